Context: an optimization exercise on an open-source flow, tuned for small area and a short achievable clock period. The choices shown serve that exercise and are no tape-out recipe. Function was checked by simulation only, so behaviour that the tests miss may differ from the original. The runs stand in the order in which they began. Some may have run side by side, so a run need not build on the results above it, and the first need not be the original design. The series may have gaps, and a smaller design here may also do less where the tests do not look.

==> design/flow/design.v <==
module BoothSeq(
    A,
    B,
    clk,
    reset,
    result
);
input clk, reset;
input [31:0] A, B;
output reg [63:0] result;
reg signed [31:0] AReg, BReg;
reg               resetReg;
wire signed [63:0] product = AReg * BReg;
always @(posedge clk) begin
    AReg <= A;
    BReg <= B;
    resetReg <= reset;
    if (reset | resetReg) result <= 64'd0;
    else result <= product;
end
endmodule
==> design/flow/run.sh <==
#!/bin/bash
# synth_recipe.tcl (not shown) runs the flow's synth.tcl, then flattens the netlist and writes it again
# the make line also repeats each setting of config.mk as NAME=value (left out here)
make -C /OpenROAD-flow-scripts/flow DESIGN_CONFIG=/design/flow/config.mk WORK_HOME=/design/flow/orfs CLKGATE_MAP_FILE= SYNTH_SCRIPT=/design/flow/synth_recipe.tcl finish
==> design/flow/config.mk <==
export PLATFORM = sky130hd
export DESIGN_NAME = BoothSeq
export DESIGN_NICKNAME = BoothSeq
export VERILOG_FILES = /design/flow/design.v
export SDC_FILE = /design/flow/constraint.sdc
export NUM_CORES = 4
export LEC_CHECK = 0
export CAP_MARGIN = 20
export CORE_MARGIN = 2
export CORE_UTILIZATION = 40
export SLEW_MARGIN = 20
==> design/flow/constraint.sdc <==
create_clock -name core_clock -period 70.0 [get_ports {clk}]
set_input_delay 14.0000 -clock core_clock [delete_from_list [all_inputs] [get_ports {clk}]]
set_output_delay 14.0000 -clock core_clock [all_outputs]
set_load 0.01 [all_outputs]
==> run summary, run 1 <==
run status complete, no violations; average size of a mapped cell 9.629 um2; Async SR Flop Fraction 0%; Max Fclk 64.98 MHz; CTS Hold Buffers Added 0; largest fanout on the critical path 1; slack of the worst reg-to-reg path 61230 ps; share of the synthesized netlist area taken by xor and xnor gates 1.416%; clock latency at the later pin of the worst-skew pair 530 ps; overall die height 316.2 um; Post-Synth Adder-Cell Area 61.48%; total DRC errors in the routed layout 0; synth unique cells 62; Net count, final 5358; cell count after synthesis 4048; Period minus WS final 15390 ps; violation count after the first detailed-route iteration 1144; number of cells on the critical path 1; critical-path cell with the highest stage delay sky130_fd_sc_hd__clkdlybuf4s50_1; clock slew seen by the registers of the worst setup and hold paths 70 ps; Max H-tree Level 4; type of the setup path with the least slack flip-flop to output port; Synth Area in Compound Gates 3.602%; num rows 114; relative slew slack 28.46%; Clk Tree Root Cell sky130_fd_sc_hd__clkbuf_16; Die Footprint 99960 um2; post-synthesis sequential element count 129; CP Cell Sequence clkdlybuf4s50_1; arrival time at the worst endpoint 1390 ps; initial antenna violation count 0; placed instance area 41410 um2; Worst path top cell family by delay buffers and inverters; placeable core region 96570 um2; Post-Synthesis Cell Area 38980 um2; required time of the critical path 56000 ps; transition time at the pin with the least slew margin 1073 ps; portion of the clock cycle consumed by the worst path in the final layout 21.99%; buffer depth of the longest clock path 2; R2R cell count 25; horizontal die dimension 316.2 um; ports placed on the boundary 130; buffers inserted by post-CTS timing repair 0; number of clock buffers inserted by TritonCTS 17; Worst Setup Start Kind flip-flop; vias after detailed routing 26520; Final Routed Wirelength 103900 um; DP HPWL 81880 um; number of global-route vias before repair 29600; Port-buffer cells 129; unrepaired setup endpoints after global routing false; number of warnings issued by yosys 1; proportion of synthesized chip area in sequential cells 6.626%; start of the worst register-to-register path BReg[5]; total iterations of the first detailed-routing run 5; Fin. Hold Viols 0; Final Slew Violations 0; area fraction in and, or, nand and nor cells after synthesis 15.57%; sum of buffers and inverters on the critical path 1; ratio of routed vias to standard cells 4.983; endpoint type of the worst setup path output port; total congestion overflow 0; aggregate negative setup slack 0 ps; detail-routed net length per standard cell 19.52 um; class of the most critical hold timing path flip-flop to flip-flop; maximum single-stage delay on the critical path 550 ps; routability-driven placement congestion ratio 0.8402; first-pass GRT wire length 166200 um; maximum number of pins on one net before global-route repair 57; ANT nets after route 0; layout overhead on the synthesized area 7.913%; share of cells above drive strength 1 2.996%; combined flip-flop and latch cell area 2619 um2; EDFF count, synth 0; Initial Utilization 40.36%; clock tree from TritonCTS built; area of all placed cells without fillers 42060 um2; post-cts resize count 0; Clock Sink Count 129; post-layout utilization of the core 43.56%; final setup vio count 0; top flip-flop cell by instance count after synthesis sky130_fd_sc_hd__dfxtp_1; Filler Cell Count 9354; all-layer global routing usage 22.06%; combinational family with the most area after synthesis adder cells; Worst Setup SP result[57]; area occupied by multi-input gates 32020 um2; mux share of post-synthesis cell area 0.07704%; capture point of the worst path result[57]; max-capacitance violation count 0; Final Skew 19.57 ps; Reg2Reg Capture Point result[62]
-- synthesized netlist by cell type (all sizes together), types with 9 or more instances --
master	n	area (um2)
xor2	23	201.4
nand2	516	1937
a21o	40	302.8
ha	184	2302
and2	521	3259
nand3	27	135.1
o21bai	9	67.56
a21oi	59	306.5
clkbuf	207	777.0
o21ai	32	167.7
nor2	95	359.1
inv	956	3588
and3	10	62.56
dfxtp	129	2582
fa	1082	21660
xnor2	40	350.3
nor3	16	85.08
-- cells by family (layout without fill, tap and decap cells) --
family                   count (synthesis)  after routing
AO/OA/AOI/OAI                          201            201
XOR/XNOR                                63             63
adder cells (fa/ha/maj)               1266           1266
buffers and inverters                 1166           1157
flip-flops                             129            129
multiplexers                             3              3
other                                    0              6
AND/OR/NAND/NOR                       1220           1220
-- worst min-delay path by stage --
stage,startpoint,to,slack [ps],depth (start not counted)
after CTS,resetReg,result[62],580,2
after floorplan,AReg[0],result[0],490,1
after global routing,resetReg,result[62],640,2
final,resetReg,result[62],590,2
after detailed placement,resetReg,result[62],560,2
after global placement,resetReg,result[62],560,2
-- layout by cell type (no fill, tap or decap), drive strengths merged, types with 59 or more instances in the layout --
master and instances:
a21oi 59, and2 521, clkdlybuf4s50 129, dfxtp 129, fa 1082, ha 184, inv 961, nand2 516
nor2 95
-- layer usage --
metal	track usage, %	routed length, um	vias up
met3	2.139	3044	176
met2	41.27	57280	581
met5	0	0	-
li1	-	-	11530
met4	9.629	4527	0
met1	25.54	39000	14230
-- worst reg2reg max path: cells and delay by family, from the launching register on --
family | cells | cell delay [ps]
and+or+nand+nor | 3 | 510
buffers and inverters | 6 | 1490
muxes | 1 | 120
adders and majority gates | 9 | 4770
DFF | 1 | 320
AOI/OAI and AO/OA | 6 | 1460
-- metrics by stage --
| stage | instances | setup slack [ps] | hold WS (ps) |
|---|---|---|---|
| 2_1_floorplan | 4048 | 55060 | 491.5 |
| 3_3_place_gp | 5283 | 53810 | 563.3 |
| 3_5_place_dp | 5283 | 53800 | 562.5 |
| 4_1_cts | 5315 | 54370 | 577.0 |
| 5_1_grt | 5315 | 54560 | 637.2 |
| 6_report | 5321 | 54610 | 585.3 |
-- sequential cells by signal, summed over array words and instances (netlist names) --
signal and cells:
result 64, BReg 32, resetReg 1, AReg 32
-- layout make-up --
| cell class | instances | area share, % |
|---|---|---|
| multi-input combinational | 2753 | 76.13 |
| inverter | 956 | 8.531 |
| timing repair buffer | 169 | 3.784 |
| tap | 1276 | 3.796 |
| clock inverter | 13 | 0.4730 |
| clock buffer | 19 | 1.029 |
| antenna | 6 | 0.03570 |
| sequential | 129 | 6.226 |
Power of run 1 is left out: the tool's default activity adds up to more than one toggle a clock period on the data nets, which glitch-free logic cannot reach.
--- run 2: outline of the changes from run 1 ---
design/flow/design.v: 21 -> 3563 lines; modules unchanged: 0
  FullAdder: new, 10 lines
  HalfAdder: new, 9 lines
  BoothEnc: new, 12 lines
  BoothEnc0: new, 7 lines
  XorCell: new, 7 lines
  BoothSel: new, 9 lines
  BoothSignN: new, 8 lines
  Booth: new, 3479 lines, shown in part
  BoothSeq: edited, 21 -> 22 lines
==> module FullAdder as of run 2 <==
module FullAdder (
    input a,
    input b,
    input cin,
    output sum,
    output cout
);
    assign sum = a ^ b ^ cin;
    assign cout = (a & b) | (cin & ( a ^ b ));
endmodule
==> module HalfAdder as of run 2 <==
module HalfAdder (
    input a,
    input b,
    output sum,
    output cout
);
    assign sum = a ^ b;
    assign cout = a & b;
endmodule
==> module BoothEnc as of run 2 <==
module BoothEnc (
    input b2,
    input b1,
    input b0,
    output one,
    output two,
    output neg
);
    assign one = b1 ^ b0;
    assign two = (b2 & ~b1 & ~b0) | (~b2 & b1 & b0);
    assign neg = b2 & ~(b1 & b0);
endmodule
==> module BoothEnc0 as of run 2 <==
module BoothEnc0 (
    input b2,
    input b1,
    output two
);
    assign two = b2 & ~b1;
endmodule
==> module XorCell as of run 2 <==
module XorCell (
    input a,
    input b,
    output y
);
    assign y = a ^ b;
endmodule
==> module BoothSel as of run 2 <==
module BoothSel (
    input one,
    input two,
    input x,
    input y,
    output pp
);
    assign pp = (one & x) | (two & y);
endmodule
==> module BoothSignN as of run 2 <==
module BoothSignN (
    input one,
    input two,
    input x,
    output ppn
);
    assign ppn = ~((one | two) & x);
endmodule
==> module Booth as of run 2, first 59 of 3479 lines <==
module Booth(
    input [31:0] AReg, BReg,
    output [63:0] result
);
    wire one0, two0, neg0;
    assign one0 = BReg[0];
    assign neg0 = BReg[1];
    BoothEnc0 u_enc0 (BReg[1], BReg[0], two0);
    wire xa0_0;
    XorCell u_xa0_0 (AReg[0], neg0, xa0_0);
    wire xa0_1;
    XorCell u_xa0_1 (AReg[1], neg0, xa0_1);
    wire xa0_2;
    XorCell u_xa0_2 (AReg[2], neg0, xa0_2);
    wire xa0_3;
    XorCell u_xa0_3 (AReg[3], neg0, xa0_3);
    wire xa0_4;
    XorCell u_xa0_4 (AReg[4], neg0, xa0_4);
    wire xa0_5;
    XorCell u_xa0_5 (AReg[5], neg0, xa0_5);
    wire xa0_6;
    XorCell u_xa0_6 (AReg[6], neg0, xa0_6);
    wire xa0_7;
    XorCell u_xa0_7 (AReg[7], neg0, xa0_7);
    wire xa0_8;
    XorCell u_xa0_8 (AReg[8], neg0, xa0_8);
    wire xa0_9;
    XorCell u_xa0_9 (AReg[9], neg0, xa0_9);
    wire xa0_10;
    XorCell u_xa0_10 (AReg[10], neg0, xa0_10);
    wire xa0_11;
    XorCell u_xa0_11 (AReg[11], neg0, xa0_11);
    wire xa0_12;
    XorCell u_xa0_12 (AReg[12], neg0, xa0_12);
    wire xa0_13;
    XorCell u_xa0_13 (AReg[13], neg0, xa0_13);
    wire xa0_14;
    XorCell u_xa0_14 (AReg[14], neg0, xa0_14);
    wire xa0_15;
    XorCell u_xa0_15 (AReg[15], neg0, xa0_15);
    wire xa0_16;
    XorCell u_xa0_16 (AReg[16], neg0, xa0_16);
    wire xa0_17;
    XorCell u_xa0_17 (AReg[17], neg0, xa0_17);
    wire xa0_18;
    XorCell u_xa0_18 (AReg[18], neg0, xa0_18);
    wire xa0_19;
    XorCell u_xa0_19 (AReg[19], neg0, xa0_19);
    wire xa0_20;
    XorCell u_xa0_20 (AReg[20], neg0, xa0_20);
    wire xa0_21;
    XorCell u_xa0_21 (AReg[21], neg0, xa0_21);
    wire xa0_22;
    XorCell u_xa0_22 (AReg[22], neg0, xa0_22);
    wire xa0_23;
    XorCell u_xa0_23 (AReg[23], neg0, xa0_23);
    wire xa0_24;
    XorCell u_xa0_24 (AReg[24], neg0, xa0_24);
    wire xa0_25;
==> module BoothSeq as of run 2 <==
module BoothSeq(
    A,
    B,
    clk,
    reset,
    result
);
input clk, reset;
input [31:0] A, B;
output reg [63:0] result;
reg [31:0] AReg, BReg;
reg        resetReg;
wire [63:0] product;
Booth multiplier(AReg, BReg, product);
always @(posedge clk) begin
    AReg <= A;
    BReg <= B;
    resetReg <= reset;
    if (reset | resetReg) result <= 64'd0;
    else result <= product;
end
endmodule
--- a/design/flow/config.mk
+++ b/design/flow/config.mk
@@ -11 +11,2 @@
 export SLEW_MARGIN = 20
+export SYNTH_HIERARCHICAL = 1
==> run summary, run 2 <==
critical-path cell with the highest stage delay sky130_fd_sc_hd__clkdlybuf4s50_1; detail-routed net length per standard cell 26.28 um (+35%); total iterations of the first detailed-routing run 5 (unchanged); all-layer global routing usage 25.32% (+3.3 points); Final Skew 10.63 ps (-8.939 ps); total DRC errors in the routed layout 0 (unchanged); CTS Hold Buffers Added 0 (unchanged); violation count after the first detailed-route iteration 1714 (+50%); most area-consuming cells after synthesis sky130_fd_sc_hd__fa_1 39%, sky130_fd_sc_hd__xor2_1 18%, sky130_fd_sc_hd__a22o_1 18%, sky130_fd_sc_hd__dfxtp_1 10%, sky130_fd_sc_hd__ha_1 3.9%; flip-flop count of the largest register, all copies and words added 64 (unchanged); maximum single-stage delay on the critical path 550 ps (about the same); Clk Tree Root Cell sky130_fd_sc_hd__clkbuf_16; clock latency at the later pin of the worst-skew pair 480 ps (-50 ps); worst setup slack after layout 54660 ps (+48.00 ps); relative slew slack 36.88% (+8.4 points); Post-Synthesis Cell Area 25400 um2 (-35%); clock slew seen by the registers of the worst setup and hold paths 60 ps (about the same); pre-CTS WS 54730 ps (+928.9 ps); highest-count cells in the layout ignoring fill and taps 530 x sky130_fd_sc_hd__xor2_1, 512 x sky130_fd_sc_hd__a22o_1, 495 x sky130_fd_sc_hd__fa_1; ports placed on the boundary 130 (unchanged); clock tree from TritonCTS built; proportion of synthesized chip area in sequential cells 10.17% (+3.5 points); arrival time at the worst endpoint 1340 ps (-50 ps); synth unique cells 49 (-21%); ANT nets after route 0 (unchanged); aggregate negative setup slack 0 ps (unchanged); average size of a mapped cell 12.08 um2 (+25%); layout overhead on the synthesized area 11.99%; top flip-flop cell by instance count after synthesis sky130_fd_sc_hd__dfxtp_1; ratio of routed vias to standard cells 6.088 (+22%); type of the setup path with the least slack flip-flop to output port; buffers inserted by post-CTS timing repair 0 (unchanged); slack of the worst reg-to-reg path 58960 ps (-2270 ps); number of warnings issued by yosys 7 (+6); vias after detailed routing 18970 (-28%); combined flip-flop and latch cell area 2594 um2 (-0.96%); portion of synthesized cell area occupied by the leading cell type 39.02% (-17 points); post-synthesis sequential element count 129 (unchanged); antenna cell count 0 (-6); initial antenna violation count 1 (+1); overall die height 256.0 um (-19%); class of the most critical hold timing path flip-flop to flip-flop; Filler Cell Count 5784 (-38%); Worst path top cell family by delay buffers and inverters; Final Routed Wirelength 81860 um (-21%); Clock Sink Count 129 (unchanged); horizontal die dimension 256.0 um (-19%); EDFF count, synth 0 (unchanged); number of clock buffers inserted by TritonCTS 17 (unchanged); Worst Setup Start Kind flip-flop; required time of the critical path 56000 ps (about the same); most common library cells after synthesis 530 x sky130_fd_sc_hd__xor2_1, 512 x sky130_fd_sc_hd__a22o_1, 495 x sky130_fd_sc_hd__fa_1; cell with the most instances after synthesis sky130_fd_sc_hd__xor2_1; number of global-route vias before repair 20630 (-30%); Final Slew Violations 0 (unchanged); post-cts resize count 0 (unchanged); area occupied by multi-input gates 22200 um2 (-31%); CP Cell Sequence clkdlybuf4s50_1; placeable core region 62970 um2 (-35%); maximum number of pins on one net before global-route repair 65 (+14%); share of cells above drive strength 1 9.652% (+6.7 points); num rows 92 (-19%); Port-buffer cells 129 (unchanged); cell count after synthesis 2102 (-48%); endpoint type of the worst setup path output port; unrepaired setup endpoints after global routing false; buffer depth of the longest clock path 2 (unchanged); Async SR Flop Fraction 0% (unchanged); portion of the clock cycle consumed by the worst path in the final layout 21.92% (-0.069 points); Max H-tree Level 4 (unchanged); Initial Utilization 40.33% (about the same); largest fanout on the critical path 1 (unchanged); register name with the most flops result; final setup vio count 0 (unchanged); first-pass GRT wire length 125700 um (-24%); Net count, final 2897 (-46%); Regs by FF count result: 64 flops, AReg: 32 flops, BReg: 32 flops; Fin. Hold Viols 0 (unchanged); sum of buffers and inverters on the critical path 1 (unchanged); routability-driven placement congestion ratio 0.9572 (+14%); Period minus WS final 15340 ps (-48.00 ps); Max Fclk 65.18 MHz (+0.31%); DP HPWL 58840 um (-28%); run status complete, no violations; total congestion overflow 0 (unchanged); cell accounting for the most synthesized area sky130_fd_sc_hd__fa_1; transition time at the pin with the least slew margin 945.0 ps (-128.1 ps); most common library cell in the layout ignoring fill and taps sky130_fd_sc_hd__xor2_1; max-capacitance violation count 0 (unchanged); Die Footprint 65520 um2 (-34%)
==> run 2: cell count changes in the layout (fill, tap and decap cells not counted), sizes merged, moves of 492 or more <==
| cell | before | now |
|---|---|---|
| inv | 961 | 44 |
| fa | 1082 | 495 |
| and2 | 521 | 0 |
| a22o | 0 | 512 |
| xor2 | 23 | 530 |
| nand2 | 516 | 24 |
==> run 2: worst register-to-register path, delay by kind of cell, from the launching register on <==
kind	cells	cell delay, ps
flops	1	310
buf+inv	2	800
xor+xnor	2	450
simple gates	3	350
compound gates	7	1880
fa+ha+maj	18	7110
==> run 2: cell families after synthesis <==
| kind of cell | share of synthesized area [%] |
|---|---|
| AO/OA/AOI/OAI | 20.07 |
| XOR/XNOR | 18.45 |
| adder cells (fa/ha/maj) | 42.96 |
| buffers and inverters | 3.074 |
| flip-flops | 10.17 |
| multiplexers | 0.03942 |
| other | 0.01477 |
| AND/OR/NAND/NOR | 5.218 |
==> run 2: path summary, 6_finish.rpt <==
kind	startpoint	to	depth (start not counted)
min reg2reg	resetReg	result[34]	1
max	result[56]	result[56]	1
min	resetReg	result[34]	1
max reg2reg	BReg[1]	result[54]	32
==> run 2: final cells by class <==
cell class / instances / area share, %
Clock inverter: 12 / 0.4355
Inverter: 38 / 0.5015
Timing Repair Buffer: 205 / 6.595
Tap cell: 846 / 3.722
Multi-Input combinational cell: 1865 / 78.06
Sequential cell: 129 / 9.120
Clock buffer: 20 / 1.571
==> run 2: layer usage <==
layer  GRT usage (%)  wire length, um  part of all wire, %  vias up
li1                -                -                    -     7870
met2           41.71            38870                   47     1087
met5          0.6579               56                0.068        -
met3           5.892             7389                  9.0      236
met1           31.09            31400                   38     9770
met4           12.65             4147                  5.1        2
==> run 2: metrics by stage <==
stage | util (%) | cell area, um2 | instances | hold slack, ps
after floorplan | - | 25430 | 2110 | 544.2
after global placement | 44.23 | 27850 | 3082 | 967.1
after detailed placement | 44.23 | 27850 | 3082 | 998.6
after CTS | 45.13 | 28420 | 3114 | 1023
after global routing | 45.17 | 28440 | 3115 | 831.1
final | 45.17 | 28440 | 3115 | 793.0
==> run 2: modules after synthesis (local to each module, per instance) <==
module	flops+latches	area [um2]	copies in the design	cells inside
Booth	0	2211	1	268
BoothEnc	0	41.29	15	5
BoothEnc0	0	13.76	1	1
BoothSel	0	8.758	512	1
BoothSeq	129	3521	1	207
BoothSignN	0	5.005	16	1
FullAdder	0	20.02	478	1
HalfAdder	0	12.51	33	1
XorCell	0	8.758	512	1
Power of run 2 is left out for the same reason.
==> run 3: too many edits to list; what changed since run 2 <==
design/flow/design.v: 3563 -> 3787 lines; modules unchanged: 3
  XnorCell: new, 7 lines
  OrCell: new, 7 lines
  BlackN: new, 11 lines
  BlackP: new, 11 lines
  GrayN: new, 8 lines
  GrayP: new, 8 lines
  Inv: new, 6 lines
  SumGate: new, 8 lines
  SumGateN: new, 8 lines
  AndGate: new, 7 lines
  BoothEnc: edited, 12 -> 12 lines
  BoothEnc0: edited, 7 -> 11 lines
  BoothXnor: new, 7 lines
  BoothSel: edited, 9 -> 9 lines
  BoothSignN: edited, 8 -> 8 lines
  Booth: edited, 3479 -> 3611 lines, shown in part
  BoothSeq: edited, 22 -> 22 lines
==> module XnorCell as of run 3 <==
module XnorCell (
    input a,
    input b,
    output y
);
    assign y = ~(a ^ b);
endmodule
==> module OrCell as of run 3 <==
module OrCell (
    input a,
    input b,
    output y
);
    assign y = a | b;
endmodule
==> module BlackN as of run 3 <==
module BlackN (
    input gh,
    input ph,
    input gl,
    input pl,
    output gn,
    output pn
);
    assign gn = ~(gh | (ph & gl));
    assign pn = ~(ph & pl);
endmodule
==> module BlackP as of run 3 <==
module BlackP (
    input ghn,
    input phn,
    input gln,
    input pln,
    output g,
    output p
);
    assign g = ~(ghn & (phn | gln));
    assign p = ~(phn | pln);
endmodule
==> module GrayN as of run 3 <==
module GrayN (
    input gh,
    input ph,
    input gl,
    output gn
);
    assign gn = ~(gh | (ph & gl));
endmodule
==> module GrayP as of run 3 <==
module GrayP (
    input ghn,
    input phn,
    input gln,
    output g
);
    assign g = ~(ghn & (phn | gln));
endmodule
==> module Inv as of run 3 <==
module Inv (
    input a,
    output y
);
    assign y = ~a;
endmodule
==> module SumGate as of run 3 <==
module SumGate (
    input p,
    input c,
    input rr,
    output q
);
    assign q = ~rr & (p ^ c);
endmodule
==> module SumGateN as of run 3 <==
module SumGateN (
    input p,
    input cn,
    input rr,
    output q
);
    assign q = ~rr & ~(p ^ cn);
endmodule
==> module AndGate as of run 3 <==
module AndGate (
    input p,
    input rrn,
    output q
);
    assign q = p & rrn;
endmodule
==> module BoothEnc as of run 3 <==
module BoothEnc (
    input b2,
    input b1,
    input b0,
    output onen,
    output twon,
    output neg
);
    assign onen = ~(b1 ^ b0);
    assign twon = ~((b2 & ~b1 & ~b0) | (~b2 & b1 & b0));
    assign neg = b2 & ~(b1 & b0);
endmodule
==> module BoothEnc0 as of run 3 <==
module BoothEnc0 (
    input b2,
    input b1,
    output onen,
    output twon,
    output neg
);
    assign onen = ~b1;
    assign twon = ~(b2 & ~b1);
    assign neg = b2;
endmodule
==> module BoothXnor as of run 3 <==
module BoothXnor (
    input a,
    input neg,
    output xn
);
    assign xn = ~(a ^ neg);
endmodule
==> module BoothSel as of run 3 <==
module BoothSel (
    input onen,
    input xn,
    input twon,
    input yn,
    output pp
);
    assign pp = ~((onen | xn) & (twon | yn));
endmodule
==> module BoothSignN as of run 3 <==
module BoothSignN (
    input onen,
    input twon,
    input xn,
    output ppn
);
    assign ppn = (onen & twon) | xn;
endmodule
==> module Booth as of run 3, first 57 of 3611 lines <==
module Booth(
    input [31:0] AReg, BReg,
    input rr,
    input rrn,
    output [63:0] result
);
    wire onen0, twon0, neg0;
    BoothEnc0 u_enc0 (BReg[1], BReg[0], onen0, twon0, neg0);
    wire xn0_0;
    BoothXnor u_xn0_0 (AReg[0], neg0, xn0_0);
    wire xn0_1;
    BoothXnor u_xn0_1 (AReg[1], neg0, xn0_1);
    wire xn0_2;
    BoothXnor u_xn0_2 (AReg[2], neg0, xn0_2);
    wire xn0_3;
    BoothXnor u_xn0_3 (AReg[3], neg0, xn0_3);
    wire xn0_4;
    BoothXnor u_xn0_4 (AReg[4], neg0, xn0_4);
    wire xn0_5;
    BoothXnor u_xn0_5 (AReg[5], neg0, xn0_5);
    wire xn0_6;
    BoothXnor u_xn0_6 (AReg[6], neg0, xn0_6);
    wire xn0_7;
    BoothXnor u_xn0_7 (AReg[7], neg0, xn0_7);
    wire xn0_8;
    BoothXnor u_xn0_8 (AReg[8], neg0, xn0_8);
    wire xn0_9;
    BoothXnor u_xn0_9 (AReg[9], neg0, xn0_9);
    wire xn0_10;
    BoothXnor u_xn0_10 (AReg[10], neg0, xn0_10);
    wire xn0_11;
    BoothXnor u_xn0_11 (AReg[11], neg0, xn0_11);
    wire xn0_12;
    BoothXnor u_xn0_12 (AReg[12], neg0, xn0_12);
    wire xn0_13;
    BoothXnor u_xn0_13 (AReg[13], neg0, xn0_13);
    wire xn0_14;
    BoothXnor u_xn0_14 (AReg[14], neg0, xn0_14);
    wire xn0_15;
    BoothXnor u_xn0_15 (AReg[15], neg0, xn0_15);
    wire xn0_16;
    BoothXnor u_xn0_16 (AReg[16], neg0, xn0_16);
    wire xn0_17;
    BoothXnor u_xn0_17 (AReg[17], neg0, xn0_17);
    wire xn0_18;
    BoothXnor u_xn0_18 (AReg[18], neg0, xn0_18);
    wire xn0_19;
    BoothXnor u_xn0_19 (AReg[19], neg0, xn0_19);
    wire xn0_20;
    BoothXnor u_xn0_20 (AReg[20], neg0, xn0_20);
    wire xn0_21;
    BoothXnor u_xn0_21 (AReg[21], neg0, xn0_21);
    wire xn0_22;
    BoothXnor u_xn0_22 (AReg[22], neg0, xn0_22);
    wire xn0_23;
    BoothXnor u_xn0_23 (AReg[23], neg0, xn0_23);
    wire xn0_24;
==> module BoothSeq as of run 3 <==
module BoothSeq(
    A,
    B,
    clk,
    reset,
    result
);
input clk, reset;
input [31:0] A, B;
output reg [63:0] result;
reg [31:0] AReg, BReg;
reg        resetReg;
wire [63:0] product;
wire rr = reset | resetReg;
Booth multiplier(AReg, BReg, rr, ~rr, product);
always @(posedge clk) begin
    AReg <= A;
    BReg <= B;
    resetReg <= reset;
    result <= product;
end
endmodule
==> run summary, run 3 <==
Period minus WS final 15380 ps (+40.00 ps); Worst path top cell family by delay buffers and inverters; horizontal die dimension 246.5 um (-3.7%); count of cells along the worst hold path 2 (+1); worst hold slack 773.0 ps (-19.97 ps); Port-buffer cells 129 (unchanged); relative slew slack 28.00% (-8.9 points); Worst Setup Start Kind flip-flop; max-capacitance violation count 0 (unchanged); Reg2Reg Capture Point result[62]; num rows 88 (-4.3%); cell accounting for the most synthesized area sky130_fd_sc_hd__fa_1; DP HPWL 55430 um (-5.8%); ratio of routed vias to standard cells 6.123 (+0.56%); critical-path cell with the highest stage delay sky130_fd_sc_hd__clkdlybuf4s50_1; ANT nets after route 0 (unchanged); clock latency at the later pin of the worst-skew pair 490 ps (about the same); Regs by FF count result: 64 flops, AReg: 32 flops, BReg: 32 flops; flip-flop count of the largest register, all copies and words added 64 (unchanged); Async SR Flop Fraction 0% (unchanged); synth unique cells 20 (-59%); overall die height 246.5 um (-3.7%); highest-count cells in the layout ignoring fill and taps 541 x sky130_fd_sc_hd__xnor2_1, 513 x sky130_fd_sc_hd__o22ai_1, 459 x sky130_fd_sc_hd__fa_1; Max Fclk 65.01 MHz (-0.26%); maximum single-stage delay on the critical path 560 ps (about the same); start point of the worst min-delay path resetReg; number of clock buffers inserted by TritonCTS 17 (unchanged); clock slew seen by the registers of the worst setup and hold paths 80 ps (+20 ps); combinational family with the most area after synthesis adder cells; Max H-tree Level 4 (unchanged); most common library cell in the layout ignoring fill and taps sky130_fd_sc_hd__xnor2_1; final setup vio count 0 (unchanged); combined flip-flop and latch cell area 2589 um2 (-0.19%); vias after detailed routing 18990 (+0.14%); share of cells above drive strength 1 9.628% (-0.024 points); post-cts resize count 0 (unchanged); Worst Hold End result[1]; arrival time at the worst endpoint 1380 ps (+40 ps); register name with the most flops result; maximum number of pins on one net before global-route repair 45 (-31%); largest fanout on the critical path 1 (unchanged); start of the worst register-to-register path BReg[1]; layout overhead on the synthesized area 13.52%; transition time at the pin with the least slew margin 1078 ps (+132.6 ps); Clock Sink Count 129 (unchanged); EDFF count, synth 0 (unchanged); violation count after the first detailed-route iteration 1746 (+1.9%); mux share of post-synthesis cell area 0% (-0.039 points); top flip-flop cell by instance count after synthesis sky130_fd_sc_hd__dfxtp_1; sum of buffers and inverters on the critical path 1 (unchanged); Initial Utilization 40.62% (+0.29 points); Die Footprint 60770 um2 (-7.3%); number of global-route vias before repair 20260 (-1.8%); type of the setup path with the least slack flip-flop to output port; average size of a mapped cell 10.98 um2 (-9.1%); detail-routed net length per standard cell 24.67 um (-6.1%); cell with the most instances after synthesis sky130_fd_sc_hd__xnor2_1; CP Cell Sequence clkdlybuf4s50_1; buffers inserted by post-CTS timing repair 0 (unchanged); required time of the critical path 56000 ps (about the same); CTS Hold Buffers Added 0 (unchanged); endpoint type of the worst setup path output port; area occupied by multi-input gates 20510 um2 (-7.6%); ports placed on the boundary 130 (unchanged); portion of synthesized cell area occupied by the leading cell type 39.06% (+0.039 points); class of the most critical hold timing path flip-flop to flip-flop; post-synthesis sequential element count 129 (unchanged); cell count after synthesis 2143 (+2.0%); aggregate negative setup slack 0 ps (unchanged); share of the synthesized netlist area taken by xor and xnor gates 21.22% (+2.8 points); routability-driven placement congestion ratio 0.9257 (-3.3%); Synth Area in Compound Gates 17.43% (-2.6 points); Post-Synth Adder-Cell Area 43.69% (+0.72 points); placeable core region 57920 um2 (-8.0%); slack of the worst reg-to-reg path 57410 ps (-1550 ps); clock tree from TritonCTS built; total iterations of the first detailed-routing run 5 (unchanged); buffer depth of the longest clock path 2 (unchanged); total DRC errors in the routed layout 0 (unchanged); Post-Synthesis Cell Area 23530 um2 (-7.4%); total congestion overflow 0 (unchanged); Clk Tree Root Cell sky130_fd_sc_hd__clkbuf_16; Net count, final 2936 (+1.3%); Final Slew Violations 0 (unchanged); Final Routed Wirelength 76510 um (-6.5%); Final Skew 24.96 ps (+14.33 ps); first-pass GRT wire length 117800 um (-6.3%); most area-consuming cells after synthesis sky130_fd_sc_hd__fa_1 39%, sky130_fd_sc_hd__xnor2_1 20%, sky130_fd_sc_hd__o22ai_1 14%, sky130_fd_sc_hd__dfxtp_1 11%, sky130_fd_sc_hd__ha_1 4.6%; antenna cell count 0 (unchanged); number of warnings issued by yosys 7 (unchanged); initial antenna violation count 0 (-1); R2R cell count 37 (+16%); unrepaired setup endpoints after global routing false; most common library cells after synthesis 541 x sky130_fd_sc_hd__xnor2_1, 513 x sky130_fd_sc_hd__o22ai_1, 459 x sky130_fd_sc_hd__fa_1; Fin. Hold Viols 0 (unchanged); all-layer global routing usage 25.63% (+0.32 points); area fraction in and, or, nand and nor cells after synthesis 3.845% (-1.4 points); portion of the clock cycle consumed by the worst path in the final layout 21.97% (+0.057 points); Filler Cell Count 5471 (-5.4%); run status complete, no violations; proportion of synthesized chip area in sequential cells 10.98% (+0.81 points)
run 3: worst max-delay path by stage:
| stage | start | end | slack [ps] | depth (start not counted) |
|---|---|---|---|---|
| 3_5_place_dp | reset | result[17] | 54510 | 3 |
| 3_3_place_gp | reset | result[44] | 54570 | 4 |
| 2_1_floorplan | reset | result[20] | 54880 | 3 |
| 5_1_grt | result[13] | result[13] | 54590 | 1 |
| 4_1_cts | result[13] | result[13] | 54570 | 1 |
| 6_report | result[13] | result[13] | 54620 | 1 |
run 3: per-layer routing:
| layer | up-vias | share of wire [%] | wire length (um) | track usage, % |
|---|---|---|---|---|
| met5 | - | 0 | 0 | 0 |
| met4 | 0 | 4.1 | 3151 | 10.77 |
| met3 | 225 | 10 | 7642 | 6.776 |
| met2 | 1179 | 48 | 36810 | 42.49 |
| met1 | 9577 | 38 | 28910 | 31.52 |
| li1 | 8011 | - | - | - |
run 3: logic make-up after synthesis:
family	after synthesis
compound gates	623
xor+xnor	570
fa+ha+maj	546
simple gates	162
flops	129
buf+inv	111
other cells	2
run 3: layout make-up:
type | count | share of cell area, %
Tap cell | 765 | 3.584
Clock buffer | 19 | 1.659
Timing Repair Buffer | 207 | 7.028
Sequential cell | 129 | 9.694
Clock inverter | 13 | 0.5716
Inverter | 46 | 0.6466
Multi-Input combinational cell | 1923 | 76.82
run 3: modules after synthesis, one instance, submodules excluded, excerpt:
module	copies in the design	cells	flip-flops and latches
BoothSeq	1	131	129
Booth	1	82	0
BoothEnc	15	6	0
FullAdder	459	1	0
BoothEnc0	1	3	0
BlackP	11	2	0
BoothXnor	512	1	0
GrayN	29	1	0
BoothSignN	16	1	0
AndGate	20	1	0
OrCell	14	1	0
BoothSel	513	1	0
GrayP	14	1	0
Inv	14	1	0
run 3: through the flow:
stage,utilization (%),worst slack [ps],instances,area (um2)
finish,46.11,54620,3102,26710
global route,46.11,54590,3102,26710
CTS,46.11,54570,3102,26710
detailed placement,45.08,54510,3070,26110
global placement,45.08,54570,3070,26110
floorplan,-,54880,2163,23600
Power of run 3 is left out for the same reason.
==> run 4, diff against run 3 <==
--- a/design/flow/design.v
+++ b/design/flow/design.v
@@ -107,2 +107,9 @@
 endmodule
+module NorCell (
+    input a,
+    input b,
+    output y
+);
+    assign y = ~(a | b);
+endmodule
 module BoothEnc (
@@ -115,4 +122,21 @@
 );
-    assign onen = ~(b1 ^ b0);
-    assign twon = ~((b2 & ~b1 & ~b0) | (~b2 & b1 & b0));
+    wire t;
+    XnorCell u_one (b1, b0, onen);
+    XorCell u_t (b2, b1, t);
+    NandCell u_two (onen, t, twon);
+    NegCell u_neg (b2, b1, b0, neg);
+endmodule
+module NandCell (
+    input a,
+    input b,
+    output y
+);
+    assign y = ~(a & b);
+endmodule
+module NegCell (
+    input b2,
+    input b1,
+    input b0,
+    output neg
+);
     assign neg = b2 & ~(b1 & b0);
@@ -3286,3 +3310,3 @@
     wire fs965, fc966;
-    FullAdder u_fs965 (pp0_1, 1'b0, fc964, fs965, fc966);
+    HalfAdder u_fs965 (pp0_1, fc964, fs965, fc966);
     wire q1;
@@ -3290,3 +3314,3 @@
     wire fs967, fc968;
-    FullAdder u_fs967 (s1, 1'b0, fc966, fs967, fc968);
+    HalfAdder u_fs967 (s1, fc966, fs967, fc968);
     wire q2;
@@ -3298,3 +3322,3 @@
     wire fs971, fc972;
-    FullAdder u_fs971 (s7, 1'b0, fc970, fs971, fc972);
+    HalfAdder u_fs971 (s7, fc970, fs971, fc972);
     wire q4;
@@ -3306,3 +3330,3 @@
     wire fs975, fc976;
-    FullAdder u_fs975 (s17, 1'b0, fc974, fs975, fc976);
+    HalfAdder u_fs975 (s17, fc974, fs975, fc976);
     wire q6;
@@ -3314,3 +3338,3 @@
     wire fs979, fc980;
-    FullAdder u_fs979 (s31, 1'b0, fc978, fs979, fc980);
+    HalfAdder u_fs979 (s31, fc978, fs979, fc980);
     wire q8;
@@ -3318,3 +3342,3 @@
     wire fs981, fc982;
-    FullAdder u_fs981 (s39, 1'b0, fc980, fs981, fc982);
+    HalfAdder u_fs981 (s39, fc980, fs981, fc982);
     wire q9;
@@ -3326,3 +3350,3 @@
     wire fs985, fc986;
-    FullAdder u_fs985 (s59, 1'b0, fc984, fs985, fc986);
+    HalfAdder u_fs985 (s59, fc984, fs985, fc986);
     wire q11;
@@ -3334,3 +3358,3 @@
     wire fs989, fc990;
-    FullAdder u_fs989 (s83, 1'b0, fc988, fs989, fc990);
+    HalfAdder u_fs989 (s83, fc988, fs989, fc990);
     wire q13;
@@ -3342,3 +3366,3 @@
     wire fs993, fc994;
-    FullAdder u_fs993 (s111, 1'b0, fc992, fs993, fc994);
+    HalfAdder u_fs993 (s111, fc992, fs993, fc994);
     wire q15;
@@ -3350,3 +3374,3 @@
     wire fs997, fc998;
-    FullAdder u_fs997 (s143, 1'b0, fc996, fs997, fc998);
+    HalfAdder u_fs997 (s143, fc996, fs997, fc998);
     wire q17;
@@ -3358,3 +3382,3 @@
     wire fs1001, fc1002;
-    FullAdder u_fs1001 (s179, 1'b0, fc1000, fs1001, fc1002);
+    HalfAdder u_fs1001 (s179, fc1000, fs1001, fc1002);
     wire q19;
@@ -3364,402 +3388,393 @@
     wire g1005, p1006;
-    HalfAdder u_g1005 (s219, 1'b0, p1006, g1005);
+    HalfAdder u_g1005 (s241, c220, p1006, g1005);
     wire g1007, p1008;
-    HalfAdder u_g1007 (s241, c220, p1008, g1007);
+    HalfAdder u_g1007 (s287, c264, p1008, g1007);
     wire g1009, p1010;
-    HalfAdder u_g1009 (s263, 1'b0, p1010, g1009);
+    HalfAdder u_g1009 (s337, c312, p1010, g1009);
     wire g1011, p1012;
-    HalfAdder u_g1011 (s287, c264, p1012, g1011);
+    HalfAdder u_g1011 (s419, c392, p1012, g1011);
     wire g1013, p1014;
-    HalfAdder u_g1013 (s311, 1'b0, p1014, g1013);
+    HalfAdder u_g1013 (s479, c450, p1014, g1013);
     wire g1015, p1016;
-    HalfAdder u_g1015 (s337, c312, p1016, g1015);
+    HalfAdder u_g1015 (s539, c510, p1016, g1015);
     wire g1017, p1018;
-    HalfAdder u_g1017 (s363, 1'b0, p1018, g1017);
+    HalfAdder u_g1017 (s597, c570, p1018, g1017);
     wire g1019, p1020;
-    HalfAdder u_g1019 (s391, 1'b0, p1020, g1019);
+    HalfAdder u_g1019 (s623, c598, p1020, g1019);
     wire g1021, p1022;
-    HalfAdder u_g1021 (s419, c392, p1022, g1021);
+    HalfAdder u_g1021 (s649, c624, p1022, g1021);
     wire g1023, p1024;
-    HalfAdder u_g1023 (s449, 1'b0, p1024, g1023);
+    HalfAdder u_g1023 (c650, s673, p1024, g1023);
     wire g1025, p1026;
-    HalfAdder u_g1025 (s479, c450, p1026, g1025);
+    HalfAdder u_g1025 (s697, c674, p1026, g1025);
     wire g1027, p1028;
-    HalfAdder u_g1027 (s509, 1'b0, p1028, g1027);
+    HalfAdder u_g1027 (c698, s719, p1028, g1027);
     wire g1029, p1030;
-    HalfAdder u_g1029 (s539, c510, p1030, g1029);
+    HalfAdder u_g1029 (s741, c720, p1030, g1029);
     wire g1031, p1032;
-    HalfAdder u_g1031 (s569, 1'b0, p1032, g1031);
+    HalfAdder u_g1031 (c742, s761, p1032, g1031);
     wire g1033, p1034;
-    HalfAdder u_g1033 (s597, c570, p1034, g1033);
+    HalfAdder u_g1033 (s781, c762, p1034, g1033);
     wire g1035, p1036;
-    HalfAdder u_g1035 (s623, c598, p1036, g1035);
+    HalfAdder u_g1035 (c782, s799, p1036, g1035);
     wire g1037, p1038;
-    HalfAdder u_g1037 (s649, c624, p1038, g1037);
+    HalfAdder u_g1037 (s817, c800, p1038, g1037);
     wire g1039, p1040;
-    HalfAdder u_g1039 (c650, s673, p1040, g1039);
+    HalfAdder u_g1039 (c818, s833, p1040, g1039);
     wire g1041, p1042;
-    HalfAdder u_g1041 (s697, c674, p1042, g1041);
+    HalfAdder u_g1041 (s849, c834, p1042, g1041);
     wire g1043, p1044;
-    HalfAdder u_g1043 (c698, s719, p1044, g1043);
+    HalfAdder u_g1043 (c850, s863, p1044, g1043);
     wire g1045, p1046;
-    HalfAdder u_g1045 (s741, c720, p1046, g1045);
+    HalfAdder u_g1045 (s877, c864, p1046, g1045);
     wire g1047, p1048;
-    HalfAdder u_g1047 (c742, s761, p1048, g1047);
+    HalfAdder u_g1047 (c878, s889, p1048, g1047);
     wire g1049, p1050;
-    HalfAdder u_g1049 (s781, c762, p1050, g1049);
+    HalfAdder u_g1049 (s901, c890, p1050, g1049);
     wire g1051, p1052;
-    HalfAdder u_g1051 (c782, s799, p1052, g1051);
+    HalfAdder u_g1051 (c902, s911, p1052, g1051);
     wire g1053, p1054;
-    HalfAdder u_g1053 (s817, c800, p1054, g1053);
+    HalfAdder u_g1053 (s921, c912, p1054, g1053);
     wire g1055, p1056;
-    HalfAdder u_g1055 (c818, s833, p1056, g1055);
+    HalfAdder u_g1055 (c922, s929, p1056, g1055);
     wire g1057, p1058;
-    HalfAdder u_g1057 (s849, c834, p1058, g1057);
+    HalfAdder u_g1057 (s937, c930, p1058, g1057);
     wire g1059, p1060;
-    HalfAdder u_g1059 (c850, s863, p1060, g1059);
+    HalfAdder u_g1059 (c938, s943, p1060, g1059);
     wire g1061, p1062;
-    HalfAdder u_g1061 (s877, c864, p1062, g1061);
+    HalfAdder u_g1061 (s949, c944, p1062, g1061);
     wire g1063, p1064;
-    HalfAdder u_g1063 (c878, s889, p1064, g1063);
+    HalfAdder u_g1063 (c950, s953, p1064, g1063);
     wire g1065, p1066;
-    HalfAdder u_g1065 (s901, c890, p1066, g1065);
+    HalfAdder u_g1065 (s957, c954, p1066, g1065);
     wire g1067, p1068;
-    HalfAdder u_g1067 (c902, s911, p1068, g1067);
+    HalfAdder u_g1067 (c958, s959, p1068, g1067);
     wire g1069, p1070;
-    HalfAdder u_g1069 (s921, c912, p1070, g1069);
-    wire g1071, p1072;
-    HalfAdder u_g1071 (c922, s929, p1072, g1071);
-    wire g1073, p1074;
-    HalfAdder u_g1073 (s937, c930, p1074, g1073);
-    wire g1075, p1076;
-    HalfAdder u_g1075 (c938, s943, p1076, g1075);
-    wire g1077, p1078;
-    HalfAdder u_g1077 (s949, c944, p1078, g1077);
-    wire g1079, p1080;
-    HalfAdder u_g1079 (c950, s953, p1080, g1079);
-    wire g1081, p1082;
-    HalfAdder u_g1081 (s957, c954, p1082, g1081);
-    wire g1083, p1084;
-    HalfAdder u_g1083 (c958, s959, p1084, g1083);
-    wire g1085, p1086;
-    HalfAdder u_g1085 (s961, 1'b0, p1086, g1085);
-    wire g1087, p1088;
-    HalfAdder u_g1087 (pp15_ns, c962, p1088, g1087);
-    wire g1089, p1090;
-    HalfAdder u_g1089 (1'b1, 1'b0, p1090, g1089);
-    wire G1091;
-    GrayN u_G1091 (g1003, p1004, fc1002, G1091);
+    HalfAdder u_g1069 (pp15_ns, c962, p1070, g1069);
+    wire G1071;
+    GrayN u_G1071 (g1003, p1004, fc1002, G1071);
+    wire P1072;
+    NandCell u_P1072 (p1006, s219, P1072);
+    wire P1073;
+    NandCell u_P1073 (p1008, s263, P1073);
+    wire P1074;
+    NandCell u_P1074 (p1010, s311, P1074);
+    wire P1075;
+    NandCell u_P1075 (s391, s363, P1075);
+    wire G1076;
+    NandCell u_G1076 (s449, g1011, G1076);
+    wire P1077;
+    NandCell u_P1077 (s449, p1012, P1077);
+    wire G1078;
+    NandCell u_G1078 (s509, g1013, G1078);
+    wire P1079;
+    NandCell u_P1079 (s509, p1014, P1079);
+    wire G1080;
+    NandCell u_G1080 (s569, g1015, G1080);
+    wire P1081;
+    NandCell u_P1081 (s569, p1016, P1081);
+    wire G1082;
+    wire P1083;
+    BlackN u_G1082 (g1019, p1020, g1017, p1018, G1082, P1083);
+    wire G1084;
+    wire P1085;
+    BlackN u_G1084 (g1023, p1024, g1021, p1022, G1084, P1085);
+    wire G1086;
+    wire P1087;
+    BlackN u_G1086 (g1027, p1028, g1025, p1026, G1086, P1087);
+    wire G1088;
+    wire P1089;
+    BlackN u_G1088 (g1031, p1032, g1029, p1030, G1088, P1089);
+    wire G1090;
+    wire P1091;
+    BlackN u_G1090 (g1035, p1036, g1033, p1034, G1090, P1091);
     wire G1092;
     wire P1093;
-    BlackN u_G1092 (g1007, p1008, g1005, p1006, G1092, P1093);
+    BlackN u_G1092 (g1039, p1040, g1037, p1038, G1092, P1093);
     wire G1094;
     wire P1095;
-    BlackN u_G1094 (g1011, p1012, g1009, p1010, G1094, P1095);
+    BlackN u_G1094 (g1043, p1044, g1041, p1042, G1094, P1095);
     wire G1096;
     wire P1097;
-    BlackN u_G1096 (g1015, p1016, g1013, p1014, G1096, P1097);
+    BlackN u_G1096 (g1047, p1048, g1045, p1046, G1096, P1097);
     wire G1098;
     wire P1099;
-    BlackN u_G1098 (g1019, p1020, g1017, p1018, G1098, P1099);
+    BlackN u_G1098 (g1051, p1052, g1049, p1050, G1098, P1099);
     wire G1100;
     wire P1101;
-    BlackN u_G1100 (g1023, p1024, g1021, p1022, G1100, P1101);
+    BlackN u_G1100 (g1055, p1056, g1053, p1054, G1100, P1101);
     wire G1102;
     wire P1103;
-    BlackN u_G1102 (g1027, p1028, g1025, p1026, G1102, P1103);
+    BlackN u_G1102 (g1059, p1060, g1057, p1058, G1102, P1103);
     wire G1104;
     wire P1105;
-    BlackN u_G1104 (g1031, p1032, g1029, p1030, G1104, P1105);
+    BlackN u_G1104 (g1063, p1064, g1061, p1062, G1104, P1105);
     wire G1106;
     wire P1107;
-    BlackN u_G1106 (g1035, p1036, g1033, p1034, G1106, P1107);
-    wire G1108;
-    wire P1109;
-    BlackN u_G1108 (g1039, p1040, g1037, p1038, G1108, P1109);
+    BlackN u_G1106 (g1067, p1068, g1065, p1066, G1106, P1107);
+    wire P1108;
+    NandCell u_P1108 (p1070, s961, P1108);
+    wire inv1109;
+    Inv u_inv1109 (g1005, inv1109);
     wire G1110;
-    wire P1111;
-    BlackN u_G1110 (g1043, p1044, g1041, p1042, G1110, P1111);
+    GrayP u_G1110 (inv1109, P1072, G1071, G1110);
+    wire inv1111;
+    Inv u_inv1111 (P1074, inv1111);
     wire G1112;
-    wire P1113;
-    BlackN u_G1112 (g1047, p1048, g1045, p1046, G1112, P1113);
-    wire G1114;
+    wire inv1113;
+    Inv u_inv1113 (P1073, inv1113);
+    wire P1114;
+    BlackN u_G1112 (g1009, inv1111, g1007, inv1113, G1112, P1114);
     wire P1115;
-    BlackN u_G1114 (g1051, p1052, g1049, p1050, G1114, P1115);
+    NorCell u_P1115 (P1077, P1075, P1115);
     wire G1116;
     wire P1117;
-    BlackN u_G1116 (g1055, p1056, g1053, p1054, G1116, P1117);
+    BlackP u_G1116 (G1080, P1081, G1078, P1079, G1116, P1117);
     wire G1118;
     wire P1119;
-    BlackN u_G1118 (g1059, p1060, g1057, p1058, G1118, P1119);
+    BlackP u_G1118 (G1084, P1085, G1082, P1083, G1118, P1119);
     wire G1120;
     wire P1121;
-    BlackN u_G1120 (g1063, p1064, g1061, p1062, G1120, P1121);
+    BlackP u_G1120 (G1088, P1089, G1086, P1087, G1120, P1121);
     wire G1122;
     wire P1123;
-    BlackN u_G1122 (g1067, p1068, g1065, p1066, G1122, P1123);
+    BlackP u_G1122 (G1092, P1093, G1090, P1091, G1122, P1123);
     wire G1124;
     wire P1125;
-    BlackN u_G1124 (g1071, p1072, g1069, p1070, G1124, P1125);
+    BlackP u_G1124 (G1096, P1097, G1094, P1095, G1124, P1125);
     wire G1126;
     wire P1127;
-    BlackN u_G1126 (g1075, p1076, g1073, p1074, G1126, P1127);
+    BlackP u_G1126 (G1100, P1101, G1098, P1099, G1126, P1127);
     wire G1128;
     wire P1129;
-    BlackN u_G1128 (g1079, p1080, g1077, p1078, G1128, P1129);
-    wire G1130;
-    wire P1131;
-    BlackN u_G1130 (g1083, p1084, g1081, p1082, G1130, P1131);
-    wire G1132;
-    wire P1133;
-    BlackN u_G1132 (g1087, p1088, g1085, p1086, G1132, P1133);
+    BlackP u_G1128 (G1104, P1105, G1102, P1103, G1128, P1129);
+    wire inv1130;
+    Inv u_inv1130 (g1069, inv1130);
+    wire G1131;
+    wire P1132;
+    BlackP u_G1131 (inv1130, P1108, G1106, P1107, G1131, P1132);
+    wire inv1133;
+    Inv u_inv1133 (G1110, inv1133);
     wire G1134;
-    GrayP u_G1134 (G1092, P1093, G1091, G1134);
-    wire G1135;
-    wire P1136;
-    BlackP u_G1135 (G1096, P1097, G1094, P1095, G1135, P1136);
-    wire G1137;
-    wire P1138;
-    BlackP u_G1137 (G1100, P1101, G1098, P1099, G1137, P1138);
-    wire G1139;
-    wire P1140;
-    BlackP u_G1139 (G1104, P1105, G1102, P1103, G1139, P1140);
-    wire G1141;
-    wire P1142;
-    BlackP u_G1141 (G1108, P1109, G1106, P1107, G1141, P1142);
-    wire G1143;
-    wire P1144;
-    BlackP u_G1143 (G1112, P1113, G1110, P1111, G1143, P1144);
+    GrayP u_G1134 (G1112, P1114, inv1133, G1134);
+    wire inv1135;
+    Inv u_inv1135 (G1076, inv1135);
+    wire G1136;
+    wire P1137;
+    BlackN u_G1136 (G1116, P1117, inv1135, P1115, G1136, P1137);
+    wire G1138;
+    wire P1139;
+    BlackN u_G1138 (G1120, P1121, G1118, P1119, G1138, P1139);
+    wire G1140;
+    wire P1141;
+    BlackN u_G1140 (G1124, P1125, G1122, P1123, G1140, P1141);
+    wire G1142;
+    wire P1143;
+    BlackN u_G1142 (G1128, P1129, G1126, P1127, G1142, P1143);
+    wire inv1144;
+    Inv u_inv1144 (G1134, inv1144);
     wire G1145;
-    wire P1146;
-    BlackP u_G1145 (G1116, P1117, G1114, P1115, G1145, P1146);
-    wire G1147;
-    wire P1148;
-    BlackP u_G1147 (G1120, P1121, G1118, P1119, G1147, P1148);
-    wire G1149;
-    wire P1150;
-    BlackP u_G1149 (G1124, P1125, G1122, P1123, G1149, P1150);
+    GrayP u_G1145 (G1136, P1137, inv1144, G1145);
+    wire G1146;
+    wire P1147;
+    BlackP u_G1146 (G1140, P1141, G1138, P1139, G1146, P1147);
+    wire G1148;
+    GrayN u_G1148 (G1146, P1147, G1145, G1148);
+    wire inv1149;
+    Inv u_inv1149 (G1145, inv1149);
+    wire G1150;
+    GrayP u_G1150 (G1138, P1139, inv1149, G1150);
     wire G1151;
-    wire P1152;
-    BlackP u_G1151 (G1128, P1129, G1126, P1127, G1151, P1152);
+    GrayP u_G1151 (G1142, P1143, G1148, G1151);
+    wire inv1152;
+    Inv u_inv1152 (G1076, inv1152);
     wire G1153;
-    wire P1154;
-    BlackP u_G1153 (G1132, P1133, G1130, P1131, G1153, P1154);
+    GrayN u_G1153 (inv1152, P1115, G1134, G1153);
+    wire G1154;
+    GrayN u_G1154 (G1118, P1119, G1145, G1154);
     wire G1155;
-    GrayN u_G1155 (G1135, P1136, G1134, G1155);
-    wire G1156;
-    wire P1157;
-    BlackN u_G1156 (G1139, P1140, G1137, P1138, G1156, P1157);
+    GrayN u_G1155 (G1122, P1123, G1150, G1155);
+    wire inv1156;
+    Inv u_inv1156 (G1148, inv1156);
+    wire G1157;
+    GrayN u_G1157 (G1126, P1127, inv1156, G1157);
     wire G1158;
-    wire P1159;
-    BlackN u_G1158 (G1143, P1144, G1141, P1142, G1158, P1159);
+    GrayN u_G1158 (G1131, P1132, G1151, G1158);
+    wire inv1159;
+    Inv u_inv1159 (P1073, inv1159);
     wire G1160;
-    wire P1161;
-    BlackN u_G1160 (G1147, P1148, G1145, P1146, G1160, P1161);
+    GrayN u_G1160 (g1007, inv1159, G1110, G1160);
+    wire inv1161;
+    Inv u_inv1161 (P1075, inv1161);
     wire G1162;
-    wire P1163;
-    BlackN u_G1162 (G1151, P1152, G1149, P1150, G1162, P1163);
-    wire G1164;
-    GrayP u_G1164 (G1156, P1157, G1155, G1164);
+    NandCell u_G1162 (inv1161, G1134, G1162);
+    wire G1163;
+    GrayP u_G1163 (G1078, P1079, G1153, G1163);
+    wire inv1164;
+    Inv u_inv1164 (G1145, inv1164);
     wire G1165;
-    wire P1166;
-    BlackP u_G1165 (G1160, P1161, G1158, P1159, G1165, P1166);
-    wire G1167;
-    GrayN u_G1167 (G1165, P1166, G1164, G1167);
-    wire inv1168;
-    Inv u_inv1168 (G1164, inv1168);
+    GrayP u_G1165 (G1082, P1083, inv1164, G1165);
+    wire G1166;
+    GrayP u_G1166 (G1086, P1087, G1154, G1166);
+    wire inv1167;
+    Inv u_inv1167 (G1150, inv1167);
+    wire G1168;
+    GrayP u_G1168 (G1090, P1091, inv1167, G1168);
     wire G1169;
-    GrayP u_G1169 (G1158, P1159, inv1168, G1169);
+    GrayP u_G1169 (G1094, P1095, G1155, G1169);
     wire G1170;
-    GrayP u_G1170 (G1162, P1163, G1167, G1170);
-    wire inv1171;
-    Inv u_inv1171 (G1155, inv1171);
-    wire G1172;
-    GrayN u_G1172 (G1137, P1138, inv1171, G1172);
+    GrayP u_G1170 (G1098, P1099, G1148, G1170);
+    wire G1171;
+    GrayP u_G1171 (G1102, P1103, G1157, G1171);
+    wire inv1172;
+    Inv u_inv1172 (G1151, inv1172);
     wire G1173;
-    GrayN u_G1173 (G1141, P1142, G1164, G1173);
-    wire G1174;
-    GrayN u_G1174 (G1145, P1146, G1169, G1174);
-    wire inv1175;
-    Inv u_inv1175 (G1167, inv1175);
+    GrayP u_G1173 (G1106, P1107, inv1172, G1173);
+    wire inv1174;
+    Inv u_inv1174 (G1071, inv1174);
+    wire G1175;
+    NandCell u_G1175 (s219, inv1174, G1175);
     wire G1176;
-    GrayN u_G1176 (G1149, P1150, inv1175, G1176);
-    wire G1177;
-    GrayN u_G1177 (G1153, P1154, G1170, G1177);
-    wire inv1178;
-    Inv u_inv1178 (G1134, inv1178);
+    NandCell u_G1176 (s263, G1110, G1176);
+    wire inv1177;
+    Inv u_inv1177 (G1160, inv1177);
+    wire G1178;
+    NandCell u_G1178 (s311, inv1177, G1178);
     wire G1179;
-    GrayP u_G1179 (G1094, P1095, inv1178, G1179);
-    wire G1180;
-    GrayP u_G1180 (G1098, P1099, G1155, G1180);
+    NandCell u_G1179 (s363, G1134, G1179);
+    wire inv1180;
+    Inv u_inv1180 (G1162, inv1180);
     wire G1181;
-    GrayP u_G1181 (G1102, P1103, G1172, G1181);
+    GrayN u_G1181 (g1011, p1012, inv1180, G1181);
     wire inv1182;
-    Inv u_inv1182 (G1164, inv1182);
+    Inv u_inv1182 (G1153, inv1182);
     wire G1183;
-    GrayP u_G1183 (G1106, P1107, inv1182, G1183);
+    GrayN u_G1183 (g1013, p1014, inv1182, G1183);
     wire G1184;
-    GrayP u_G1184 (G1110, P1111, G1173, G1184);
-    wire inv1185;
-    Inv u_inv1185 (G1169, inv1185);
+    GrayN u_G1184 (g1015, p1016, G1163, G1184);
+    wire G1185;
+    GrayN u_G1185 (g1017, p1018, G1145, G1185);
     wire G1186;
-    GrayP u_G1186 (G1114, P1115, inv1185, G1186);
-    wire G1187;
-    GrayP u_G1187 (G1118, P1119, G1174, G1187);
+    GrayN u_G1186 (g1021, p1022, G1165, G1186);
+    wire inv1187;
+    Inv u_inv1187 (G1154, inv1187);
     wire G1188;
-    GrayP u_G1188 (G1122, P1123, G1167, G1188);
+    GrayN u_G1188 (g1025, p1026, inv1187, G1188);
     wire G1189;
-    GrayP u_G1189 (G1126, P1127, G1176, G1189);
-    wire inv1190;
-    Inv u_inv1190 (G1170, inv1190);
+    GrayN u_G1189 (g1029, p1030, G1166, G1189);
+    wire G1190;
+    GrayN u_G1190 (g1033, p1034, G1150, G1190);
     wire G1191;
-    GrayP u_G1191 (G1130, P1131, inv1190, G1191);
+    GrayN u_G1191 (g1037, p1038, G1168, G1191);
     wire inv1192;
-    Inv u_inv1192 (G1091, inv1192);
+    Inv u_inv1192 (G1155, inv1192);
     wire G1193;
-    GrayN u_G1193 (g1005, p1006, inv1192, G1193);
+    GrayN u_G1193 (g1041, p1042, inv1192, G1193);
     wire G1194;
-    GrayN u_G1194 (g1009, p1010, G1134, G1194);
-    wire G1195;
-    GrayN u_G1195 (g1013, p1014, G1179, G1195);
-    wire inv1196;
-    Inv u_inv1196 (G1155, inv1196);
+    GrayN u_G1194 (g1045, p1046, G1169, G1194);
+    wire inv1195;
+    Inv u_inv1195 (G1148, inv1195);
+    wire G1196;
+    GrayN u_G1196 (g1049, p1050, inv1195, G1196);
     wire G1197;
-    GrayN u_G1197 (g1017, p1018, inv1196, G1197);
-    wire G1198;
-    GrayN u_G1198 (g1021, p1022, G1180, G1198);
-    wire inv1199;
-    Inv u_inv1199 (G1172, inv1199);
+    GrayN u_G1197 (g1053, p1054, G1170, G1197);
+    wire inv1198;
+    Inv u_inv1198 (G1157, inv1198);
+    wire G1199;
+    GrayN u_G1199 (g1057, p1058, inv1198, G1199);
     wire G1200;
-    GrayN u_G1200 (g1025, p1026, inv1199, G1200);
+    GrayN u_G1200 (g1061, p1062, G1171, G1200);
     wire G1201;
-    GrayN u_G1201 (g1029, p1030, G1181, G1201);
+    GrayN u_G1201 (g1065, p1066, G1151, G1201);
     wire G1202;
-    GrayN u_G1202 (g1033, p1034, G1164, G1202);
-    wire G1203;
-    GrayN u_G1203 (g1037, p1038, G1183, G1203);
-    wire inv1204;
-    Inv u_inv1204 (G1173, inv1204);
-    wire G1205;
-    GrayN u_G1205 (g1041, p1042, inv1204, G1205);
-    wire G1206;
-    GrayN u_G1206 (g1045, p1046, G1184, G1206);
-    wire G1207;
-    GrayN u_G1207 (g1049, p1050, G1169, G1207);
-    wire G1208;
-    GrayN u_G1208 (g1053, p1054, G1186, G1208);
-    wire inv1209;
-    Inv u_inv1209 (G1174, inv1209);
-    wire G1210;
-    GrayN u_G1210 (g1057, p1058, inv1209, G1210);
-    wire G1211;
-    GrayN u_G1211 (g1061, p1062, G1187, G1211);
-    wire inv1212;
-    Inv u_inv1212 (G1167, inv1212);
-    wire G1213;
-    GrayN u_G1213 (g1065, p1066, inv1212, G1213);
-    wire G1214;
-    GrayN u_G1214 (g1069, p1070, G1188, G1214);
-    wire inv1215;
-    Inv u_inv1215 (G1176, inv1215);
-    wire G1216;
-    GrayN u_G1216 (g1073, p1074, inv1215, G1216);
-    wire G1217;
-    GrayN u_G1217 (g1077, p1078, G1189, G1217);
-    wire G1218;
-    GrayN u_G1218 (g1081, p1082, G1170, G1218);
-    wire G1219;
-    GrayN u_G1219 (g1085, p1086, G1191, G1219);
-    wire inv1220;
-    Inv u_inv1220 (G1177, inv1220);
-    wire G1221;
-    GrayN u_G1221 (g1089, p1090, inv1220, G1221);
+    NandCell u_G1202 (s961, G1173, G1202);
+    wire q1203;
+    SumGate u_q1203 (p1004, fc1002, rr, q1203);
+    wire q1204;
+    SumGateN u_q1204 (s219, G1071, rr, q1204);
+    wire q1205;
+    SumGateN u_q1205 (p1006, G1175, rr, q1205);
+    wire q1206;
+    SumGate u_q1206 (s263, G1110, rr, q1206);
+    wire q1207;
+    SumGateN u_q1207 (p1008, G1176, rr, q1207);
+    wire q1208;
+    SumGateN u_q1208 (s311, G1160, rr, q1208);
+    wire q1209;
+    SumGateN u_q1209 (p1010, G1178, rr, q1209);
+    wire q1210;
+    SumGate u_q1210 (s363, G1134, rr, q1210);
+    wire q1211;
+    SumGateN u_q1211 (s391, G1179, rr, q1211);
+    wire q1212;
+    SumGateN u_q1212 (p1012, G1162, rr, q1212);
+    wire q1213;
+    SumGateN u_q1213 (s449, G1181, rr, q1213);
+    wire q1214;
+    SumGateN u_q1214 (p1014, G1153, rr, q1214);
+    wire q1215;
+    SumGateN u_q1215 (s509, G1183, rr, q1215);
+    wire q1216;
+    SumGate u_q1216 (p1016, G1163, rr, q1216);
+    wire q1217;
+    SumGateN u_q1217 (s569, G1184, rr, q1217);
+    wire q1218;
+    SumGate u_q1218 (p1018, G1145, rr, q1218);
+    wire q1219;
+    SumGateN u_q1219 (p1020, G1185, rr, q1219);
+    wire q1220;
+    SumGate u_q1220 (p1022, G1165, rr, q1220);
+    wire q1221;
+    SumGateN u_q1221 (p1024, G1186, rr, q1221);
     wire q1222;
-    SumGate u_q1222 (p1004, fc1002, rr, q1222);
+    SumGateN u_q1222 (p1026, G1154, rr, q1222);
     wire q1223;
-    SumGateN u_q1223 (p1006, G1091, rr, q1223);
+    SumGateN u_q1223 (p1028, G1188, rr, q1223);
     wire q1224;
-    SumGateN u_q1224 (p1008, G1193, rr, q1224);
+    SumGate u_q1224 (p1030, G1166, rr, q1224);
     wire q1225;
-    SumGate u_q1225 (p1010, G1134, rr, q1225);
+    SumGateN u_q1225 (p1032, G1189, rr, q1225);
     wire q1226;
-    SumGateN u_q1226 (p1012, G1194, rr, q1226);
+    SumGate u_q1226 (p1034, G1150, rr, q1226);
     wire q1227;
-    SumGate u_q1227 (p1014, G1179, rr, q1227);
+    SumGateN u_q1227 (p1036, G1190, rr, q1227);
     wire q1228;
-    SumGateN u_q1228 (p1016, G1195, rr, q1228);
+    SumGate u_q1228 (p1038, G1168, rr, q1228);
     wire q1229;
-    SumGateN u_q1229 (p1018, G1155, rr, q1229);
+    SumGateN u_q1229 (p1040, G1191, rr, q1229);
     wire q1230;
-    SumGateN u_q1230 (p1020, G1197, rr, q1230);
+    SumGateN u_q1230 (p1042, G1155, rr, q1230);
     wire q1231;
-    SumGate u_q1231 (p1022, G1180, rr, q1231);
+    SumGateN u_q1231 (p1044, G1193, rr, q1231);
     wire q1232;
-    SumGateN u_q1232 (p1024, G1198, rr, q1232);
+    SumGate u_q1232 (p1046, G1169, rr, q1232);
     wire q1233;
-    SumGateN u_q1233 (p1026, G1172, rr, q1233);
+    SumGateN u_q1233 (p1048, G1194, rr, q1233);
     wire q1234;
-    SumGateN u_q1234 (p1028, G1200, rr, q1234);
+    SumGateN u_q1234 (p1050, G1148, rr, q1234);
     wire q1235;
-    SumGate u_q1235 (p1030, G1181, rr, q1235);
+    SumGateN u_q1235 (p1052, G1196, rr, q1235);
     wire q1236;
-    SumGateN u_q1236 (p1032, G1201, rr, q1236);
+    SumGate u_q1236 (p1054, G1170, rr, q1236);
     wire q1237;
-    SumGate u_q1237 (p1034, G1164, rr, q1237);
+    SumGateN u_q1237 (p1056, G1197, rr, q1237);
     wire q1238;
-    SumGateN u_q1238 (p1036, G1202, rr, q1238);
+    SumGateN u_q1238 (p1058, G1157, rr, q1238);
     wire q1239;
-    SumGate u_q1239 (p1038, G1183, rr, q1239);
+    SumGateN u_q1239 (p1060, G1199, rr, q1239);
     wire q1240;
-    SumGateN u_q1240 (p1040, G1203, rr, q1240);
+    SumGate u_q1240 (p1062, G1171, rr, q1240);
     wire q1241;
-    SumGateN u_q1241 (p1042, G1173, rr, q1241);
+    SumGateN u_q1241 (p1064, G1200, rr, q1241);
     wire q1242;
-    SumGateN u_q1242 (p1044, G1205, rr, q1242);
+    SumGate u_q1242 (p1066, G1151, rr, q1242);
     wire q1243;
-    SumGate u_q1243 (p1046, G1184, rr, q1243);
+    SumGateN u_q1243 (p1068, G1201, rr, q1243);
     wire q1244;
-    SumGateN u_q1244 (p1048, G1206, rr, q1244);
+    SumGate u_q1244 (s961, G1173, rr, q1244);
     wire q1245;
-    SumGate u_q1245 (p1050, G1169, rr, q1245);
+    SumGateN u_q1245 (p1070, G1202, rr, q1245);
     wire q1246;
-    SumGateN u_q1246 (p1052, G1207, rr, q1246);
-    wire q1247;
-    SumGate u_q1247 (p1054, G1186, rr, q1247);
-    wire q1248;
-    SumGateN u_q1248 (p1056, G1208, rr, q1248);
-    wire q1249;
-    SumGateN u_q1249 (p1058, G1174, rr, q1249);
-    wire q1250;
-    SumGateN u_q1250 (p1060, G1210, rr, q1250);
-    wire q1251;
-    SumGate u_q1251 (p1062, G1187, rr, q1251);
-    wire q1252;
-    SumGateN u_q1252 (p1064, G1211, rr, q1252);
-    wire q1253;
-    SumGateN u_q1253 (p1066, G1167, rr, q1253);
-    wire q1254;
-    SumGateN u_q1254 (p1068, G1213, rr, q1254);
-    wire q1255;
-    SumGate u_q1255 (p1070, G1188, rr, q1255);
-    wire q1256;
-    SumGateN u_q1256 (p1072, G1214, rr, q1256);
-    wire q1257;
-    SumGateN u_q1257 (p1074, G1176, rr, q1257);
-    wire q1258;
-    SumGateN u_q1258 (p1076, G1216, rr, q1258);
-    wire q1259;
-    SumGate u_q1259 (p1078, G1189, rr, q1259);
-    wire q1260;
-    SumGateN u_q1260 (p1080, G1217, rr, q1260);
-    wire q1261;
-    SumGate u_q1261 (p1082, G1170, rr, q1261);
-    wire q1262;
-    SumGateN u_q1262 (p1084, G1218, rr, q1262);
-    wire q1263;
-    SumGate u_q1263 (p1086, G1191, rr, q1263);
-    wire q1264;
-    SumGateN u_q1264 (p1088, G1219, rr, q1264);
-    wire q1265;
-    SumGateN u_q1265 (p1090, G1177, rr, q1265);
-    assign result = {q1265, q1264, q1263, q1262, q1261, q1260, q1259, q1258, q1257, q1256, q1255, q1254, q1253, q1252, q1251, q1250, q1249, q1248, q1247, q1246, q1245, q1244, q1243, q1242, q1241, q1240, q1239, q1238, q1237, q1236, q1235, q1234, q1233, q1232, q1231, q1230, q1229, q1228, q1227, q1226, q1225, q1224, q1223, q1222, q19, q18, q17, q16, q15, q14, q13, q12, q11, q10, q9, q8, q7, q6, q5, q4, q3, q2, q1, q0};
+    AndGate u_q1246 (G1158, rrn, q1246);
+    assign result = {q1246, q1245, q1244, q1243, q1242, q1241, q1240, q1239, q1238, q1237, q1236, q1235, q1234, q1233, q1232, q1231, q1230, q1229, q1228, q1227, q1226, q1225, q1224, q1223, q1222, q1221, q1220, q1219, q1218, q1217, q1216, q1215, q1214, q1213, q1212, q1211, q1210, q1209, q1208, q1207, q1206, q1205, q1204, q1203, q19, q18, q17, q16, q15, q14, q13, q12, q11, q10, q9, q8, q7, q6, q5, q4, q3, q2, q1, q0};
 endmodule
==> run summary, run 4 <==
Die Footprint 59380 um2 (-2.3%); clock tree from TritonCTS built; num rows 87 (-1.1%); Regs by FF count result: 64 flops, AReg: 32 flops, BReg: 32 flops; share of cells above drive strength 1 8.732% (-0.90 points); Port-buffer cells 129 (unchanged); horizontal die dimension 243.7 um (-1.1%); DP HPWL 53470 um (-3.5%); number of cells on the critical path 1 (unchanged); Async SR Flop Fraction 0% (unchanged); combined flip-flop and latch cell area 2585 um2 (-0.14%); start of the worst register-to-register path BReg[1]; total congestion overflow 0 (unchanged); detail-routed net length per standard cell 24.08 um (-2.4%); Worst path top cell family by delay buffers and inverters; clock latency at the later pin of the worst-skew pair 490 ps (about the same); most area-consuming cells after synthesis sky130_fd_sc_hd__fa_1 39%, sky130_fd_sc_hd__xnor2_1 21%, sky130_fd_sc_hd__o22ai_1 14%, sky130_fd_sc_hd__dfxtp_1 11%, sky130_fd_sc_hd__ha_1 4.0%; aggregate negative setup slack 0 ps (unchanged); overall die height 243.7 um (-1.1%); most common library cell in the layout ignoring fill and taps sky130_fd_sc_hd__xnor2_1; largest fanout on the critical path 1 (unchanged); clock slew seen by the registers of the worst setup and hold paths 70 ps (about the same); routability-driven placement congestion ratio 0.9060 (-2.1%); max-capacitance violation count 0 (unchanged); CP Cell Sequence clkdlybuf4s50_1; sum of buffers and inverters on the critical path 1 (unchanged); area occupied by multi-input gates 19990 um2 (-2.5%); global-route met1 utilization 30.93% (-0.59 points); transition time at the pin with the least slew margin 1154 ps (+76.01 ps); final setup vio count 0 (unchanged); number of global-route vias before repair 20030 (-1.1%); violation count after the first detailed-route iteration 1771 (+1.4%); met3 Resource Use GR 6.731% (-0.045 points); average size of a mapped cell 10.93 um2 (-0.46%); Post-Synthesis Cell Area 22980 um2 (-2.3%); capture point of the worst path result[54]; ports placed on the boundary 130 (unchanged); unrepaired setup endpoints after global routing false; ratio of routed vias to standard cells 6.109 (-0.22%); most congested layer reported by global routing met2; ANT nets after route 0 (unchanged); buffer depth of the longest clock path 2 (unchanged); class of the most critical hold timing path flip-flop to flip-flop; Clock Sink Count 129 (unchanged); Max Fclk 65.17 MHz (+0.24%); post-cts resize count 0 (unchanged); post-synthesis sequential element count 129 (unchanged); cell with the most instances after synthesis sky130_fd_sc_hd__xnor2_1; Net count, final 2853 (-2.8%); layout overhead on the synthesized area 14.03%; total iterations of the first detailed-routing run 6 (+1); cell count after synthesis 2103 (-1.9%); CTS Hold Buffers Added 0 (unchanged); type of the setup path with the least slack flip-flop to output port; met2 usage in global routing 41.03% (-1.5 points); maximum single-stage delay on the critical path 540 ps (-20 ps); EDFF count, synth 0 (unchanged); arrival time at the worst endpoint 1340 ps (-40 ps); Final Skew 18.50 ps (-6.462 ps); total DRC errors in the routed layout 0 (unchanged); relative slew slack 22.98% (-5.0 points); Final Routed Wirelength 73090 um (-4.5%); number of warnings issued by yosys 7 (unchanged); proportion of synthesized chip area in sequential cells 11.24% (+0.26 points); endpoint type of the worst setup path output port; cell accounting for the most synthesized area sky130_fd_sc_hd__fa_1; placeable core region 56600 um2 (-2.3%); flip-flop count of the largest register, all copies and words added 64 (unchanged); most common library cells after synthesis 555 x sky130_fd_sc_hd__xnor2_1, 513 x sky130_fd_sc_hd__o22ai_1, 448 x sky130_fd_sc_hd__fa_1; register name with the most flops result; R2R cell count 38 (+2.7%); Filler Cell Count 5374 (-1.8%); synth unique cells 18 (-10%); buffers inserted by post-CTS timing repair 0 (unchanged); initial antenna violation count 1 (+1); highest-count cells in the layout ignoring fill and taps 540 x sky130_fd_sc_hd__xnor2_1, 513 x sky130_fd_sc_hd__o22ai_1, 448 x sky130_fd_sc_hd__fa_1; Worst Setup SP result[54]; Reg2Reg Capture Point result[62]; Period minus WS final 15340 ps (-37.40 ps); slack of the worst reg-to-reg path 60100 ps (+2690 ps); Max H-tree Level 4 (unchanged); Final Slew Violations 0 (unchanged); vias after detailed routing 18540 (-2.4%); Worst Setup Start Kind flip-flop; Clk Tree Root Cell sky130_fd_sc_hd__clkbuf_16; portion of the clock cycle consumed by the worst path in the final layout 21.92% (-0.053 points); first-pass GRT wire length 114700 um (-2.6%); top flip-flop cell by instance count after synthesis sky130_fd_sc_hd__dfxtp_1; portion of synthesized cell area occupied by the leading cell type 39.03% (about the same); Initial Utilization 40.60% (about the same); maximum number of pins on one net before global-route repair 44 (-2.2%); all-layer global routing usage 25.17% (-0.47 points); Fin. Hold Viols 0 (unchanged); run status complete, no violations; critical-path cell with the highest stage delay sky130_fd_sc_hd__clkdlybuf4s50_1; required time of the critical path 56000 ps (about the same); antenna cell count 0 (unchanged); number of clock buffers inserted by TritonCTS 17 (unchanged)
-- run 4: cell types whose count changed in the layout (fill, tap and decap cells not counted), sizes merged, moves of 14 or more --
cell / before / now
nor2b: 30 / 0
a21oi: 69 / 42
nand2: 25 / 50
conb: 22 / 0
a21boi: 0 / 15
nor3b: 15 / 0
xor2: 29 / 44
ha: 87 / 73
xnor2: 541 / 555
-- run 4: through the flow --
stage / hold slack [ps] / util, % / setup WS, ps / instance area, um2 / instances
after floorplan: 761.2 / - / 54900 / 22980 / 2103
after global placement: 760.7 / 45.16 / 54580 / 25560 / 3003
after detailed placement: 790.1 / 45.16 / 54500 / 25560 / 3003
after CTS: 803.7 / 46.29 / 54610 / 26200 / 3035
after global routing: 756.1 / 46.30 / 54600 / 26210 / 3035
final: 685.5 / 46.30 / 54660 / 26210 / 3035
-- run 4: Yosys stat by module, one instance, submodules excluded, a selection --
| module | flops+latches | copies in the design |
|---|---|---|
| OrCell | 0 | 14 |
| GrayP | 0 | 13 |
| BoothSignN | 0 | 16 |
| BoothXnor | 0 | 512 |
| GrayN | 0 | 24 |
| FullAdder | 0 | 448 |
| XnorCell | 0 | 29 |
| NorCell | 0 | 1 |
| AndGate | 0 | 21 |
| XorCell | 0 | 15 |
| BoothSeq | 129 | 1 |
| BoothEnc0 | 0 | 1 |
| BlackP | 0 | 9 |
| Booth | 0 | 1 |
-- run 4: layer usage --
layer | share of wire (%) | vias to the layer above | wire (um)
met5 | 0 | - | 0
met4 | 4.9 | 0 | 3575
met3 | 10 | 261 | 7428
met2 | 47 | 1157 | 34580
met1 | 38 | 9275 | 27500
li1 | - | 7847 | -
-- run 4: kinds of logic after synthesis --
group / share of synthesized area [%]
buffers and inverters: 2.777
and+or+nand+nor: 2.706
AOI/OAI and AO/OA: 17.45
DFF: 11.24
xor gates and xnor gates: 22.83
adders and majority gates: 43.00
-- run 4: how the worst min path moves through the flow --
stage | from | endpoint | slack [ps] | cells after the start
finish | resetReg | result[6] | 690 | 2
global route | resetReg | result[6] | 760 | 2
CTS | resetReg | result[6] | 800 | 2
detailed placement | resetReg | result[6] | 790 | 2
global placement | resetReg | result[7] | 760 | 2
floorplan | resetReg | result[0] | 760 | 3
-- run 4: final cells by class --
cell class	instances	share of cell area (%)
Multi-Input combinational cell	1869	76.29
Sequential cell	129	9.864
Timing Repair Buffer	209	7.219
Tap cell	756	3.610
Clock buffer	17	1.623
Clock inverter	15	0.8165
Inverter	40	0.5730
Power of run 4 is left out for the same reason.
==> run 5, diff against run 4 <==
==> design/flow/flow/run.sh (new file) <==
#!/bin/bash
# The standard layout (standard.sh: standard synthesis, then ORFS to
# finish), except that the port buffers are the smallest plain buffer
# instead of the delay cell buffer_ports picks by default.
set -euo pipefail
export BUFFER_PORTS_ARGS="-buffer_cell sky130_fd_sc_hd__buf_1"
bash standard.sh > standard.log 2>&1
==> design/flow/standard.sh (new file) <==
#!/bin/bash
# synth_recipe.tcl (not shown) runs the flow's synth.tcl, then flattens the netlist and writes it again
# the make line also repeats each setting of config.mk as NAME=value (left out here)
make -C /OpenROAD-flow-scripts/flow DESIGN_CONFIG=/design/flow/config.mk WORK_HOME=/design/flow/orfs CLKGATE_MAP_FILE= SYNTH_SCRIPT=/design/flow/synth_recipe.tcl "${@:-finish}"
removed: design/flow/run.sh
==> run summary, run 5 <==
DP HPWL 53260 um (-0.39%); number of global-route vias before repair 20230 (+0.98%); proportion of synthesized chip area in sequential cells 11.24% (unchanged); clock slew seen by the registers of the worst setup and hold paths 70 ps (about the same); maximum single-stage delay on the critical path 330 ps (-210 ps); aggregate negative setup slack 0 ps (unchanged); cell count after synthesis 2103 (unchanged); start of the worst register-to-register path BReg[1]; maximum number of pins on one net before global-route repair 44 (unchanged); share of cells above drive strength 1 8.644% (-0.088 points); DRT met1 WL 27930 um (+1.5%); R2R cell count 38 (unchanged); final setup vio count 0 (unchanged); flip-flop count of the largest register, all copies and words added 64 (unchanged); buffers inserted by post-CTS timing repair 0 (unchanged); Worst path top cell family by delay flip-flops; Period minus WS final 14960 ps (-384.9 ps); num rows 87 (unchanged); Post-Synthesis Cell Area 22980 um2 (unchanged); CP Cell Sequence buf_1; Max Fclk 66.85 MHz (+2.6%); total congestion overflow 0 (unchanged); portion of synthesized cell area occupied by the leading cell type 39.03% (unchanged); synth unique cells 18 (unchanged); arrival time at the worst endpoint 960 ps (-380 ps); Max H-tree Level 4 (unchanged); layout overhead on the synthesized area 10.49%; detail-routed net length per standard cell 24.04 um (-0.19%); critical-path cell with the highest stage delay sky130_fd_sc_hd__dfxtp_1; EDFF count, synth 0 (unchanged); Clk Tree Root Cell sky130_fd_sc_hd__clkbuf_16; vias after detailed routing 18480 (-0.32%); post-synthesis sequential element count 129 (unchanged); Reg2Reg Capture Point result[62]; Die Footprint 59380 um2 (unchanged); required time of the critical path 56000 ps (about the same); register name with the most flops result; top flip-flop cell by instance count after synthesis sky130_fd_sc_hd__dfxtp_1; slack of the worst reg-to-reg path 60050 ps (-50 ps); post-cts resize count 0 (unchanged); buffer depth of the longest clock path 2 (unchanged); largest fanout on the critical path 1 (unchanged); CTS Hold Buffers Added 0 (unchanged); most area-consuming cells after synthesis sky130_fd_sc_hd__fa_1 39%, sky130_fd_sc_hd__xnor2_1 21%, sky130_fd_sc_hd__o22ai_1 14%, sky130_fd_sc_hd__dfxtp_1 11%, sky130_fd_sc_hd__ha_1 4.0%; all-layer global routing usage 25.12% (-0.048 points); unrepaired setup endpoints after global routing false; run status complete, no violations; total DRC errors in the routed layout 0 (unchanged); count of cells along the worst hold path 2 (unchanged); total iterations of the first detailed-routing run 6 (unchanged); Worst Setup Start Kind flip-flop; violation count after the first detailed-route iteration 1980 (+12%); Final Slew Violations 0 (unchanged); overall die height 243.7 um (unchanged); most common library cells after synthesis 555 x sky130_fd_sc_hd__xnor2_1, 513 x sky130_fd_sc_hd__o22ai_1, 448 x sky130_fd_sc_hd__fa_1; number of clock buffers inserted by TritonCTS 17 (unchanged); number of warnings issued by yosys 7 (unchanged); ratio of routed vias to standard cells 6.089 (-0.32%); worst setup slack after layout 55040 ps (+384.9 ps); initial antenna violation count 0 (-1); portion of the clock cycle consumed by the worst path in the final layout 21.37% (-0.55 points); routed length on met3 7593 um (+2.2%); max-capacitance violation count 0 (unchanged); highest-count cells in the layout ignoring fill and taps 540 x sky130_fd_sc_hd__xnor2_1, 513 x sky130_fd_sc_hd__o22ai_1, 448 x sky130_fd_sc_hd__fa_1; transition time at the pin with the least slew margin 1077 ps (-77.02 ps); routability-driven placement congestion ratio 0.8795 (-2.9%); Clock Sink Count 129 (unchanged); placeable core region 56600 um2 (unchanged); class of the most critical hold timing path flip-flop to flip-flop; Port-buffer cells 129 (unchanged); Net count, final 2853 (unchanged); antenna cell count 0 (unchanged); most common library cell in the layout ignoring fill and taps sky130_fd_sc_hd__xnor2_1; Fin. Hold Viols 0 (unchanged); Final Routed Wirelength 72950 um (-0.19%); ANT nets after route 0 (unchanged); relative slew slack 28.13% (+5.1 points); cell with the most instances after synthesis sky130_fd_sc_hd__xnor2_1; ports placed on the boundary 130 (unchanged); Regs by FF count result: 64 flops, AReg: 32 flops, BReg: 32 flops; start point of the worst min-delay path resetReg; first-pass GRT wire length 114800 um (about the same); average size of a mapped cell 10.93 um2 (unchanged); endpoint type of the worst setup path output port; clock tree from TritonCTS built; Final Skew 14.94 ps (-3.561 ps); Initial Utilization 40.60% (unchanged); cell accounting for the most synthesized area sky130_fd_sc_hd__fa_1; clock latency at the later pin of the worst-skew pair 490 ps (about the same); pre-CTS WS 54850 ps (+354.3 ps); Detail Route met2 WL 34090 um (-1.4%); Worst Hold End result[8]; Async SR Flop Fraction 0% (unchanged); horizontal die dimension 243.7 um (unchanged); type of the setup path with the least slack flip-flop to output port; top routing layer in use met4; sum of buffers and inverters on the critical path 1 (unchanged)
==> run 5: cell counts after synthesis <==
No cell type changed its count.
==> run 5: cell type report <==
type / count / area, um2
repair buffers: 209 / 1085
flip-flops and latches: 129 / 2585
clock buffers: 17 / 425.4
inverters: 40 / 150.1
clock inverters: 15 / 211.5
fillers: 5409 / 31210
multi-input cells: 1869 / 19990
well taps: 756 / 945.9
==> run 5: worst max path at each step <==
| stage | start | endpoint | slack (ps) | depth (start not counted) |
|---|---|---|---|---|
| global route | result[24] | result[24] | 54980 | 1 |
| floorplan | reset | result[20] | 54900 | 3 |
| detailed placement | reset | result[1] | 54850 | 3 |
| finish | result[62] | result[62] | 55040 | 1 |
| CTS | result[62] | result[62] | 54980 | 1 |
| global placement | reset | result[18] | 54930 | 3 |
==> run 5: kinds of logic (layout without fill, tap and decap cells) <==
kind of cell    Yosys count  after routing  synth area share, %
fa+ha+maj               521            521                43.00
xor+xnor                599            599                22.83
simple gates            141            141                2.706
flops                   129            129                11.24
compound gates          608            608                17.45
buf+inv                 105            281                2.777
==> run 5: metrics by stage <==
step / utilization [%] / instances / hold slack (ps) / instance area, um2
global placement: 43.73 / 3003 / 773.3 / 24750
global route: 44.86 / 3035 / 874.1 / 25390
detailed placement: 43.73 / 3003 / 786.9 / 24750
floorplan: - / 2103 / 761.2 / 22980
finish: 44.86 / 3035 / 811.9 / 25390
CTS: 44.86 / 3035 / 809.6 / 25390
==> run 5: modules after synthesis (local to each module, per instance), a selection <==
module	flops+latches	times used	cells	cell area (um2)
BoothEnc0	0	1	3	17.52
NorCell	0	1	1	3.754
BoothSignN	0	16	1	7.507
XorCell	0	15	1	8.758
NandCell	0	32	1	3.754
BlackN	0	18	2	12.51
==> run 5: layer usage <==
layer	vias to the layer above	track usage, %
met4	0	11.78
met3	263	7.336
met2	1152	40.57
met1	9235	30.90
li1	7830	-
met5	-	0
Power of run 5 is left out for the same reason.
## Run 6: large edit since run 5, in outline
design/flow/design.v: 3802 -> 3247 lines; modules unchanged: 16
  Sel1: new, 7 lines
  AndCell: new, 7 lines
  PPSel: new, 11 lines
  BoothSelN: new, 9 lines
  BoothSignP: new, 8 lines
  Booth: edited, 3602 -> 3055 lines, shown in part
  BoothSeq: edited, 22 -> 22 lines
  removed: BoothEnc, NegCell, BoothEnc0, BoothSel, BoothSignN
==> module Sel1 as of run 6 <==
module Sel1 (
    input a,
    input b,
    output y
);
    assign y = b & ~a;
endmodule
==> module AndCell as of run 6 <==
module AndCell (
    input a,
    input b,
    output y
);
    assign y = a & b;
endmodule
==> module PPSel as of run 6 <==
module PPSel (
    input s1,
    input x,
    input s2,
    input y,
    input s3,
    input z,
    output ppn
);
    assign ppn = ~((s1 & x) | (s2 & y) | (s3 & z));
endmodule
==> module BoothSelN as of run 6 <==
module BoothSelN (
    input onen,
    input xn,
    input twon,
    input yn,
    output ppn
);
    assign ppn = (onen | xn) & (twon | yn);
endmodule
==> module BoothSignP as of run 6 <==
module BoothSignP (
    input onen,
    input twon,
    input xn,
    output s
);
    assign s = ~((onen & twon) | xn);
endmodule
==> module Booth as of run 6, first 52 of 3055 lines <==
module Booth(
    input [31:0] AReg, BReg,
    input a31n,
    input rr,
    input rrn,
    output [63:0] result
);
    wire tg1, tp2;
    HalfAdder u_i3 (AReg[1], AReg[0], tp2, tg1);
    wire tg4, tp5;
    HalfAdder u_i6 (AReg[2], AReg[1], tp5, tg4);
    wire tg7, tp8;
    HalfAdder u_i9 (AReg[3], AReg[2], tp8, tg7);
    wire tg10, tp11;
    HalfAdder u_i12 (AReg[4], AReg[3], tp11, tg10);
    wire tg13, tp14;
    HalfAdder u_i15 (AReg[5], AReg[4], tp14, tg13);
    wire tg16, tp17;
    HalfAdder u_i18 (AReg[6], AReg[5], tp17, tg16);
    wire tg19, tp20;
    HalfAdder u_i21 (AReg[7], AReg[6], tp20, tg19);
    wire tg22, tp23;
    HalfAdder u_i24 (AReg[8], AReg[7], tp23, tg22);
    wire tg25, tp26;
    HalfAdder u_i27 (AReg[9], AReg[8], tp26, tg25);
    wire tg28, tp29;
    HalfAdder u_i30 (AReg[10], AReg[9], tp29, tg28);
    wire tg31, tp32;
    HalfAdder u_i33 (AReg[11], AReg[10], tp32, tg31);
    wire tg34, tp35;
    HalfAdder u_i36 (AReg[12], AReg[11], tp35, tg34);
    wire tg37, tp38;
    HalfAdder u_i39 (AReg[13], AReg[12], tp38, tg37);
    wire tg40, tp41;
    HalfAdder u_i42 (AReg[14], AReg[13], tp41, tg40);
    wire tg43, tp44;
    HalfAdder u_i45 (AReg[15], AReg[14], tp44, tg43);
    wire tg46, tp47;
    HalfAdder u_i48 (AReg[16], AReg[15], tp47, tg46);
    wire tg49, tp50;
    HalfAdder u_i51 (AReg[17], AReg[16], tp50, tg49);
    wire tg52, tp53;
    HalfAdder u_i54 (AReg[18], AReg[17], tp53, tg52);
    wire tg55, tp56;
    HalfAdder u_i57 (AReg[19], AReg[18], tp56, tg55);
    wire tg58, tp59;
    HalfAdder u_i60 (AReg[20], AReg[19], tp59, tg58);
    wire tg61, tp62;
    HalfAdder u_i63 (AReg[21], AReg[20], tp62, tg61);
    wire tg64, tp65;
    HalfAdder u_i66 (AReg[22], AReg[21], tp65, tg64);
    wire tg67, tp68;
==> module BoothSeq, changes in run 6 <==
@@ -14,3 +14,3 @@
 wire rr = reset | resetReg;
-Booth multiplier(AReg, BReg, rr, ~rr, product);
+Booth multiplier(AReg, BReg, ~AReg[31], rr, ~rr, product);
 always @(posedge clk) begin
==> run summary, run 6 <==
aggregate negative setup slack 0 ps (unchanged); horizontal die dimension 236.0 um (-3.2%); global-route met1 utilization 37.19% (+6.3 points); unrepaired setup endpoints after global routing false; number of cells on the critical path 1 (unchanged); Worst Setup Start Kind flip-flop; count of cells along the worst hold path 3 (+1); Final Routed Wirelength 88780 um (+22%); met3 Resource Use GR 14.22% (+6.9 points); sum of buffers and inverters on the critical path 1 (unchanged); Max H-tree Level 4 (unchanged); clock latency at the later pin of the worst-skew pair 490 ps (about the same); number of global-route vias before repair 21750 (+7.5%); transition time at the pin with the least slew margin 1071 ps (-6.118 ps); highest-count cells in the layout ignoring fill and taps 480 x sky130_fd_sc_hd__a222oi_1, 462 x sky130_fd_sc_hd__fa_1, 129 x sky130_fd_sc_hd__buf_1; Net count, final 2578 (-9.6%); Final Slew Violations 0 (unchanged); dpl cells 2662 (-11%); placeable core region 53500 um2 (-5.5%); total iterations of the first detailed-routing run 22 (+16); Port-buffer cells 129 (unchanged); violation count after the first detailed-route iteration 6241 (+220%); register name with the most flops result; start point of the worst min-delay path BReg[2]; Final Skew 19.32 ps (+4.381 ps); Clock Sink Count 129 (unchanged); R2R cell count 35 (-7.9%); layout overhead on the synthesized area 12.39%; max-capacitance violation count 0 (unchanged); most congested layer reported by global routing met2; required time of the critical path 56000 ps (about the same); run status complete, no violations; all-layer global routing usage 32.03% (+6.9 points); cell count after synthesis 1801 (-14%); Die Footprint 55690 um2 (-6.2%); Reg2Reg Capture Point result[62]; total congestion overflow 0 (unchanged); DP HPWL 57370 um (+7.7%); ANT nets after route 0 (unchanged); slack of the worst reg-to-reg path 58770 ps (-1280 ps); type of the setup path with the least slack flip-flop to output port; maximum number of pins on one net before global-route repair 49 (+11%); critical-path cell with the highest stage delay sky130_fd_sc_hd__dfxtp_1; Post-Synthesis Cell Area 21530 um2 (-6.3%); ratio of routed vias to standard cells 7.638 (+25%); class of the most critical hold timing path flip-flop to flip-flop; number of warnings issued by yosys 7 (unchanged); Clk Tree Root Cell sky130_fd_sc_hd__clkbuf_16; CTS Hold Buffers Added 0 (unchanged); pre-CTS WS 54530 ps (-315.9 ps); vias after detailed routing 20580 (+11%); antenna cell count 0 (unchanged); endpoint type of the worst setup path output port; clock slew seen by the registers of the worst setup and hold paths 60 ps (about the same); num rows 85 (-2.3%); relative slew slack 28.63% (+0.51 points); start of the worst register-to-register path AReg[3]; flip-flop count of the largest register, all copies and words added 64 (unchanged); Initial Utilization 40.24% (-0.36 points); overall die height 236.0 um (-3.2%); largest fanout on the critical path 1 (unchanged); Worst path top cell family by delay flip-flops; Regs by FF count result: 64 flops, AReg: 32 flops, BReg: 32 flops; number of clock buffers inserted by TritonCTS 17 (unchanged); total DRC errors in the routed layout 0 (unchanged); average size of a mapped cell 11.95 um2 (+9.4%); Worst Setup SP result[7]; most common library cell in the layout ignoring fill and taps sky130_fd_sc_hd__a222oi_1; buffers inserted by post-CTS timing repair 0 (unchanged); worst setup slack after layout 55030 ps (-15.20 ps); maximum single-stage delay on the critical path 330 ps (about the same); detail-routed net length per standard cell 32.95 um (+37%); clock tree from TritonCTS built; Worst Hold End result[2]; Max Fclk 66.78 MHz (-0.10%); post-cts resize count 0 (unchanged); initial antenna violation count 0 (unchanged); Period minus WS final 14980 ps (+15.20 ps); routability-driven placement congestion ratio 0.9292 (+5.7%); ports placed on the boundary 130 (unchanged); CP Cell Sequence buf_1; non-filler cells, final 2694 (-11%); Fin. Hold Viols 0 (unchanged); met2 usage in global routing 48.48% (+7.9 points); final setup vio count 0 (unchanged); portion of the clock cycle consumed by the worst path in the final layout 21.39% (+0.022 points); share of cells above drive strength 1 14.81% (+6.2 points); buffer depth of the longest clock path 2 (unchanged); first-pass GRT wire length 134500 um (+17%); arrival time at the worst endpoint 980 ps (+20 ps)
==> run 6: how the worst max path moves through the flow <==
| stage | endpoint | slack, ps |
|---|---|---|
| final | result[7] | 55030 |
| after global routing | result[7] | 54960 |
| after CTS | result[7] | 54980 |
| after detailed placement | result[7] | 54530 |
| after global placement | result[4] | 54600 |
| after floorplan | result[0] | 54550 |
==> run 6: cell type report <==
type	count	area, um2
fill	4984	29300
tap	696	870.8
sequential	129	2596
clock buffer	18	429.2
multi-input combinational	1547	18690
timing repair buffer	229	1235
clock inverter	14	147.6
inverter	61	229.0
==> run 6: stage by stage <==
stage	hold WS, ps	cell area [um2]	utilization [%]
finish	620.6	24190	45.23
global placement	609.8	23560	44.04
floorplan	560.5	21530	-
CTS	631.8	24160	45.16
detailed placement	612.2	23580	44.09
global route	667.3	24190	45.23
==> run 6: metal layers <==
metal  up-vias  wire length (um)
li1       7832                 -
met3       517             14880
met4         0              6706
met2      2183             38680
met1     10050             28520
met5         -                 0
Power of run 6 is left out for the same reason.
==> run 7, diff against run 6 <==
--- a/design/flow/config.mk
+++ b/design/flow/config.mk
@@ -7,6 +7,8 @@
 export LEC_CHECK = 0
-export CAP_MARGIN = 20
+export CAP_MARGIN = 5
 export CORE_MARGIN = 2
 export CORE_UTILIZATION = 40
-export SLEW_MARGIN = 20
+export CTS_CLUSTER_SIZE = 30
+export PLACE_DENSITY = 0.45
+export SLEW_MARGIN = 5
 export SYNTH_HIERARCHICAL = 1
==> run summary, run 7 <==
DRT met1 WL 35820 um (+26%); Detail Route met2 WL 41910 um (+8.4%); Initial Utilization 40.24% (unchanged); run status complete, no violations; top routing layer in use met4; worst hold slack 514.9 ps (-105.7 ps); relative slew slack 5.069% (-24 points); Worst path top cell family by delay flip-flops; Port-buffer cells 129 (unchanged); antenna cell count 0 (unchanged); pre-CTS WS 54820 ps (+289.3 ps); violation count after the first detailed-route iteration 5749 (-7.9%); arrival time at the worst endpoint 1000 ps (+20 ps); class of the most critical hold timing path flip-flop to flip-flop; clock tree from TritonCTS built; buffers inserted by post-CTS timing repair 0 (unchanged); routed length on met3 14140 um (-5.0%); total congestion overflow 0 (unchanged); routability-driven placement congestion ratio 0.9113 (-1.9%); Clock Sink Count 129 (unchanged); total iterations of the first detailed-routing run 15 (-32%); maximum number of pins on one net before global-route repair 65 (+33%); CTS Hold Buffers Added 0 (unchanged); average size of a mapped cell 11.95 um2 (unchanged); required time of the critical path 56000 ps (about the same); Filler Cell Count 5078 (+1.9%); critical-path cell with the highest stage delay sky130_fd_sc_hd__dfxtp_1; horizontal die dimension 236.0 um (unchanged); ratio of routed vias to standard cells 7.532 (-1.4%); Max H-tree Level 4 (unchanged); DP HPWL 62300 um (+8.6%); max-capacitance violation count 0 (unchanged); Post-Synthesis Cell Area 21530 um2 (unchanged); layout overhead on the synthesized area 12.07%; overall die height 236.0 um (unchanged); Final Slew Violations 0 (unchanged); final setup vio count 0 (unchanged); largest fanout on the critical path 1 (unchanged); total DRC errors in the routed layout 0 (unchanged); clock slew seen by the registers of the worst setup and hold paths 110 ps (+50 ps); Final Skew 38.92 ps (+19.60 ps); highest-count cells in the layout ignoring fill and taps 480 x sky130_fd_sc_hd__a222oi_1, 462 x sky130_fd_sc_hd__fa_1, 129 x sky130_fd_sc_hd__buf_1; clock latency at the later pin of the worst-skew pair 520 ps (+30 ps); number of cells on the critical path 1 (unchanged); R2R cell count 33 (-5.7%); share of cells above drive strength 1 14.18% (-0.64 points); maximum single-stage delay on the critical path 330 ps (about the same); buffer depth of the longest clock path 2 (unchanged); Clk Tree Root Cell sky130_fd_sc_hd__clkbuf_16; Max Fclk 66.68 MHz (-0.15%); number of warnings issued by yosys 7 (unchanged); transition time at the pin with the least slew margin 1417 ps (+346.5 ps); Final Routed Wirelength 97790 um (+10%); Die Footprint 55690 um2 (unchanged); cell count after synthesis 1801 (unchanged); unrepaired setup endpoints after global routing false; most common library cell in the layout ignoring fill and taps sky130_fd_sc_hd__a222oi_1; post-cts resize count 0 (unchanged); Worst Setup Start Kind flip-flop; placeable core region 53500 um2 (unchanged); sum of buffers and inverters on the critical path 1 (unchanged); CP Cell Sequence buf_1; worst setup slack after layout 55000 ps (-21.80 ps); type of the setup path with the least slack flip-flop to output port; Period minus WS final 15000 ps (+21.80 ps); ANT nets after route 0 (unchanged); count of cells along the worst hold path 2 (-1); Net count, final 2576 (-0.078%); register name with the most flops result; portion of the clock cycle consumed by the worst path in the final layout 21.42% (+0.031 points); number of clock buffers inserted by TritonCTS 17 (unchanged); flip-flop count of the largest register, all copies and words added 64 (unchanged); Fin. Hold Viols 0 (unchanged); num rows 85 (unchanged); number of global-route vias before repair 21590 (-0.74%); Regs by FF count result: 64 flops, AReg: 32 flops, BReg: 32 flops; endpoint type of the worst setup path output port; first-pass GRT wire length 146600 um (+9.0%); initial antenna violation count 0 (unchanged); aggregate negative setup slack 0 ps (unchanged); vias after detailed routing 20280 (-1.5%); detail-routed net length per standard cell 36.32 um (+10%); ports placed on the boundary 130 (unchanged); all-layer global routing usage 35.64% (+3.6 points)
[run 7: worst register-to-register path: cells and delay by family (launching register included)]
family	cells	cell delay, ps
AO/OA/AOI/OAI	10	4220
buffers and inverters	4	640
XOR/XNOR	2	1250
flip-flops	1	310
AND/OR/NAND/NOR	7	1250
adder cells (fa/ha/maj)	10	4430
[run 7: worst paths after layout]
kind	startpoint	endpoint	slack, ps
min reg2reg	BReg[0]	result[0]	510
min	BReg[0]	result[0]	510
max	result[54]	result[54]	55000
max reg2reg	AReg[1]	result[62]	57770
[run 7: per-layer routing]
| metal | vias up | track usage [%] |
|---|---|---|
| li1 | 7831 | - |
| met1 | 10190 | 47.20 |
| met2 | 1921 | 52.25 |
| met3 | 335 | 10.36 |
| met4 | 0 | 20.05 |
| met5 | - | 0 |
[run 7: cell type report]
type	instances	area (um2)	share of cell area [%]
multi-input cells	1547	18590	77.06
flip-flops and latches	129	2596	10.76
repair buffers	227	1220	5.057
well taps	696	870.8	3.610
clock buffers	17	425.4	1.763
inverters	61	229.0	0.9491
clock inverters	15	192.7	0.7987
[run 7: metrics by stage]
step	area, um2	util, %	instances
6_report	24120	45.10	2692
4_1_cts	24120	45.10	2692
5_1_grt	24120	45.10	2692
2_1_floorplan	21530	-	1801
3_3_place_gp	23510	43.94	2660
3_5_place_dp	23510	43.94	2660
Power of run 7 is left out for the same reason.
==> run 8, diff against run 7 <==
--- a/design/flow/config.mk
+++ b/design/flow/config.mk
@@ -7,3 +7,3 @@
 export LEC_CHECK = 0
-export CAP_MARGIN = 5
+export CAP_MARGIN = 10
 export CORE_MARGIN = 2
@@ -11,4 +11,3 @@
 export CTS_CLUSTER_SIZE = 30
-export PLACE_DENSITY = 0.45
-export SLEW_MARGIN = 5
+export SLEW_MARGIN = 10
 export SYNTH_HIERARCHICAL = 1
==> run summary, run 8 <==
Net count, final 2578 (+0.078%); placeable core region 53500 um2 (unchanged); number of cells on the critical path 1 (unchanged); CTS Hold Buffers Added 0 (unchanged); first-pass GRT wire length 134200 um (-8.4%); all-layer global routing usage 31.82% (-3.8 points); flip-flop count of the largest register, all copies and words added 64 (unchanged); ratio of routed vias to standard cells 7.621 (+1.2%); register name with the most flops result; cell count after synthesis 1801 (unchanged); clock latency at the later pin of the worst-skew pair 500 ps (-20 ps); Final Slew Violations 0 (unchanged); clock slew seen by the registers of the worst setup and hold paths 80 ps (-30 ps); unrepaired setup endpoints after global routing false; Worst Setup Start Kind flip-flop; initial antenna violation count 0 (unchanged); count of cells along the worst hold path 3 (+1); final setup vio count 0 (unchanged); ANT nets after route 0 (unchanged); highest-count cells in the layout ignoring fill and taps 480 x sky130_fd_sc_hd__a222oi_1, 462 x sky130_fd_sc_hd__fa_1, 129 x sky130_fd_sc_hd__buf_1; type of the setup path with the least slack flip-flop to output port; number of clock buffers inserted by TritonCTS 17 (unchanged); Die Footprint 55690 um2 (unchanged); Final Skew 36.51 ps (-2.411 ps); maximum single-stage delay on the critical path 320 ps (about the same); vias after detailed routing 20520 (+1.2%); buffer depth of the longest clock path 2 (unchanged); horizontal die dimension 236.0 um (unchanged); buffers inserted by post-CTS timing repair 0 (unchanged); clock tree from TritonCTS built; R2R cell count 33 (unchanged); ports placed on the boundary 130 (unchanged); overall die height 236.0 um (unchanged); CP Cell Sequence buf_1; relative slew slack 12.99% (+7.9 points); Post-Synthesis Cell Area 21530 um2 (unchanged); share of cells above drive strength 1 14.82% (+0.64 points); aggregate negative setup slack 0 ps (unchanged); largest fanout on the critical path 1 (unchanged); critical-path cell with the highest stage delay sky130_fd_sc_hd__dfxtp_1; layout overhead on the synthesized area 12.41%; detail-routed net length per standard cell 32.66 um (-10%); Fin. Hold Viols 0 (unchanged); num rows 85 (unchanged); Initial Utilization 40.24% (unchanged); run status complete, no violations; required time of the critical path 56000 ps (about the same); most common library cell in the layout ignoring fill and taps sky130_fd_sc_hd__a222oi_1; Regs by FF count result: 64 flops, AReg: 32 flops, BReg: 32 flops; Max H-tree Level 4 (unchanged); Clock Sink Count 129 (unchanged); Port-buffer cells 129 (unchanged); routability-driven placement congestion ratio 0.9292 (+2.0%); violation count after the first detailed-route iteration 6378 (+11%); Max Fclk 66.78 MHz (+0.16%); class of the most critical hold timing path flip-flop to flip-flop; Period minus WS final 14970 ps (-23.30 ps); arrival time at the worst endpoint 970 ps (-30 ps); maximum number of pins on one net before global-route repair 49 (-25%); total iterations of the first detailed-routing run 19 (+4); DP HPWL 57410 um (-7.8%); post-layout utilization of the core 45.23% (+0.14 points); antenna cell count 0 (unchanged); sum of buffers and inverters on the critical path 1 (unchanged); average size of a mapped cell 11.95 um2 (unchanged); total DRC errors in the routed layout 0 (unchanged); max-capacitance violation count 0 (unchanged); transition time at the pin with the least slew margin 1304 ps (-113.0 ps); endpoint type of the worst setup path output port; Final Routed Wirelength 87960 um (-10%); post-cts resize count 0 (unchanged); number of warnings issued by yosys 7 (unchanged); portion of the clock cycle consumed by the worst path in the final layout 21.39% (-0.033 points); number of global-route vias before repair 21790 (+0.92%); Clk Tree Root Cell sky130_fd_sc_hd__clkbuf_16; total congestion overflow 0 (unchanged); Worst path top cell family by delay flip-flops
## run 8: worst paths after layout
path | start | endpoint | slack (ps)
worst max register to register | AReg[1] | result[62] | 58700
worst min register to register | BReg[2] | result[2] | 640
worst max-delay path | result[56] | result[56] | 55030
worst min-delay path | BReg[2] | result[2] | 640
## run 8: layer usage
metal,up-vias,part of all wire [%],track usage [%]
met1,10060,32,36.90
met4,0,7.5,20.36
li1,7833,-,-
met2,2136,44,48.95
met5,-,0,0
met3,491,16,12.83
## run 8: cell type report
class / count / area, um2
repair buffers: 229 / 1235
well taps: 696 / 870.8
flip-flops and latches: 129 / 2596
fillers: 4945 / 29300
clock inverters: 13 / 175.2
clock buffers: 18 / 439.2
multi-input cells: 1547 / 18650
inverters: 61 / 229.0
## run 8: through the flow
stage / cells / hold slack [ps] / instance area, um2 / worst slack (ps)
2_1_floorplan: 1801 / 560.5 / 21530 / 54550
4_1_cts: 2693 / 647.6 / 24180 / 54980
3_3_place_gp: 2662 / 609.8 / 23560 / 54600
6_report: 2693 / 642.4 / 24200 / 55030
5_1_grt: 2693 / 662.0 / 24200 / 54920
3_5_place_dp: 2662 / 618.2 / 23560 / 54520
Power of run 8 is left out for the same reason.

[static timing again, ports no longer ideal]
In the flow no input, the clock included, has a driving cell. The finished layouts below were timed again as built, in two steps.
Step 1, drivers: a clkbuf_16 drives clk and a buf_2 each remaining input, both assumed.
Step 2, shift: input delay + t, output delay - t, t = (earliest + latest rising clock arrival at the registers) / 2. This alone moves slack from input paths to output paths.
a / b / c = no drivers / after step 1 / after step 2; a / b = the first two.
run | t, ns | slack for setup (ns) | latest minus earliest clock arrival (ns)
run 1 | 0.583 | 54.610 / 54.546 / 54.151 | 0.019 / 0.019
run 2 | 0.538 | 54.658 / 54.597 / 54.981 | 0.015 / 0.015
run 3 | 0.536 | 54.618 / 54.556 / 54.549 | 0.025 / 0.025
run 4 | 0.543 | 54.655 / 54.594 / 54.511 | 0.018 / 0.018
run 5 | 0.546 | 55.040 / 54.975 / 54.817 | 0.015 / 0.014
run 6 | 0.542 | 55.025 / 54.963 / 54.591 | 0.022 / 0.023
run 7 | 0.559 | 55.003 / 54.943 / 54.813 | 0.039 / 0.039
run 8 | 0.542 | 55.027 / 54.969 / 54.555 | 0.037 / 0.036
After both steps every run listed still meets setup and hold. For run 8, which loses most, drivers alone change the setup slack by -0.058 ns; drivers and shift together by -0.472 ns.
